What follows belongs to an exercise in optimizing a design on an open flow for small area, a short achievable clock period and few clock cycles; a production flow would make more cautious choices.
RTL that was checked went through simulation tests only; none was proved equivalent to the original.
The runs stand in the order in which they began. Some may have run side by side, so a run need not build on the results above it, and the first need not be the original design.
Some runs may be left out. An edit can pass the tests and still lose a function that they never use.
For runs 2 and 3, only the layout was checked, not whether the RTL still works.
Power and IR drop assume default switching activity.

==> design/flow/config.mk <==
export PLATFORM = sky130hd
export DESIGN_NAME = kronos_top
export DESIGN_NICKNAME = kronos_top
export VERILOG_FILES = /design/flow/design.v
export SDC_FILE = /design/flow/constraint.sdc
export NUM_CORES = 4
export LEC_CHECK = 0
export CAP_MARGIN = 20
export CORE_MARGIN = 2
export CORE_UTILIZATION = 45
export PLACE_DENSITY = 0.6
export SLEW_MARGIN = 20
==> design/flow/constraint.sdc <==
create_clock -name core_clock -period 10.0 [get_ports {clk}]
set_input_delay 2.0000 -clock core_clock [delete_from_list [all_inputs] [get_ports {clk}]]
set_output_delay 2.0000 -clock core_clock [all_outputs]
set_load 0.01 [all_outputs]
==> design/flow/design.v <==
package kronos_types;
typedef logic [31:0] instr_t;
typedef struct packed {
    logic [31:0] pc;
    logic [31:0] ir;
} pipeIFID_t;
typedef struct packed {
    logic [31:0] pc;
    logic [31:0] ir;
    logic [31:0] op1;
    logic [31:0] op2;
    logic [31:0] addr;
    logic        basic;
    logic [3:0]  aluop;
    logic        regwr_alu;
    logic        jump;
    logic        branch;
    logic        load;
    logic        store;
    logic [3:0]  mask;
    logic        csr;
    logic        system;
    logic [1:0]  sysop;
    logic        illegal;
    logic        misaligned_jmp;
    logic        misaligned_ldst;
} pipeIDEX_t;
parameter logic [4:0] INSTR_LOAD  = 5'b00_000;
parameter logic [4:0] INSTR_STORE = 5'b01_000;
parameter logic [4:0] INSTR_BR    = 5'b11_000;
parameter logic [4:0] INSTR_JALR  = 5'b11_001;
parameter logic [4:0] INSTR_MISC  = 5'b00_011;
parameter logic [4:0] INSTR_JAL   = 5'b11_011;
parameter logic [4:0] INSTR_OPIMM = 5'b00_100;
parameter logic [4:0] INSTR_OP    = 5'b01_100;
parameter logic [4:0] INSTR_SYS   = 5'b11_100;
parameter logic [4:0] INSTR_AUIPC = 5'b00_101;
parameter logic [4:0] INSTR_LUI   = 5'b01_101;
parameter logic [3:0] ADD       = 4'b0000;
parameter logic [3:0] SUB       = 4'b1000;
parameter logic [3:0] SLT       = 4'b0010;
parameter logic [3:0] SLTU      = 4'b0011;
parameter logic [3:0] XOR       = 4'b0100;
parameter logic [3:0] OR        = 4'b0110;
parameter logic [3:0] AND       = 4'b0111;
parameter logic [3:0] SLL       = 4'b0001;
parameter logic [3:0] SRL       = 4'b0101;
parameter logic [3:0] SRA       = 4'b1101;
parameter logic [2:0] BEQ       = 3'b000;
parameter logic [2:0] BNE       = 3'b001;
parameter logic [2:0] BLT       = 3'b100;
parameter logic [2:0] BGE       = 3'b101;
parameter logic [2:0] BLTU      = 3'b110;
parameter logic [2:0] BGEU      = 3'b111;
parameter logic [1:0] EQ        = 2'b00;
parameter logic [1:0] LT        = 2'b01;
parameter logic [1:0] GT        = 2'b10;
parameter logic [1:0] BYTE      = 2'b00;
parameter logic [1:0] HALF      = 2'b01;
parameter logic [1:0] WORD      = 2'b10;
parameter logic [1:0] ECALL     = 2'b00;
parameter logic [1:0] EBREAK    = 2'b01;
parameter logic [1:0] MRET      = 2'b10;
parameter logic [1:0] WFI       = 2'b11;
parameter logic [31:0] ZERO   = 32'h0;
parameter logic [31:0] FOUR   = 32'h4;
parameter logic [3:0] SOFTWARE_INTERRUPT    = 4'd3;
parameter logic [3:0] TIMER_INTERRUPT       = 4'd7;
parameter logic [3:0] EXTERNAL_INTERRUPT    = 4'd11;
parameter logic [3:0] INSTR_ADDR_MISALIGNED = 4'd0;
parameter logic [3:0] ILLEGAL_INSTR         = 4'd2;
parameter logic [3:0] BREAKPOINT            = 4'd3;
parameter logic [3:0] LOAD_ADDR_MISALIGNED  = 4'd4;
parameter logic [3:0] STORE_ADDR_MISALIGNED = 4'd6;
parameter logic [3:0] ECALL_MACHINE         = 4'd11;
parameter logic [1:0]  CSR_RW       = 2'b01;
parameter logic [1:0]  CSR_RS       = 2'b10;
parameter logic [1:0]  CSR_RC       = 2'b11;
parameter logic [11:0] MSTATUS      = 12'h300;
parameter logic [11:0] MIE          = 12'h304;
parameter logic [11:0] MTVEC        = 12'h305;
parameter logic [11:0] MSCRATCH     = 12'h340;
parameter logic [11:0] MEPC         = 12'h341;
parameter logic [11:0] MCAUSE       = 12'h342;
parameter logic [11:0] MTVAL        = 12'h343;
parameter logic [11:0] MIP          = 12'h344;
parameter logic [11:0] MCYCLE       = 12'hB00;
parameter logic [11:0] MINSTRET     = 12'hB02;
parameter logic [11:0] MCYCLEH      = 12'hB80;
parameter logic [11:0] MINSTRETH    = 12'hB82;
parameter logic [1:0] PRIVILEGE_MACHINE = 2'b11;
parameter logic [1:0] DIRECT_MODE   = 2'b00;
endpackage
module kronos_counter64 #(
  parameter EN_COUNTERS = 1,
  parameter EN_COUNTERS64B = 1
)(
  input  logic        clk,
  input  logic        rstz,
  input  logic        incr,
  input  logic [31:0] load_data,
  input  logic        load_low,
  input  logic        load_high,
  output logic [63:0] count,
  output logic        count_vld
);
logic [31:0] count_low, count_high;
logic incr_high;
always_ff @(posedge clk) begin
  if (~rstz) begin
    count_low <= '0;
    count_high <= '0;
    incr_high <= 1'b0;
  end
  else begin
    incr_high <= 1'b0;
    if (load_low) count_low <= load_data;
    else if (load_high) count_high <= load_data;
    else begin
      if (incr) begin
        count_low <= count_low + 1'b1;
        incr_high <= count_low == '1;
      end
      if (incr_high) count_high <= count_high + 1'b1;
    end
  end
end
generate
  if (EN_COUNTERS) begin
    if (EN_COUNTERS64B) begin
      assign count = {count_high, count_low};
      assign count_vld = ~incr_high;
    end
    else begin
      assign count = {32'b0, count_low};
      assign count_vld = 1'b1;
    end
  end
  else begin
    assign count = '0;
    assign count_vld = 1'b1;
  end
endgenerate
endmodule
module kronos_alu
(
  input  logic [31:0] op1,
  input  logic [31:0] op2,
  input  logic [3:0]  aluop,
  output logic [31:0] result
);
function automatic logic [31:0] reverse_bits(input logic [31:0] value);
  logic [31:0] reversed_value;
  integer i;
  for (i = 0; i < 32; i = i + 1) begin
    reversed_value[i] = value[31 - i];
  end
  reverse_bits = reversed_value;
endfunction
logic cin, rev, uns;
logic [31:0] r_adder, r_and, r_or, r_xor, r_shift;
logic [31:0] adder_A, adder_B;
logic cout;
logic A_sign, B_sign, R_sign;
logic r_lt, r_ltu, r_comp;
logic [31:0] data;
logic [4:0] shamt;
logic shift_in;
logic [31:0] p0, p1, p2, p3, p4;
assign cin = aluop[3] || aluop[1];
assign rev = ~aluop[2];
assign uns = aluop[0];
always_comb begin
  adder_A = op1;
  adder_B = cin ? ~op2 : op2;
  /*verilator lint_off WIDTH*/
  {cout, r_adder} = {1'b0, adder_A} + {1'b0, adder_B} + cin;
  /*verilator lint_on WIDTH*/
end
always_comb begin
  r_and = op1 & op2;
  r_or  = op1 | op2;
  r_xor = op1 ^ op2;
end
always_comb begin
  A_sign = op1[31];
  B_sign = op2[31];
  R_sign = r_adder[31];
  case({A_sign, B_sign})
    2'b00: r_lt = R_sign;  
    2'b01: r_lt = 1'b0;    
    2'b10: r_lt = 1'b1;    
    2'b11: r_lt = R_sign;  
  endcase
  r_ltu = ~cout;
  r_comp = (uns) ? r_ltu : r_lt;
end
assign data = rev ? reverse_bits(op1) : op1;
assign shift_in = cin & op1[31];
assign shamt = op2[4:0];
assign p0 = shamt[0] ? {    shift_in  , data[31:1]} : data;
assign p1 = shamt[1] ? {{ 2{shift_in}}, p0[31:2]}   : p0;
assign p2 = shamt[2] ? {{ 4{shift_in}}, p1[31:4]}   : p1;
assign p3 = shamt[3] ? {{ 8{shift_in}}, p2[31:8]}   : p2;
assign p4 = shamt[4] ? {{16{shift_in}}, p3[31:16]}  : p3;
assign r_shift = rev ? reverse_bits(p4) : p4;
always_comb begin
  unique case(aluop)
    kronos_types::SLT,
    kronos_types::SLTU        : result = {31'b0, r_comp};
    kronos_types::XOR         : result = r_xor;
    kronos_types::OR          : result = r_or;
    kronos_types::AND         : result = r_and;
    kronos_types::SLL,
    kronos_types::SRL,
    kronos_types::SRA         : result = r_shift;
    default     : result = r_adder;  
  endcase
end
endmodule
module kronos_RF
(
  input  logic        clk,
  input  logic        rstz,
  input  logic [31:0] instr_data,
  input  logic        instr_vld,
  input  logic        fetch_rdy,
  output logic [31:0] immediate,
  output logic [31:0] regrd_rs1,
  output logic [31:0] regrd_rs2,
  output logic        regrd_rs1_en,
  output logic        regrd_rs2_en,
  input  logic [31:0] regwr_data,
  input  logic [4:0]  regwr_sel,
  input  logic        regwr_en
);
logic reg_vld, instr_rdy;
logic [4:0] reg_rs1, reg_rs2;
logic [31:0] IR;
logic [4:0] OP;
logic [4:0] rs1, rs2;
logic [2:0] funct3;
logic           ImmA;
logic [3:0]     ImmB;
logic [5:0]     ImmC;
logic           ImmD;
logic [7:0]     ImmE;
logic [11:0]    ImmF;
logic [31:0]    Imm;
logic sign;
logic format_I;
logic format_J;
logic format_S;
logic format_B;
logic format_U;
logic csr_regrd;
logic is_regrd_rs1_en;
logic is_regrd_rs2_en;
assign IR = instr_data;
assign OP = IR[6:2];
assign rs1 = IR[19:15];
assign rs2 = IR[24:20];
assign funct3 = IR[14:12];
assign sign = IR[31];
always_comb begin
  format_I = OP == kronos_types::INSTR_OPIMM || OP == kronos_types::INSTR_JALR || OP == kronos_types::INSTR_LOAD;
  format_J = OP == kronos_types::INSTR_JAL;
  format_S = OP == kronos_types::INSTR_STORE;
  format_B = OP == kronos_types::INSTR_BR;
  format_U = OP == kronos_types::INSTR_LUI || OP == kronos_types::INSTR_AUIPC;
  if (format_I) ImmA = IR[20];
  else if (format_S) ImmA = IR[7];
  else ImmA = 1'b0;  
  if (format_U) ImmB = 4'b0;
  else if (format_I || format_J) ImmB = IR[24:21];
  else ImmB = IR[11:8];  
  if (format_U) ImmC = 6'b0;
  else ImmC = IR[30:25];
  if (format_U) ImmD = 1'b0;
  else if (format_B) ImmD = IR[7];
  else if (format_J) ImmD = IR[20];
  else ImmD = sign;
  if (format_U || format_J) ImmE = IR[19:12];
  else ImmE = {8{sign}};
  if (format_U) ImmF = IR[31:20];
  else ImmF = {12{sign}};
end
assign Imm = {ImmF, ImmE, ImmD, ImmC, ImmB, ImmA};
assign csr_regrd = OP == kronos_types::INSTR_SYS && (funct3 == 3'b001
                                    || funct3 == 3'b010
                                    || funct3 == 3'b011);
assign is_regrd_rs1_en = OP == kronos_types::INSTR_OPIMM 
                || OP == kronos_types::INSTR_OP 
                || OP == kronos_types::INSTR_JALR 
                || OP == kronos_types::INSTR_BR
                || OP == kronos_types::INSTR_LOAD
                || OP == kronos_types::INSTR_STORE
                || csr_regrd;
assign is_regrd_rs2_en = OP == kronos_types::INSTR_OP 
                || OP == kronos_types::INSTR_BR
                || OP == kronos_types::INSTR_STORE;
logic [31:0] REG [32]  ;
always_ff @(posedge clk) begin
  if (~rstz) begin
    reg_vld <= 1'b0;
  end
  else begin
    if (instr_vld && instr_rdy) begin
      reg_vld <= 1'b1;
      immediate <= Imm;
      if (rs1 == 0) regrd_rs1 <= '0;
      else if (regwr_en && rs1 == regwr_sel) regrd_rs1 <= regwr_data;
      else regrd_rs1 <= REG[rs1];
      if (rs2 == 0) regrd_rs2 <= '0;
      else if (regwr_en && rs2 == regwr_sel) regrd_rs2 <= regwr_data;
      else regrd_rs2 <= REG[rs2];
      regrd_rs1_en <= is_regrd_rs1_en;
      regrd_rs2_en <= is_regrd_rs2_en;
      reg_rs1 <= rs1;
      reg_rs2 <= rs2;
    end
    else if (reg_vld && regwr_en) begin
      if (reg_rs1 == regwr_sel) regrd_rs1 <= regwr_data;
      if (reg_rs2 == regwr_sel) regrd_rs2 <= regwr_data;
    end
    else if (reg_vld && fetch_rdy) begin
      reg_vld <= 1'b0;
    end
  end
end
assign instr_rdy = ~reg_vld | fetch_rdy;
always_ff @(posedge clk) begin
  if (regwr_en) REG[regwr_sel] <= regwr_data;
end
logic _unused = &{1'b0
    , IR[1:0]
};
endmodule
module kronos_hcu 
(
  input  logic        clk,
  input  logic        rstz,
  input  logic        flush,
  input  logic [31:0] instr,
  input  logic        regrd_rs1_en,
  input  logic        regrd_rs2_en,
  input  logic        fetch_vld,
  input  logic        fetch_rdy,
  input  logic        decode_vld,
  input  logic        decode_rdy,
  input  logic [4:0]  regwr_sel,
  input  logic        regwr_en,
  input  logic        regwr_pending,
  output logic        stall
);
logic [4:0] OP;
logic [4:0] rs1, rs2, rd;
logic [2:0] funct3;
logic is_reg_write, csr_regwr;
logic rs1_hazard, rs2_hazard;
logic [4:0] rpend;
assign OP = instr[6:2];
assign rs1 = instr[19:15];
assign rs2 = instr[24:20];
assign rd  = instr[11: 7];
assign funct3 = instr[14:12];
assign is_reg_write = (rd != '0) &&  (OP == kronos_types::INSTR_LUI
                    || OP == kronos_types::INSTR_AUIPC
                    || OP == kronos_types::INSTR_JAL
                    || OP == kronos_types::INSTR_JALR
                    || OP == kronos_types::INSTR_OPIMM 
                    || OP == kronos_types::INSTR_OP
                    || OP == kronos_types::INSTR_LOAD
                    || csr_regwr);
assign csr_regwr = OP == kronos_types::INSTR_SYS && (funct3 == 3'b001
                    || funct3 == 3'b010
                    || funct3 == 3'b011
                    || funct3 == 3'b101
                    || funct3 == 3'b110
                    || funct3 == 3'b111);
assign rs1_hazard = regrd_rs1_en & regwr_pending & rpend == rs1;
assign rs2_hazard = regrd_rs2_en & regwr_pending & rpend == rs2;
assign stall = (rs1_hazard | rs2_hazard) & ~(regwr_en & ~(decode_vld && decode_rdy));
always_ff @(posedge clk) begin
    if(fetch_vld && fetch_rdy) begin
      rpend <= rd;
    end
end
logic _unused = &{1'b0
    , instr[1:0]
    , instr[31:25]
};
endmodule
module kronos_IF
#(
  parameter logic [31:0] BOOT_ADDR = 32'h0,
  parameter FAST_BRANCH = 0
)(
  input  logic        clk,
  input  logic        rstz,
  output logic [31:0] instr_addr,
  input  logic [31:0] instr_data,
  output logic        instr_req,
  input  logic        instr_ack,
  output kronos_types::pipeIFID_t   fetch,
  output logic [31:0] immediate,
  output logic [31:0] regrd_rs1,
  output logic [31:0] regrd_rs2,
  output logic        regrd_rs1_en,
  output logic        regrd_rs2_en,
  output logic        fetch_vld,
  input  logic        fetch_rdy,
  input logic [31:0]  branch_target,
  input logic         branch,
  input  logic [31:0] regwr_data,
  input  logic [4:0]  regwr_sel,
  input  logic        regwr_en
);
logic [31:0] pc, pc_last;
logic [31:0] skid_buffer;
logic pipe_rdy;
logic instr_vld;
logic [31:0] next_instr;
enum logic [1:0] {
  INIT,
  FETCH,
  MISS,
  STALL
} state, next_state;
always_ff @(posedge clk) begin
  if (~rstz) begin
    pc <= BOOT_ADDR;
    pc_last <= '0;
  end
  else if (branch) begin
    if (FAST_BRANCH) begin
      pc <= branch_target + 32'h4;
      pc_last <= branch_target;
    end
    else begin
      pc <= branch_target;
    end
  end
  else if (next_state == FETCH) begin
    pc <= pc + 32'h4;
    pc_last <= pc;
  end
end
always_ff @(posedge clk) begin
  if (~rstz) state <= INIT;
  else if (branch) state <= FAST_BRANCH ? FETCH : INIT;
  else state <= next_state;
end
always_comb begin
  next_state = state;
  /*verilator lint_off CASEINCOMPLETE*/
  unique case (state)
    INIT: next_state = FETCH;
    FETCH:
      if (instr_ack) begin
        if (pipe_rdy) next_state = FETCH;
        else next_state = STALL;
      end
      else next_state = MISS;
    MISS: if (instr_ack) begin
      if (pipe_rdy) next_state = FETCH;
      else next_state = STALL;
    end
    STALL: if (fetch_rdy) next_state = FETCH;
  endcase  
  /*verilator lint_on CASEINCOMPLETE*/
end
always_ff @(posedge clk) begin
  if (~rstz) begin
    fetch_vld <= '0;
  end
  else begin
    if (branch) begin
      fetch_vld <= 1'b0;
    end
    else if ((state == FETCH || state == MISS) && instr_ack) begin
      if (pipe_rdy) begin
        fetch.pc <= pc_last;
        fetch.ir <= instr_data;
        fetch_vld <= 1'b1;
      end
      else begin
        skid_buffer <= instr_data;
      end
    end
    else if (state == STALL && fetch_rdy) begin
      fetch.pc <= pc_last;
      fetch.ir <= skid_buffer;
      fetch_vld <= 1'b1;
    end
    else if (fetch_vld && fetch_rdy) begin
      fetch_vld <= 1'b0;
    end
  end
end
assign pipe_rdy = ~fetch_vld || fetch_rdy;
always_comb begin
  if (FAST_BRANCH & branch) instr_addr = branch_target;
  else instr_addr = ((state == FETCH || state == MISS) && ~instr_ack) ? pc_last : pc;
end
assign instr_req = 1'b1;
always_comb begin
  if ((state == FETCH || state == MISS) && instr_ack && pipe_rdy) begin
    instr_vld = 1'b1;
    next_instr = instr_data;
  end
  else if (state == STALL && fetch_rdy) begin
    instr_vld = 1'b1;
    next_instr = skid_buffer;
  end
  else begin
    instr_vld = 1'b0;
    next_instr = instr_data;
  end
end
kronos_RF u_rf (
  .clk         (clk         ),
  .rstz        (rstz        ),
  .instr_data  (next_instr  ),
  .instr_vld   (instr_vld   ),
  .fetch_rdy   (fetch_rdy   ),
  .immediate   (immediate   ),
  .regrd_rs1   (regrd_rs1   ),
  .regrd_rs2   (regrd_rs2   ),
  .regrd_rs1_en(regrd_rs1_en),
  .regrd_rs2_en(regrd_rs2_en),
  .regwr_data  (regwr_data  ),
  .regwr_sel   (regwr_sel   ),
  .regwr_en    (regwr_en    )
);
endmodule
module kronos_ID
#(
  parameter CATCH_ILLEGAL_INSTR = 1,
  parameter CATCH_MISALIGNED_JMP = 1,
  parameter CATCH_MISALIGNED_LDST = 1
)(
  input  logic        clk,
  input  logic        rstz,
  input  logic        flush,
  input  kronos_types::pipeIFID_t   fetch,
  input  logic [31:0] immediate,
  input  logic [31:0] regrd_rs1,
  input  logic [31:0] regrd_rs2,
  input  logic        regrd_rs1_en,
  input  logic        regrd_rs2_en,
  input  logic        fetch_vld,
  output logic        fetch_rdy,
  output kronos_types::pipeIDEX_t   decode,
  output logic        decode_vld,
  input  logic        decode_rdy,
  input  logic [31:0] regwr_data,
  input  logic [4:0]  regwr_sel,
  input  logic        regwr_en,
  input  logic        regwr_pending
);
logic [31:0] IR, PC;
logic [4:0] OP;
logic [6:0] opcode;
logic [4:0] rs1, rs2, rd;
logic [2:0] funct3;
logic [6:0] funct7;
logic [1:0] data_size;
logic [31:0] op1, op2;
logic [3:0] aluop;
logic regwr_alu;
logic branch;
logic csr;
logic [1:0] sysop;
logic is_fencei;
logic illegal;
logic instr_valid;
logic illegal_opcode;
logic [31:0] addr, base, offset;
logic misaligned_jmp;
logic misaligned_ldst;
logic [3:0] mask;
logic [1:0] byte_addr;
logic [3:0][7:0] sdata, store_data;
logic rs1_forward, rs2_forward;
logic [31:0] rs1_data, rs2_data;
logic stall;
assign IR = fetch.ir;
assign PC = fetch.pc;
assign opcode = IR[6:0];
assign OP = opcode[6:2];
assign rs1 = IR[19:15];
assign rs2 = IR[24:20];
assign rd  = IR[11: 7];
assign funct3 = IR[14:12];
assign funct7 = IR[31:25];
assign data_size = funct3[1:0];
assign illegal_opcode = opcode[1:0] != 2'b11;
assign regwr_alu = (rd != '0) && (OP == kronos_types::INSTR_LUI
                    || OP == kronos_types::INSTR_AUIPC
                    || OP == kronos_types::INSTR_JAL
                    || OP == kronos_types::INSTR_JALR
                    || OP == kronos_types::INSTR_OPIMM 
                    || OP == kronos_types::INSTR_OP);
assign rs1_forward = regwr_en & (regwr_sel == rs1);
assign rs2_forward = regwr_en & (regwr_sel == rs2);
assign rs1_data = rs1_forward ? regwr_data : regrd_rs1;
assign rs2_data = rs2_forward ? regwr_data : regrd_rs2;
always_comb begin
  instr_valid = 1'b0;
  is_fencei = 1'b0;
  sysop = 2'b0;
  csr = 1'b0;
  aluop = kronos_types::ADD;
  op1 = PC;
  op2 = kronos_types::FOUR;
  base = PC;
  offset = kronos_types::FOUR;
  byte_addr = addr[1:0];
  sdata = rs2_data;
  case(byte_addr)
    2'b00: store_data = sdata;
    2'b01: store_data = {sdata[2:0], sdata[3]};
    2'b10: store_data = {sdata[1:0], sdata[3:2]};
    2'b11: store_data = {sdata[0]  , sdata[3:1]};
  endcase
  if (OP == kronos_types::INSTR_STORE) begin
    if (data_size == kronos_types::BYTE) mask = 4'h1 << byte_addr;
    else if (data_size == kronos_types::HALF) mask = byte_addr[1] ? 4'hC : 4'h3;
    else mask = 4'hF;
  end
  else begin
    mask = 4'hF;
  end
  /*verilator lint_off CASEINCOMPLETE*/
  unique case(OP)
    kronos_types::INSTR_LUI: begin
      op1 = kronos_types::ZERO;
      op2 = immediate;
      instr_valid = 1'b1;
    end
    kronos_types::INSTR_AUIPC: begin
      op2 = immediate;
      instr_valid = 1'b1;
    end
    kronos_types::INSTR_JAL: begin
      op2 = kronos_types::FOUR;
      offset = immediate;
      instr_valid = 1'b1;
    end
    kronos_types::INSTR_JALR: begin
      op2 = kronos_types::FOUR;
      base = rs1_data;
      offset = immediate;
      instr_valid = funct3 == 3'b000;
    end
    kronos_types::INSTR_BR: begin
      offset = immediate;
      case(funct3)
        kronos_types::BEQ,
        kronos_types::BNE,
        kronos_types::BLT,
        kronos_types::BGE,
        kronos_types::BLTU,
        kronos_types::BGEU:
          instr_valid  = 1'b1;
      endcase  
    end
    kronos_types::INSTR_LOAD: begin
      base = rs1_data;
      offset = immediate;
      case(funct3)
        3'b000,  
        3'b001,  
        3'b010,  
        3'b100,  
        3'b101:  
          instr_valid = 1'b1;
      endcase  
    end
    kronos_types::INSTR_STORE: begin
      op2 = store_data;
      base = rs1_data;
      offset = immediate;
      case(funct3)
        3'b000,  
        3'b001,  
        3'b010:  
          instr_valid = 1'b1;
      endcase  
    end
    kronos_types::INSTR_OPIMM: begin
      if (funct3 == 3'b001 || funct3 == 3'b101) aluop = {funct7[5], funct3};
      else aluop = {1'b0, funct3};
      op1 = rs1_data;
      op2 = immediate;
      case(funct3)
        3'b000,  
        3'b010,  
        3'b011,  
        3'b100,  
        3'b110,  
        3'b111:  
          instr_valid = 1'b1;
        3'b001: begin  
          if (funct7 == 7'd0) instr_valid = 1'b1;
        end
        3'b101: begin  
          if (funct7 == 7'd0) instr_valid = 1'b1;
          else if (funct7 == 7'd32) instr_valid = 1'b1;
        end
      endcase  
    end
    kronos_types::INSTR_OP: begin
      aluop = {funct7[5], funct3};
      op1 = rs1_data;
      op2 = rs2_data;
      case(funct3)
        3'b000: begin  
          if (funct7 == 7'd0) instr_valid = 1'b1;
          else if (funct7 == 7'd32) instr_valid = 1'b1;
        end
        3'b001: begin  
          if (funct7 == 7'd0) instr_valid = 1'b1;
        end
        3'b010: begin  
          if (funct7 == 7'd0) instr_valid = 1'b1;
        end
        3'b011: begin  
          if (funct7 == 7'd0) instr_valid = 1'b1;
        end
        3'b100: begin  
          if (funct7 == 7'd0) instr_valid = 1'b1;
        end
        3'b101: begin  
          if (funct7 == 7'd0) instr_valid = 1'b1;
          else if (funct7 == 7'd32) instr_valid = 1'b1;
        end
        3'b110: begin  
          if (funct7 == 7'd0) instr_valid = 1'b1;
        end
        3'b111: begin  
          if (funct7 == 7'd0) instr_valid = 1'b1;
        end
      endcase  
    end
    kronos_types::INSTR_MISC: begin
      case(funct3)
        3'b000: begin  
          if (funct7[6:3] == '0 && rs1 == '0 && rd =='0) instr_valid = 1'b1;
        end
        3'b001: begin  
          if (IR[31:20] == 12'b0 && rs1 == '0 && rd =='0) begin
            is_fencei = 1'b1;
            instr_valid = 1'b1;
          end
        end
      endcase  
    end
    kronos_types::INSTR_SYS: begin
      unique case(funct3)
        3'b000: begin
          if (rs1 == '0 && rd =='0) begin
            if (IR[31:20] == 12'h000) begin  
              sysop = kronos_types::ECALL;
              instr_valid = 1'b1;
            end
            else if (IR[31:20] == 12'h001) begin  
              sysop = kronos_types::EBREAK;
              instr_valid = 1'b1;
            end
            else if (IR[31:20] == 12'h302) begin  
              sysop = kronos_types::MRET;
              instr_valid = 1'b1;
            end
            else if (IR[31:20] == 12'h105) begin  
              sysop = kronos_types::WFI;
              instr_valid = 1'b1;
            end
          end
        end
        3'b001,        
        3'b010,        
        3'b011: begin  
          op1 = rs1_data;
          csr = 1'b1;
          instr_valid = 1'b1;
        end
        3'b101,        
        3'b110,        
        3'b111: begin  
          csr = 1'b1;
          instr_valid = 1'b1;
        end
      endcase  
    end
    default: begin
    end
  endcase  
  /*verilator lint_on CASEINCOMPLETE*/
end
assign illegal = CATCH_ILLEGAL_INSTR ? (~instr_valid | illegal_opcode) : 1'b0;
kronos_agu #(
  .CATCH_MISALIGNED_JMP (CATCH_MISALIGNED_JMP),
  .CATCH_MISALIGNED_LDST(CATCH_MISALIGNED_LDST)
) u_agu (
  .instr          (IR             ),
  .base           (base           ),
  .offset         (offset         ),
  .addr           (addr           ),
  .misaligned_jmp (misaligned_jmp ),
  .misaligned_ldst(misaligned_ldst)
);
kronos_branch u_branch (
  .op    (funct3  ),
  .rs1   (rs1_data),
  .rs2   (rs2_data),
  .branch(branch  )
);
kronos_hcu u_hcu (
  .clk          (clk          ),
  .rstz         (rstz         ),
  .flush        (flush        ),
  .instr        (IR           ),
  .regrd_rs1_en (regrd_rs1_en ),
  .regrd_rs2_en (regrd_rs2_en ),
  .fetch_vld    (fetch_vld    ),
  .fetch_rdy    (fetch_rdy    ),
  .decode_vld   (decode_vld   ),
  .decode_rdy   (decode_rdy   ),
  .regwr_sel    (regwr_sel    ),
  .regwr_en     (regwr_en     ),
  .regwr_pending(regwr_pending),
  .stall        (stall        )
);
always_ff @(posedge clk) begin
  if (~rstz) begin
    decode_vld <= 1'b0;
  end
  else begin
    if (flush) begin
      decode_vld <= 1'b0;
    end
    else if(fetch_vld && fetch_rdy) begin
      decode_vld <= 1'b1;
      decode.pc <= PC;
      decode.ir <= IR;
      decode.basic <= OP == kronos_types::INSTR_LUI
                    || OP == kronos_types::INSTR_AUIPC
                    || OP == kronos_types::INSTR_OPIMM
                    || OP == kronos_types::INSTR_OP
                    || OP == kronos_types::INSTR_BR
                    || OP == kronos_types::INSTR_JAL
                    || OP == kronos_types::INSTR_JALR
                    || OP == kronos_types::INSTR_MISC;
      decode.aluop <= aluop;
      decode.regwr_alu <= regwr_alu;
      decode.op1 <= op1;
      decode.op2 <= op2;
      decode.addr <= addr;
      decode.jump <= OP == kronos_types::INSTR_JAL || OP == kronos_types::INSTR_JALR || is_fencei;
      decode.branch <= branch && OP == kronos_types::INSTR_BR;
      decode.load <= OP == kronos_types::INSTR_LOAD; 
      decode.store <= OP == kronos_types::INSTR_STORE;
      decode.mask  <= mask;
      decode.csr <= csr;
      decode.system <= OP == kronos_types::INSTR_SYS && ~csr;
      decode.sysop <= sysop;
      decode.illegal <= illegal;
      decode.misaligned_jmp <= misaligned_jmp;
      decode.misaligned_ldst <= misaligned_ldst;
    end
    else if (decode_vld && decode_rdy) begin
      decode_vld <= 1'b0;
    end
  end
end
assign fetch_rdy = (~decode_vld | decode_rdy) & ~stall;
endmodule
module kronos_csr
#(
  parameter logic [31:0]  BOOT_ADDR = 32'h0,
  parameter EN_COUNTERS = 1,
  parameter EN_COUNTERS64B = 1
)(
  input  logic        clk,
  input  logic        rstz,
  input  kronos_types::pipeIDEX_t   decode,
  input  logic        csr_vld,
  output logic        csr_rdy,
  output logic [31:0] csr_data,
  output logic        regwr_csr,
  input  logic        instret,
  input  logic        activate_trap,
  input  logic        return_trap,
  input  logic [31:0] trap_cause,
  input  logic [31:0] trap_value,
  output logic [31:0] trap_handle,
  output logic        trap_jump,
  input  logic        software_interrupt,
  input  logic        timer_interrupt,
  input  logic        external_interrupt,
  output logic        core_interrupt,
  output logic [3:0]  core_interrupt_cause
);
logic [2:0] funct3;
logic [11:0] addr;
logic [4:0] zimm, rd;
logic [31:0] wr_data;
logic [31:0] csr_rd_data, csr_wr_data;
logic csr_rd_vld, csr_wr_vld;
logic csr_rd_en, csr_wr_en;
struct packed {
  logic [1:0] mpp;
  logic mpie;
  logic mie;
} mstatus;
struct packed {
  logic meie;
  logic mtie;
  logic msie;
} mie;
struct packed {
  logic meip;
  logic mtip;
  logic msip;
} mip;
struct packed {
  logic [29:0] base;
  logic [1:0] mode;
} mtvec;
logic [31:0] mscratch, mepc, mcause, mtval;
logic mcycle_wrenl, mcycle_wrenh;
logic mcycle_rd_vld;
logic [63:0] mcycle;
logic minstret_wrenl, minstret_wrenh;
logic minstret_rd_vld;
logic [63:0] minstret;
enum logic [1:0] {
  IDLE,
  READ,
  WRITE
} state, next_state;
assign addr = decode.ir[31-:12];
assign funct3 = decode.ir[14:12];
assign rd = decode.ir[11:7];
assign zimm = decode.ir[19:15];
assign wr_data = funct3[2] ? {27'b0, zimm} : decode.op1;
assign csr_rdy = state == WRITE;
always_ff @(posedge clk) begin
  if (~rstz) state <= IDLE;
  else state <= next_state;
end
always_comb begin
  next_state = state;
  /*verilator lint_off CASEINCOMPLETE*/
  unique case (state)
    IDLE: if (csr_vld && decode.csr) next_state = READ;
    READ: if (csr_rd_vld) next_state = WRITE;
    WRITE: next_state = IDLE;
  endcase  
  /*verilator lint_on CASEINCOMPLETE*/
end
always_ff @(posedge clk) begin
  if (~rstz) begin
    csr_wr_vld <= 1'b0;
    regwr_csr <= 1'b0;
  end
  else if (state == IDLE && csr_vld && decode.csr) begin
    csr_wr_vld <= ~((funct3 == 3'b010 || funct3 == 3'b011) && zimm == '0);
    regwr_csr <= rd != '0;
  end
  else if (state == WRITE) begin
    regwr_csr <= 1'b0;
  end
end
assign csr_rd_vld = mcycle_rd_vld && minstret_rd_vld;
assign csr_rd_en = state == READ && csr_rd_vld;
assign csr_wr_en = state == WRITE && csr_wr_vld;
always_ff @(posedge clk) begin
  if (csr_rd_en) csr_data <= csr_rd_data;
end
always_ff @(posedge clk) begin
  if (~rstz) trap_jump <= 1'b0;
  else if (activate_trap) begin
    trap_jump <= 1'b1;
    trap_handle <= mtvec;  
  end
  else if (return_trap) begin
    trap_jump <= 1'b1;
    trap_handle <= mepc;
  end
  else trap_jump <= 1'b0;
end
always_comb begin
  csr_rd_data  = '0;
  /*verilator lint_off CASEINCOMPLETE*/
  case(addr)
    kronos_types::MSTATUS : begin
      csr_rd_data[3]    = mstatus.mie; 
      csr_rd_data[7]    = mstatus.mpie;
      csr_rd_data[12:11]= mstatus.mpp;
    end
    kronos_types::MIE : begin
      csr_rd_data[3]  = mie.msie; 
      csr_rd_data[7]  = mie.mtie;
      csr_rd_data[11] = mie.meie;
    end
    kronos_types::MTVEC     : csr_rd_data = mtvec;
    kronos_types::MSCRATCH  : csr_rd_data = mscratch;
    kronos_types::MEPC      : csr_rd_data = mepc;
    kronos_types::MCAUSE    : csr_rd_data = mcause;
    kronos_types::MTVAL     : csr_rd_data = mtval;
    kronos_types::MIP : begin
      csr_rd_data[3]  = mip.msip; 
      csr_rd_data[7]  = mip.mtip;
      csr_rd_data[11] = mip.meip;
    end
    kronos_types::MCYCLE    : csr_rd_data = mcycle[31:0];
    kronos_types::MINSTRET  : csr_rd_data = minstret[31:0];
    kronos_types::MCYCLEH   : csr_rd_data = mcycle[63:32];
    kronos_types::MINSTRETH : csr_rd_data = minstret[63:32];
  endcase  
  /*verilator lint_on CASEINCOMPLETE*/
end
always_comb begin
  case (funct3[1:0])
    kronos_types::CSR_RS: csr_wr_data = csr_data | wr_data;
    kronos_types::CSR_RC: csr_wr_data = csr_data & ~wr_data;
    default: csr_wr_data = wr_data;
  endcase
end
always_ff @(posedge clk) begin
  if (~rstz) begin
    mstatus.mie <= 1'b0;
    mstatus.mpie <= 1'b0;
    mstatus.mpp <= kronos_types::PRIVILEGE_MACHINE;  
    mip <= '0;
    mie <= '0;
    mtvec.base <= BOOT_ADDR[31:2];
    mtvec.mode <= kronos_types::DIRECT_MODE;  
  end
  else begin
    if (csr_wr_en) begin
      /*verilator lint_off CASEINCOMPLETE*/
      case (addr)
        kronos_types::MSTATUS: begin
          mstatus.mie <= csr_wr_data[3];
          mstatus.mpie <= csr_wr_data[7];
        end
        kronos_types::MIE: begin
          mie.msie <= csr_wr_data[3];
          mie.mtie <= csr_wr_data[7];
          mie.meie <= csr_wr_data[11];
        end
        kronos_types::MTVEC: begin
          mtvec.base <= csr_wr_data[31:2];
        end
        kronos_types::MSCRATCH: mscratch <= csr_wr_data;
        kronos_types::MEPC: mepc <= {csr_wr_data[31:2], 2'b00};
        kronos_types::MCAUSE: mcause <= csr_wr_data;
        kronos_types::MTVAL: mtval <= csr_wr_data;
      endcase  
      /*verilator lint_on CASEINCOMPLETE*/
    end
    else if (activate_trap) begin
      mstatus.mie <= 1'b0;
      mstatus.mpie <= mstatus.mie;
      mepc <= {decode.pc[31:2], 2'b00};
      mcause <= trap_cause;
      mtval <= trap_value;
    end
    else if (return_trap) begin
      mstatus.mie <= mstatus.mpie;
      mstatus.mpie <= 1'b1;
    end
    mip.msip <= software_interrupt & mstatus.mie & mie.msie;
    mip.mtip <= timer_interrupt    & mstatus.mie & mie.mtie;
    mip.meip <= external_interrupt & mstatus.mie & mie.meie;
  end
end
always_ff @(posedge clk) begin
  if (~rstz) begin
    core_interrupt <= 1'b0;
  end
  else begin
    core_interrupt <= |{mip};
    if (mip.meip)
      core_interrupt_cause <= kronos_types::EXTERNAL_INTERRUPT;
    else if (mip.msip) 
      core_interrupt_cause <= kronos_types::SOFTWARE_INTERRUPT;
    else if (mip.mtip) 
      core_interrupt_cause <= kronos_types::TIMER_INTERRUPT;
  end
end
assign mcycle_wrenl = csr_wr_en && addr == kronos_types::MCYCLE;
assign mcycle_wrenh = csr_wr_en && addr == kronos_types::MCYCLEH;
kronos_counter64 #(
  .EN_COUNTERS   (EN_COUNTERS),
  .EN_COUNTERS64B(EN_COUNTERS64B)
) u_hpmcounter0 (
  .clk      (clk          ),
  .rstz     (rstz         ),
  .incr     (1'b1         ),
  .load_data(csr_wr_data  ),
  .load_low (mcycle_wrenl ),
  .load_high(mcycle_wrenh ),
  .count    (mcycle       ),
  .count_vld(mcycle_rd_vld)
);
assign minstret_wrenl = csr_wr_en && addr == kronos_types::MINSTRET;
assign minstret_wrenh = csr_wr_en && addr == kronos_types::MINSTRETH;
kronos_counter64 #(
  .EN_COUNTERS   (EN_COUNTERS),
  .EN_COUNTERS64B(EN_COUNTERS64B)
) u_hpmcounter1 (
  .clk      (clk            ),
  .rstz     (rstz           ),
  .incr     (instret        ),
  .load_data(csr_wr_data    ),
  .load_low (minstret_wrenl ),
  .load_high(minstret_wrenh ),
  .count    (minstret       ),
  .count_vld(minstret_rd_vld)
);
logic _unused = &{1'b0
  , decode
};
endmodule
module kronos_lsu
(
  input  kronos_types::pipeIDEX_t   decode,
  input  logic        lsu_vld,
  output logic        lsu_rdy,
  output logic [31:0] load_data,
  output logic        regwr_lsu,
  output logic [31:0] data_addr,
  input  logic [31:0] data_rd_data,
  output logic [31:0] data_wr_data,
  output logic [3:0]  data_mask,
  output logic        data_wr_en,
  output logic        data_req,
  input  logic        data_ack
);
logic [4:0] rd;
logic [1:0] byte_addr;
logic [1:0] data_size;
logic load_uns;
logic [3:0][7:0] ldata;
logic [31:0] word_data, half_data, byte_data;
assign byte_addr = decode.addr[1:0];
assign data_size = decode.ir[13:12];
assign load_uns = decode.ir[14];
assign rd  = decode.ir[11:7];
assign data_addr = {decode.addr[31:2], 2'b0};
assign data_wr_data = decode.op2;
assign data_mask = decode.mask;
assign data_wr_en = lsu_vld && decode.store && ~data_ack;
assign data_req = lsu_vld && (decode.load | decode.store) && ~data_ack;
assign lsu_rdy = data_ack;
assign regwr_lsu = decode.load && rd != '0;
assign ldata = data_rd_data;
always_comb begin
  case(byte_addr)
    2'b00: word_data = ldata;
    2'b01: word_data = {ldata[0]  , ldata[3:1]};
    2'b10: word_data = {ldata[1:0], ldata[3:2]};
    2'b11: word_data = {ldata[2:0], ldata[3]};
  endcase
end
always_comb begin
  if (load_uns) byte_data = {24'b0, word_data[7:0]};
  else byte_data = {{24{word_data[7]}}, word_data[7:0]};
  if (load_uns) half_data = {16'b0, word_data[15:0]};
  else half_data = {{16{word_data[15]}}, word_data[15:0]};
end
always_comb begin
  if (data_size == kronos_types::BYTE) load_data = byte_data;
  else if (data_size == kronos_types::HALF) load_data = half_data;
  else load_data = word_data;
end
logic _unused = &{1'b0
  , decode
};
endmodule
module kronos_branch 
(
  input  logic [2:0]  op,
  input  logic [31:0] rs1,
  input  logic [31:0] rs2,
  output logic        branch
);
logic uns;
logic eq, lt;
assign uns = op[1];
assign eq = rs1 == rs2;
assign lt = uns ? (rs1 < rs2) : ($signed(rs1) < $signed(rs2));
always_comb begin
  unique case (op)
    kronos_types::BEQ: branch = eq;
    kronos_types::BNE: branch = ~eq;
    kronos_types::BGE,
    kronos_types::BGEU: branch = ~lt;
    default: branch = lt;  
  endcase  
end
endmodule
module kronos_agu
#(
  parameter CATCH_MISALIGNED_JMP = 1,
  parameter CATCH_MISALIGNED_LDST = 1
)(
  input  logic [31:0] instr,
  input  logic [31:0] base,
  input  logic [31:0] offset,
  output logic [31:0] addr,
  output logic        misaligned_jmp,
  output logic        misaligned_ldst
);
logic [4:0] OP;
logic [1:0] data_size;
logic align;
logic [31:0] addr_raw;
logic [1:0] byte_addr;
assign OP = instr[6:2];
assign data_size = instr[13:12];
assign align = OP == kronos_types::INSTR_JALR;
always_comb begin
  addr_raw = base + offset;
  addr[31:1] = addr_raw[31:1];
  addr[0] = ~align & addr_raw[0];
end
assign byte_addr = addr[1:0];
generate
  if (CATCH_MISALIGNED_JMP) begin
    assign misaligned_jmp = (OP == kronos_types::INSTR_JAL || OP == kronos_types::INSTR_JALR || OP == kronos_types::INSTR_BR)
                        && byte_addr != 2'b00;
  end
  else begin
    assign misaligned_jmp = 1'b0;
  end
endgenerate
generate
  if (CATCH_MISALIGNED_LDST) begin
    always_comb begin
      if (OP == kronos_types::INSTR_LOAD || OP == kronos_types::INSTR_STORE) begin
        if (data_size == kronos_types::WORD && byte_addr != 2'b00) misaligned_ldst = 1'b1;
        else if (data_size == kronos_types::HALF && byte_addr[0] != 1'b0) misaligned_ldst = 1'b1;
        else misaligned_ldst = 1'b0;
      end
      else misaligned_ldst = 1'b0;
    end
  end
  else begin
    assign misaligned_ldst = 1'b0;
  end
endgenerate
logic _unused = &{1'b0
  , instr[31:14]
  , instr[11:7]
  , instr[1:0]
};
endmodule
module kronos_EX
#(
  parameter logic [31:0]  BOOT_ADDR = 32'h0,
  parameter EN_COUNTERS = 1,
  parameter EN_COUNTERS64B = 1
)(
  input  logic        clk,
  input  logic        rstz,
  input  kronos_types::pipeIDEX_t   decode,
  input  logic        decode_vld,
  output logic        decode_rdy,
  output logic [31:0] regwr_data,
  output logic [4:0]  regwr_sel,
  output logic        regwr_en,
  output logic        regwr_pending,
  output logic [31:0] branch_target,
  output logic        branch,
  output logic [31:0] data_addr,
  input  logic [31:0] data_rd_data,
  output logic [31:0] data_wr_data,
  output logic [3:0]  data_mask,
  output logic        data_wr_en,
  output logic        data_req,
  input  logic        data_ack,
  input  logic        software_interrupt,
  input  logic        timer_interrupt,
  input  logic        external_interrupt
);
logic [31:0] result;
logic [4:0] rd;
logic instr_vld;
logic instr_jump;
logic basic_rdy;
logic lsu_vld, lsu_rdy;
logic [31:0] load_data;
logic regwr_lsu;
logic csr_vld,csr_rdy;
logic [31:0] csr_data;
logic regwr_csr;
logic instret;
logic core_interrupt;
logic [3:0] core_interrupt_cause;
logic exception;
logic activate_trap, return_trap;
logic [31:0] trap_cause, trap_handle, trap_value;
logic trap_jump;
logic regwr_pending_firstcycle, regwr_pending_later;
enum logic [2:0] {
  STEADY,
  LSU,
  CSR,
  TRAP,
  RETURN,
  WFINTR,
  JUMP
} state, next_state;
assign rd  = decode.ir[11:7];
always_ff @(posedge clk) begin
  if (~rstz) state <= STEADY;
  else state <= next_state;
end
always_comb begin
  next_state = state;
  /*verilator lint_off CASEINCOMPLETE*/
  unique case (state)
    STEADY: if (decode_vld) begin
      if (core_interrupt) next_state = TRAP;
      else if (exception) next_state = TRAP;
      else if (decode.system) begin
        unique case (decode.sysop)
          kronos_types::ECALL,
          kronos_types::EBREAK: next_state = TRAP;
          kronos_types::MRET  : next_state = RETURN;
          kronos_types::WFI   : next_state = WFINTR;
        endcase
      end
      else if (decode.load || decode.store) next_state = LSU;
      else if (decode.csr) next_state = CSR;
    end
    LSU: if (lsu_rdy) next_state = STEADY;
    CSR: if (csr_rdy) next_state = STEADY;
    WFINTR: if (core_interrupt) next_state = TRAP;
    TRAP: next_state = JUMP;
    RETURN: next_state = JUMP;
    JUMP: if (trap_jump) next_state = STEADY;
  endcase  
  /*verilator lint_on CASEINCOMPLETE*/
end
assign instr_vld = decode_vld && state == STEADY && ~exception && ~core_interrupt;
assign basic_rdy = instr_vld && decode.basic;
assign decode_rdy = |{basic_rdy, lsu_rdy, csr_rdy};
kronos_alu u_alu (
  .op1   (decode.op1  ),
  .op2   (decode.op2  ),
  .aluop (decode.aluop),
  .result(result      )
);
assign lsu_vld = instr_vld || state == LSU;
kronos_lsu u_lsu (
  .decode      (decode      ),
  .lsu_vld     (lsu_vld     ),
  .lsu_rdy     (lsu_rdy     ),
  .load_data   (load_data   ),
  .regwr_lsu   (regwr_lsu   ),
  .data_addr   (data_addr   ),
  .data_rd_data(data_rd_data),
  .data_wr_data(data_wr_data),
  .data_mask   (data_mask   ),
  .data_wr_en  (data_wr_en  ),
  .data_req    (data_req    ),
  .data_ack    (data_ack    )
);
assign regwr_pending_firstcycle = (decode_vld && decode_rdy) & (decode.regwr_alu | regwr_lsu | regwr_csr);
assign regwr_pending = regwr_pending_firstcycle | (~(decode_vld && decode_rdy) && regwr_pending_later);
always_ff @(posedge clk) begin
  if (~rstz) begin
    regwr_en <= 1'b0;
    regwr_pending_later <= 1'b0;
  end
  else begin
    regwr_sel <= rd;
    if (decode_vld && decode_rdy)
      regwr_pending_later <= (regwr_lsu && ~lsu_rdy) | (regwr_csr && ~csr_rdy);
    if (instr_vld && decode.regwr_alu) begin
      regwr_en <= 1'b1;
      regwr_data <= result;
    end
    else if (lsu_rdy && regwr_lsu) begin
      regwr_pending_later <= 1'b0;
      regwr_en <= 1'b1;
      regwr_data <= load_data;
    end
    else if (csr_rdy && regwr_csr) begin
      regwr_pending_later <= 1'b0;
      regwr_en <= 1'b1;
      regwr_data <= csr_data;
    end
    else begin
      regwr_en <= 1'b0;
    end
  end
end
assign branch_target = trap_jump ? trap_handle : decode.addr;
assign instr_jump =  decode.jump || decode.branch;
assign branch = (instr_vld && instr_jump) || trap_jump;
assign exception = decode.illegal || decode.misaligned_ldst || (instr_jump && decode.misaligned_jmp);
always_ff @(posedge clk) begin
  if (decode_vld && state == STEADY) begin
    if (core_interrupt) begin
      trap_cause <= {1'b1, 27'b0, core_interrupt_cause};
      trap_value <= '0;
    end
    else if (decode.illegal) begin
      trap_cause <= {28'b0, kronos_types::ILLEGAL_INSTR};
      trap_value <= decode.ir;
    end
    else if (decode.misaligned_jmp && instr_jump) begin
      trap_cause <= {28'b0, kronos_types::INSTR_ADDR_MISALIGNED};
      trap_value <= decode.addr;
    end
    else if (decode.misaligned_ldst && decode.load) begin
      trap_cause <= {28'b0, kronos_types::LOAD_ADDR_MISALIGNED};
      trap_value <= decode.addr;
    end
    else if (decode.misaligned_ldst && decode.store) begin
      trap_cause <= {28'b0, kronos_types::STORE_ADDR_MISALIGNED};
      trap_value <= decode.addr;
    end
    else if (decode.sysop == kronos_types::ECALL) begin
      trap_cause <= {28'b0, kronos_types::ECALL_MACHINE};
      trap_value <= '0;
    end
    else if (decode.sysop == kronos_types::EBREAK) begin
      trap_cause <= {28'b0, kronos_types::BREAKPOINT};
      trap_value <= decode.pc;
    end
  end
  else if (state == WFINTR) begin
    if (core_interrupt) begin
      trap_cause <= {1'b1, 27'b0, core_interrupt_cause};
      trap_value <= '0;
    end
  end
end
assign csr_vld = instr_vld || state == CSR;
kronos_csr #(
  .BOOT_ADDR     (BOOT_ADDR     ),
  .EN_COUNTERS   (EN_COUNTERS   ),
  .EN_COUNTERS64B(EN_COUNTERS64B)
) u_csr (
  .clk                 (clk                 ),
  .rstz                (rstz                ),
  .decode              (decode              ),
  .csr_vld             (csr_vld             ),
  .csr_rdy             (csr_rdy             ),
  .csr_data            (csr_data            ),
  .regwr_csr           (regwr_csr           ),
  .instret             (instret             ),
  .activate_trap       (activate_trap       ),
  .return_trap         (return_trap         ),
  .trap_cause          (trap_cause          ),
  .trap_value          (trap_value          ),
  .trap_handle         (trap_handle         ),
  .trap_jump           (trap_jump           ),
  .software_interrupt  (software_interrupt  ),
  .timer_interrupt     (timer_interrupt     ),
  .external_interrupt  (external_interrupt  ),
  .core_interrupt      (core_interrupt      ),
  .core_interrupt_cause(core_interrupt_cause)
);
assign activate_trap = state == TRAP;
assign return_trap = state == RETURN;
always_ff @(posedge clk) begin
  if (~rstz) instret <= 1'b0;
  else instret <= (decode_vld && decode_rdy)
              || (decode.system && trap_jump);
end
endmodule
module kronos_core 
#(
  parameter logic [31:0]  BOOT_ADDR = 32'h0,
  parameter FAST_BRANCH = 1,
  parameter EN_COUNTERS = 1,
  parameter EN_COUNTERS64B = 1,
  parameter CATCH_ILLEGAL_INSTR = 1,
  parameter CATCH_MISALIGNED_JMP = 1,
  parameter CATCH_MISALIGNED_LDST = 1
)(
  input  logic        clk,
  input  logic        rstz,
  output logic [31:0] instr_addr,
  input  logic [31:0] instr_data,
  output logic        instr_req,
  input  logic        instr_ack,
  output logic [31:0] data_addr,
  input  logic [31:0] data_rd_data,
  output logic [31:0] data_wr_data,
  output logic [3:0]  data_mask,
  output logic        data_wr_en,
  output logic        data_req,
  input  logic        data_ack,
  input  logic        software_interrupt,
  input  logic        timer_interrupt,
  input  logic        external_interrupt
);
logic [31:0] immediate;
logic [31:0] regrd_rs1;
logic [31:0] regrd_rs2;
logic regrd_rs1_en;
logic regrd_rs2_en;
logic [31:0] branch_target;
logic branch;
logic [31:0] regwr_data;
logic [4:0] regwr_sel;
logic regwr_en;
logic flush;
kronos_types::pipeIFID_t fetch;
kronos_types::pipeIDEX_t decode;
logic fetch_vld, fetch_rdy;
logic decode_vld, decode_rdy;
logic regwr_pending;
kronos_IF #(
  .BOOT_ADDR(BOOT_ADDR),
  .FAST_BRANCH(FAST_BRANCH)
) u_if (
  .clk          (clk          ),
  .rstz         (rstz         ),
  .instr_addr   (instr_addr   ),
  .instr_data   (instr_data   ),
  .instr_req    (instr_req    ),
  .instr_ack    (instr_ack    ),
  .fetch        (fetch        ),
  .immediate    (immediate    ),
  .regrd_rs1    (regrd_rs1    ),
  .regrd_rs2    (regrd_rs2    ),
  .regrd_rs1_en (regrd_rs1_en ),
  .regrd_rs2_en (regrd_rs2_en ),
  .fetch_vld    (fetch_vld    ),
  .fetch_rdy    (fetch_rdy    ),
  .branch_target(branch_target),
  .branch       (branch       ),
  .regwr_data   (regwr_data   ),
  .regwr_sel    (regwr_sel    ),
  .regwr_en     (regwr_en     )
);
kronos_ID #(
  .CATCH_ILLEGAL_INSTR(CATCH_ILLEGAL_INSTR),
  .CATCH_MISALIGNED_JMP(CATCH_MISALIGNED_JMP),
  .CATCH_MISALIGNED_LDST(CATCH_MISALIGNED_LDST)
) u_id (
  .clk           (clk          ),
  .rstz          (rstz         ),
  .flush         (flush        ),
  .fetch         (fetch        ),
  .immediate     (immediate    ),
  .regrd_rs1     (regrd_rs1    ),
  .regrd_rs2     (regrd_rs2    ),
  .regrd_rs1_en  (regrd_rs1_en ),
  .regrd_rs2_en  (regrd_rs2_en ),
  .fetch_vld     (fetch_vld    ),
  .fetch_rdy     (fetch_rdy    ),
  .decode        (decode       ),
  .decode_vld    (decode_vld   ),
  .decode_rdy    (decode_rdy   ),
  .regwr_data    (regwr_data   ),
  .regwr_sel     (regwr_sel    ),
  .regwr_en      (regwr_en     ),
  .regwr_pending (regwr_pending)
);
kronos_EX #(
  .BOOT_ADDR     (BOOT_ADDR),
  .EN_COUNTERS   (EN_COUNTERS),
  .EN_COUNTERS64B(EN_COUNTERS64B)
) u_ex (
  .clk               (clk               ),
  .rstz              (rstz              ),
  .decode            (decode            ),
  .decode_vld        (decode_vld        ),
  .decode_rdy        (decode_rdy        ),
  .regwr_data        (regwr_data        ),
  .regwr_sel         (regwr_sel         ),
  .regwr_en          (regwr_en          ),
  .regwr_pending     (regwr_pending     ),
  .branch_target     (branch_target     ),
  .branch            (branch            ),
  .data_addr         (data_addr         ),
  .data_rd_data      (data_rd_data      ),
  .data_wr_data      (data_wr_data      ),
  .data_mask         (data_mask         ),
  .data_wr_en        (data_wr_en        ),
  .data_req          (data_req          ),
  .data_ack          (data_ack          ),
  .software_interrupt(software_interrupt),
  .timer_interrupt   (timer_interrupt   ),
  .external_interrupt(external_interrupt)
);
assign flush = branch;
endmodule
module kronos_top (
  input  logic        clk,
  input  logic        rstz,
  output logic [31:0] instr_addr,
  input  logic [31:0] instr_data,
  output logic        instr_req,
  input  logic        instr_ack,
  output logic [31:0] data_addr,
  input  logic [31:0] data_rd_data,
  output logic [31:0] data_wr_data,
  output logic [3:0]  data_mask,
  output logic        data_wr_en,
  output logic        data_req,
  input  logic        data_ack
);
kronos_core #(
  .BOOT_ADDR            (32'h0),
  .FAST_BRANCH          (1),
  .EN_COUNTERS          (1),
  .EN_COUNTERS64B       (1),
  .CATCH_ILLEGAL_INSTR  (1),
  .CATCH_MISALIGNED_JMP (1),
  .CATCH_MISALIGNED_LDST(1)
) u_core (
  .clk               (clk         ),
  .rstz              (rstz        ),
  .instr_addr        (instr_addr  ),
  .instr_data        (instr_data  ),
  .instr_req         (instr_req   ),
  .instr_ack         (instr_ack   ),
  .data_addr         (data_addr   ),
  .data_rd_data      (data_rd_data),
  .data_wr_data      (data_wr_data),
  .data_mask         (data_mask   ),
  .data_wr_en        (data_wr_en  ),
  .data_req          (data_req    ),
  .data_ack          (data_ack    ),
  .software_interrupt(1'b0        ),
  .timer_interrupt   (1'b0        ),
  .external_interrupt(1'b0        )
);
endmodule
==> design/flow/run.sh <==
#!/bin/bash
# synth_recipe.tcl (not shown) runs the flow's synth.tcl, then flattens the netlist and writes it again
# the make line also repeats each setting of config.mk as NAME=value (left out here)
make -C /OpenROAD-flow-scripts/flow DESIGN_CONFIG=/design/flow/config.mk WORK_HOME=/design/flow/orfs CLKGATE_MAP_FILE= SYNTH_SCRIPT=/design/flow/synth_recipe.tcl finish
==> results.yml, run 1 <==
status:
  status: "no timing/DRC/antenna violations"
pwr:
  irDropWorstVdd_uv: 181
  switching_share_pct: 26.8
  p_per_area_mw_per_mm2: 170
  p_seq_share_pct: 47.7
  finalPower_w: 0.0193
  pwr-share-comb_pct: 12.6
  power_leakage_nw: 38.2
  power_switching_w: 0.00519
  internal-power_w: 0.0142
  clkPwrFrac_pct: 39.7
floorplanning:
  die_y_um: 480
  num_rows: 174
  core_mm2: 0.225
  die_w_um: 480
  start_util_pct: 45.3
  dieArea_mm2: 0.230
  ioPinCount: 171
synth:
  synth_top_family_by_area: "compound AO/OA/AOI/OAI gates"
  synth_top_area_share_pct: 49.3
  syn_inst: 8613
  yosys_warnings: 11
  synth-seq-cells: 1920
  synth_mux_area_share_pct: 12.3
  synth_top_cells_by_area: "edfxtp_1 49%, mux4_2 6.8%, dfxtp_1 4.8%, mux2i_1 3.6%, a211oi_1 3.1%"
  synth-xor-area-share_pct: 1.53
  yosys.area_share.simple_pct: 10.8
  synth_ff_type: "edfxtp_1"
  ys_async_sr_fraction_pct: 0
  syn-cell-area_mm2: 0.102
  synth_cell_types: 101
  avgSynthCellArea_um2: 11.8
  yosysSeqAreaShare_pct: 54.1
  synth_area_leader_cell: "edfxtp_1"
  synthAdderAreaFrac_pct: 2.15
  synth-compound-area-share_pct: 15.1
  synth_edf_count: 1675
placed_design:
  dp_hpwl_um: 251000
  routabilityCongestion: 0.993
  port_buffers: 167
cts:
  root_buffer: "clkbuf_16"
  post_cts_buffers: 0
  cts_tree: "yes"
  ctsResizeCount: 0
  htree_levels: 4
  clk_path_buf_depth: 3
  insertion_delay_ns: 0.91
  cts_buffers: 201
  clock-sinks: 1920
  clkTransAtPathRegs_ns: 0.06
  cts_hold_buf: 0
sta:
  skew_ns: 0.0825
  slew_headroom_pct: 7.98
  finalCriticalPeriod_ns: 6.95
  worst_pin_slew_ns: 1.34
  finalHoldViolCount: 0
  fmax_mhz: 144
  finalMaxSlewViolations: 0
  post-route-period-util_pct: 69.5
  setup_tns_ns: 0
  grt_setup_unrepaired: "no"
  finalSetupViolations: 0
layout:
  layout.nets: 8748
  mostFrequentLayoutCells: "1,675 x edfxtp_1, 791 x nand2_1, 545 x nor2_1"
  final_common_cell: "edfxtp_1"
  num-fill-cells: 19500
  multiInputGateArea_mm2: 0.0435
  drive_gt1_share_pct: 13.5
  ff_latch_area_mm2: 0.0552
  syn2layout_area_growth_pct: 11.4
critical_path:
  cp.required_ns: 8.00
  critPathCaptureType: "output pin"
  reg2reg_depth: 17
  worstPathMaxFanout: 28
  critPathBufInv: 2
  worst_path_largest_cell_delay_ns: 0.72
  startpoint_type: "input port"
  worst_path_max_delay_cell: "nand2b_2"
  path_depth: 7
  cpLargestDelayFamily: "buffers and inverters"
  path_class: "input port to output pin"
  cp_data_arrival_time_ns: 4.95
  crit_path_cell_trace: "clkdlybuf4s50_1 -> nand2b_2 -> nand2_1 -> a21oi_1 -> a21oi_1 -> o21ai_0 -> clkdlybuf4s50_1"
detailed_routing:
  drc: 0
  antenna_left: 0
  routedWlPerCell_um: 33.4
  routed_wirelength_um: 390000
  via_per_inst: 6.73
  drt_iter0_drc: 11700
  num_vias: 78600
  firstDrtPassIters: 9
global_route:
  grt_util_all_layers_pct: 32.9
  antenna_found_initial: 23
  use_met2_pct: 51.7
  grt_max_degree: 161
  grt_overflow: 0
  met1_usage_pct: 41.1
  top_usage_layer: "met2"
  grt_pass1_vias: 74300
  grt_pass1_wl_um: 545000
  grtUsageMet3_pct: 7.06
hold_path:
  min_path_type: "flip-flop to flip-flop"
  min_path_cells: 0
run:
  maxCapViolCount: 0
[area by class of cell]
type                            instances  share of cell area [%]
Clock inverter                        117                    1.22
Sequential cell                      1920                    48.6
Tap cell                             2992                    3.30
Timing Repair Buffer                  392                    3.18
Multi-Input combinational cell       5790                    38.3
Clock buffer                          260                    4.71
Inverter                              201                   0.691
Antenna cell                            8                  0.0176
[registers in the layout (all words and copies together) (netlist names), 32 cells and up]
name / cells
u_core.u_if.pc_last: 32
u_core.u_ex.u_csr.mcause: 32
u_core.u_ex.u_csr.u_hpmcounter1.count_high: 32
u_core.u_if.pc: 32
u_core.u_ex.trap_value: 32
u_core.u_if.u_rf.regrd_rs1: 32
u_core.u_if.fetch: 64
u_core.u_ex.u_csr.u_hpmcounter0.count_high: 32
u_core.u_ex.u_csr.mscratch: 32
u_core.u_if.u_rf.immediate: 32
u_core.u_ex.u_csr.u_hpmcounter0.count_low: 32
u_core.u_if.u_rf.REG: 1024
u_core.u_ex.u_csr.csr_data: 32
u_core.u_id.decode: 181
u_core.u_if.skid_buffer: 32
u_core.u_if.u_rf.regrd_rs2: 32
u_core.u_ex.u_csr.u_hpmcounter1.count_low: 32
u_core.u_ex.regwr_data: 32
u_core.u_ex.u_csr.mtval: 32
[final timing paths]
path	start	endpoint	slack (ns)
setup reg to reg	u_core.u_ex.regwr_sel[4]$_DFFE_PP_	u_core.u_id.decode[52]$_DFFE_PP_	3.71
hold / removal	u_core.u_if.fetch[27]$_DFFE_PP_	u_core.u_id.decode[144]$_DFFE_PP_	0.44
hold reg to reg	u_core.u_if.fetch[27]$_DFFE_PP_	u_core.u_id.decode[144]$_DFFE_PP_	0.44
setup / recovery	instr_ack	instr_addr[4]	3.05
[cells in the mapped netlist, types with 53 or more instances]
| cell type | instances |
|---|---|
| a221oi_1 | 55 |
| xnor2_1 | 119 |
| xor2_1 | 59 |
| nor2_1 | 597 |
| buf_2 | 122 |
| nand3_1 | 113 |
| and3_1 | 58 |
| a22oi_1 | 187 |
| nor2b_1 | 163 |
| a21oi_1 | 438 |
| mux2_2 | 167 |
| o21ai_0 | 376 |
| buf_4 | 84 |
| mux4_2 | 306 |
| dfxtp_1 | 245 |
| nand2_1 | 802 |
| a311oi_1 | 79 |
| nand4_1 | 102 |
| nor3_1 | 129 |
| o211ai_1 | 96 |
| edfxtp_1 | 1675 |
| a22o_1 | 59 |
| clkbuf_1 | 445 |
| a211oi_1 | 416 |
| inv_1 | 190 |
| a31oi_1 | 53 |
| o32ai_1 | 69 |
| a21o_1 | 116 |
| and2_1 | 211 |
| o31ai_1 | 71 |
| mux2i_1 | 365 |
| ha_1 | 172 |
[worst register-to-register path: cells and delay by family (launching register included)]
family,cells,cell delay [ns]
and+or+nand+nor,7,1.51
adders and majority gates,1,0.42
buffers and inverters,1,0.51
DFF,1,0.91
xor gates and xnor gates,1,0.21
AOI/OAI and AO/OA,6,1.52
muxes,1,0.94
[power by group through the flow]
stage | registers (W) | logic, W | clock network [W]
floorplan | 0.00926 | 0.00148 | 0
global placement | 0.00939 | 0.00231 | 0
detailed placement | 0.00939 | 0.00234 | 0
CTS | 0.00922 | 0.00235 | 0.00773
global route | 0.00923 | 0.00257 | 0.00807
finish | 0.00923 | 0.00243 | 0.00769
[through the flow]
step                      std cells  hold slack [ns]  setup slack (ns)  util (%)  area (µm²)
after CTS                     11700            0.456              3.16      50.3      113000
final                         11700            0.444              3.05      50.5      114000
after detailed placement      11300            0.435              2.63      47.4      107000
after global placement        11300            0.433              2.72      47.3      107000
after floorplan                8614            0.417              2.30         -      102000
after global routing          11700            0.463              3.04      50.4      114000
[layer usage]
| layer | part of all wire (%) | vias up |
|---|---|---|
| met2 | 46 | 5116 |
| met5 | 0.023 | - |
| li1 | - | 33000 |
| met4 | 7.6 | 14 |
| met1 | 36 | 39300 |
| met3 | 10 | 1128 |
[cells by family (layout without fill, tap and decap cells)]
logic type,Yosys count,count (layout)
xor+xnor,178,178
simple gates,2341,2341
compound gates,2249,2249
other cells,2,11
buf+inv,904,970
mux,845,845
flops,1920,1920
fa+ha+maj,174,174
Testbench counts, summed over its fixed seeds: cycles 119,675.
==> run 2: changes to the inputs <==
==> design/flow/design.v (replaced) <==
package kronos_types;
typedef logic [31:0] instr_t;
typedef struct packed {
    logic [31:0] pc;
    logic [31:0] ir;
} pipeIFID_t;
typedef struct packed {
    logic [31:0] pc;
    logic [31:0] ir;
    logic [31:0] op1;
    logic [31:0] op2;
    logic [31:0] addr;
    logic        basic;
    logic [3:0]  aluop;
    logic        regwr_alu;
    logic        jump;
    logic        branch;
    logic        load;
    logic        store;
    logic [3:0]  mask;
    logic        csr;
    logic        system;
    logic [1:0]  sysop;
    logic        illegal;
    logic        misaligned_jmp;
    logic        misaligned_ldst;
} pipeIDEX_t;
parameter logic [4:0] INSTR_LOAD  = 5'b00_000;
parameter logic [4:0] INSTR_STORE = 5'b01_000;
parameter logic [4:0] INSTR_BR    = 5'b11_000;
parameter logic [4:0] INSTR_JALR  = 5'b11_001;
parameter logic [4:0] INSTR_MISC  = 5'b00_011;
parameter logic [4:0] INSTR_JAL   = 5'b11_011;
parameter logic [4:0] INSTR_OPIMM = 5'b00_100;
parameter logic [4:0] INSTR_OP    = 5'b01_100;
parameter logic [4:0] INSTR_SYS   = 5'b11_100;
parameter logic [4:0] INSTR_AUIPC = 5'b00_101;
parameter logic [4:0] INSTR_LUI   = 5'b01_101;
parameter logic [3:0] ADD       = 4'b0000;
parameter logic [3:0] SUB       = 4'b1000;
parameter logic [3:0] SLT       = 4'b0010;
parameter logic [3:0] SLTU      = 4'b0011;
parameter logic [3:0] XOR       = 4'b0100;
parameter logic [3:0] OR        = 4'b0110;
parameter logic [3:0] AND       = 4'b0111;
parameter logic [3:0] SLL       = 4'b0001;
parameter logic [3:0] SRL       = 4'b0101;
parameter logic [3:0] SRA       = 4'b1101;
parameter logic [2:0] BEQ       = 3'b000;
parameter logic [2:0] BNE       = 3'b001;
parameter logic [2:0] BLT       = 3'b100;
parameter logic [2:0] BGE       = 3'b101;
parameter logic [2:0] BLTU      = 3'b110;
parameter logic [2:0] BGEU      = 3'b111;
parameter logic [1:0] EQ        = 2'b00;
parameter logic [1:0] LT        = 2'b01;
parameter logic [1:0] GT        = 2'b10;
parameter logic [1:0] BYTE      = 2'b00;
parameter logic [1:0] HALF      = 2'b01;
parameter logic [1:0] WORD      = 2'b10;
parameter logic [1:0] ECALL     = 2'b00;
parameter logic [1:0] EBREAK    = 2'b01;
parameter logic [1:0] MRET      = 2'b10;
parameter logic [1:0] WFI       = 2'b11;
parameter logic [31:0] ZERO   = 32'h0;
parameter logic [31:0] FOUR   = 32'h4;
parameter logic [3:0] SOFTWARE_INTERRUPT    = 4'd3;
parameter logic [3:0] TIMER_INTERRUPT       = 4'd7;
parameter logic [3:0] EXTERNAL_INTERRUPT    = 4'd11;
parameter logic [3:0] INSTR_ADDR_MISALIGNED = 4'd0;
parameter logic [3:0] ILLEGAL_INSTR         = 4'd2;
parameter logic [3:0] BREAKPOINT            = 4'd3;
parameter logic [3:0] LOAD_ADDR_MISALIGNED  = 4'd4;
parameter logic [3:0] STORE_ADDR_MISALIGNED = 4'd6;
parameter logic [3:0] ECALL_MACHINE         = 4'd11;
parameter logic [1:0]  CSR_RW       = 2'b01;
parameter logic [1:0]  CSR_RS       = 2'b10;
parameter logic [1:0]  CSR_RC       = 2'b11;
parameter logic [11:0] MSTATUS      = 12'h300;
parameter logic [11:0] MIE          = 12'h304;
parameter logic [11:0] MTVEC        = 12'h305;
parameter logic [11:0] MSCRATCH     = 12'h340;
parameter logic [11:0] MEPC         = 12'h341;
parameter logic [11:0] MCAUSE       = 12'h342;
parameter logic [11:0] MTVAL        = 12'h343;
parameter logic [11:0] MIP          = 12'h344;
parameter logic [11:0] MCYCLE       = 12'hB00;
parameter logic [11:0] MINSTRET     = 12'hB02;
parameter logic [11:0] MCYCLEH      = 12'hB80;
parameter logic [11:0] MINSTRETH    = 12'hB82;
parameter logic [1:0] PRIVILEGE_MACHINE = 2'b11;
parameter logic [1:0] DIRECT_MODE   = 2'b00;
endpackage
module kronos_top (
  input  logic        clk,
  input  logic        rstz,
  output logic [31:0] instr_addr,
  input  logic [31:0] instr_data,
  output logic        instr_req,
  input  logic        instr_ack,
  output logic [31:0] data_addr,
  input  logic [31:0] data_rd_data,
  output logic [31:0] data_wr_data,
  output logic [3:0]  data_mask,
  output logic        data_wr_en,
  output logic        data_req,
  input  logic        data_ack
);
logic [31:2] f_addr;      
logic [31:2] d_pc;        
logic [31:2] d_pc4;       
logic        d_valid;     
logic        f_same;      
logic        e_valid;
logic [31:2] e_pc;
logic [31:0] e_a, e_b, e_c;
logic [4:0]  e_rd;
logic        e_rdw;            
logic [2:0]  e_f3;
logic        e_sub, e_shl, e_sra;
logic [2:0]  e_rsel;           
logic        e_jal, e_jalr, e_br, e_load, e_store, e_csr, e_csr_we;
logic        e_fencei, e_ecall, e_ebreak, e_mret, e_wfi, e_illegal, e_syscnt;
logic        e_misjmp;         
logic        m_valid;
logic [31:2] m_addr;
logic [31:0] m_wdata;
logic [3:0]  m_mask;
logic        m_we;
logic        m_rdw;            
logic [4:0]  m_rd;
logic [1:0]  m_ba;
logic [2:0]  m_f3;
logic        lb_valid;
logic [4:0]  lb_rd;
logic [31:0] lb_data;
logic [31:1][31:0] rf;
logic        mst_mie, mst_mpie;
logic        mie_msie, mie_mtie, mie_meie;
logic [31:2] mtvec;
logic [31:0] mscratch, mcause, mtval;
logic [31:2] mepc;
logic [63:0] mcycle, minstret;
logic [32:0] sum;
logic [31:0] alu_res, shin, shr, shout;
logic        lt, ltu, eq, br_taken;
assign sum = {1'b0, e_a} + {1'b0, (e_sub ? ~e_b : e_b)} + {32'b0, e_sub};
assign ltu = ~sum[32];
assign lt  = (e_a[31] ^ e_b[31]) ? e_a[31] : sum[31];
assign eq  = e_a == e_b;
always_comb begin
  for (int i = 0; i < 32; i++) shin[i] = e_shl ? e_a[31-i] : e_a[i];
end
assign shr = 32'($signed({e_sra & e_a[31], shin}) >>> e_b[4:0]);
always_comb begin
  for (int i = 0; i < 32; i++) shout[i] = e_shl ? shr[31-i] : shr[i];
end
always_comb begin
  case (e_rsel)
    3'b000: alu_res = sum[31:0];
    3'b001: alu_res = shout;
    3'b010: alu_res = {31'b0, lt};
    3'b011: alu_res = {31'b0, ltu};
    3'b100: alu_res = e_a ^ e_b;
    3'b101: alu_res = shout;
    3'b110: alu_res = e_a | e_b;
    default: alu_res = e_a & e_b;
  endcase
end
always_comb begin
  case (e_f3)
    3'b000:  br_taken = eq;
    3'b001:  br_taken = ~eq;
    3'b100:  br_taken = lt;
    3'b101:  br_taken = ~lt;
    3'b110:  br_taken = ltu;
    default: br_taken = ~ltu;
  endcase
end
logic jump_taken, mis_jmp, mis_ldst, trap, mret_go, redirect, e_done, e_free;
logic retire, m_free, m_take;
logic [31:0] trap_cause, trap_value;
logic [31:2] target;
assign jump_taken = e_jal | e_jalr | (e_br & br_taken);
assign mis_jmp  = jump_taken & (e_jalr ? sum[1] : e_misjmp);
assign mis_ldst = (e_load | e_store) &
                  ((e_f3[1:0] == 2'b10 && sum[1:0] != 2'b00) || (e_f3[1:0] == 2'b01 && sum[0]));
assign trap     = e_valid & (e_illegal | mis_jmp | mis_ldst | e_ecall | e_ebreak);
assign mret_go  = e_valid & e_mret;
always_comb begin
  if (e_illegal) begin
    trap_cause = 32'd2;
    trap_value = e_c;
  end
  else if (mis_jmp) begin
    trap_cause = 32'd0;
    trap_value = e_jalr ? {sum[31:1], 1'b0} : e_c;
  end
  else if (mis_ldst) begin
    trap_cause = e_load ? 32'd4 : 32'd6;
    trap_value = sum[31:0];
  end
  else if (e_ecall) begin
    trap_cause = 32'd11;
    trap_value = 32'd0;
  end
  else begin
    trap_cause = 32'd3;
    trap_value = {e_pc, 2'b00};
  end
end
logic e_wb_en;
assign m_free = ~m_valid | data_ack;
always_comb begin
  if (!e_valid)                    e_done = 1'b0;
  else if (trap)                   e_done = 1'b1;
  else if (e_store)                e_done = m_free;
  else if (e_load)                 e_done = m_free;
  else if (e_wfi)                  e_done = 1'b0;
  else                             e_done = 1'b1;
end
assign e_free = ~e_valid | e_done;
assign m_take = e_valid & (e_load | e_store) & ~trap & e_done;
assign redirect = trap | mret_go | (e_valid & (e_fencei | jump_taken));
always_comb begin
  if (trap)         target = mtvec;
  else if (e_mret)  target = mepc;
  else if (e_jalr)  target = sum[31:2];
  else              target = e_c[31:2];
end
assign retire = e_valid & (trap ? e_syscnt : e_done);
logic [31:0] st_data;
logic [3:0]  st_mask;
logic [1:0]  ba;
assign ba = sum[1:0];
always_comb begin
  case (ba)
    2'b00: st_data = e_c;
    2'b01: st_data = {e_c[23:0], e_c[31:24]};
    2'b10: st_data = {e_c[15:0], e_c[31:16]};
    default: st_data = {e_c[7:0], e_c[31:8]};
  endcase
  if (e_f3[1:0] == 2'b00)      st_mask = 4'b0001 << ba;
  else if (e_f3[1:0] == 2'b01) st_mask = ba[1] ? 4'b1100 : 4'b0011;
  else                         st_mask = 4'b1111;
end
always_ff @(posedge clk) begin
  if (m_take) m_rdw <= e_load & e_rdw;
  else if (e_wb_en && e_rd == m_rd) m_rdw <= 1'b0;
end
always_ff @(posedge clk) begin
  if (~rstz) m_valid <= 1'b0;
  else if (m_take) m_valid <= 1'b1;
  else if (data_ack) m_valid <= 1'b0;
end
always_ff @(posedge clk) begin
  if (m_free) begin
    m_addr  <= sum[31:2];
    m_wdata <= st_data;
    m_mask  <= st_mask;
    m_we    <= e_store;
    m_rd    <= e_rd;
    m_ba    <= ba;
    m_f3    <= e_f3;
  end
end
assign data_req     = m_valid;
assign data_addr    = {m_addr, 2'b00};
assign data_wr_en   = m_we;
assign data_wr_data = m_wdata;
assign data_mask    = m_mask;
logic [31:0] ld_word, ld_data;
logic        ld_wr;       
always_comb begin
  case (m_ba)
    2'b00: ld_word = data_rd_data;
    2'b01: ld_word = {data_rd_data[7:0], data_rd_data[31:8]};
    2'b10: ld_word = {data_rd_data[15:0], data_rd_data[31:16]};
    default: ld_word = {data_rd_data[23:0], data_rd_data[31:24]};
  endcase
  if (m_f3[1:0] == 2'b00)      ld_data = {{24{~m_f3[2] & ld_word[7]}}, ld_word[7:0]};
  else if (m_f3[1:0] == 2'b01) ld_data = {{16{~m_f3[2] & ld_word[15]}}, ld_word[15:0]};
  else                         ld_data = ld_word;
end
assign ld_wr = m_valid & m_rdw & data_ack;
logic [11:0] csr_addr;
logic [31:0] csr_rdata, csr_wdata;
logic        csr_wen;
assign csr_addr = e_b[11:0];
always_comb begin
  csr_rdata = 32'b0;
  case (csr_addr)
    12'h300: begin csr_rdata[3] = mst_mie; csr_rdata[7] = mst_mpie; csr_rdata[12:11] = 2'b11; end
    12'h304: begin csr_rdata[3] = mie_msie; csr_rdata[7] = mie_mtie; csr_rdata[11] = mie_meie; end
    12'h305: csr_rdata = {mtvec, 2'b00};
    12'h340: csr_rdata = mscratch;
    12'h341: csr_rdata = {mepc, 2'b00};
    12'h342: csr_rdata = mcause;
    12'h343: csr_rdata = mtval;
    12'hB00: csr_rdata = mcycle[31:0];
    12'hB02: csr_rdata = minstret[31:0];
    12'hB80: csr_rdata = mcycle[63:32];
    12'hB82: csr_rdata = minstret[63:32];
    default: csr_rdata = 32'b0;
  endcase
end
always_comb begin
  case (e_f3[1:0])
    2'b10:   csr_wdata = csr_rdata | e_a;
    2'b11:   csr_wdata = csr_rdata & ~e_a;
    default: csr_wdata = e_a;
  endcase
end
assign csr_wen = e_valid & e_csr & e_csr_we;
logic [31:0] e_wb_data;
assign e_wb_en = e_valid & e_rdw & ~e_load & ~trap;
always_comb begin
  if (e_csr)       e_wb_data = csr_rdata;
  else if (e_jalr) e_wb_data = e_c;
  else             e_wb_data = alu_res;
end
logic        rf_we;
logic [4:0]  rf_wa;
logic [31:0] rf_wd;
always_comb begin
  if (e_wb_en) begin
    rf_we = 1'b1; rf_wa = e_rd; rf_wd = e_wb_data;
  end
  else if (ld_wr) begin
    rf_we = 1'b1; rf_wa = m_rd; rf_wd = ld_data;
  end
  else begin
    rf_we = lb_valid; rf_wa = lb_rd; rf_wd = lb_data;
  end
end
always_ff @(posedge clk) begin
  for (int i = 1; i < 32; i++)
    if (rf_we && rf_wa == 5'(i)) rf[i] <= rf_wd;
end
always_ff @(posedge clk) begin
  if (~rstz) lb_valid <= 1'b0;
  else if (ld_wr && e_wb_en) lb_valid <= e_rd != m_rd;
  else if (e_wb_en) lb_valid <= lb_valid & (e_rd != lb_rd);
  else lb_valid <= 1'b0;
end
always_ff @(posedge clk) begin
  if (ld_wr) begin
    lb_rd <= m_rd;
    lb_data <= ld_data;
  end
end
logic [31:0] ir;
logic [4:0]  OP, rs1, rs2, rd;
logic [2:0]  f3;
logic [6:0]  f7;
assign ir  = instr_data;
assign OP  = ir[6:2];
assign rs1 = ir[19:15];
assign rs2 = ir[24:20];
assign rd  = ir[11:7];
assign f3  = ir[14:12];
assign f7  = ir[31:25];
logic is_lui, is_auipc, is_jal, is_jalr, is_br, is_load, is_store, is_opimm, is_op, is_misc, is_sys;
assign is_lui   = OP == 5'b01101;
assign is_auipc = OP == 5'b00101;
assign is_jal   = OP == 5'b11011;
assign is_jalr  = OP == 5'b11001;
assign is_br    = OP == 5'b11000;
assign is_load  = OP == 5'b00000;
assign is_store = OP == 5'b01000;
assign is_opimm = OP == 5'b00100;
assign is_op    = OP == 5'b01100;
assign is_misc  = OP == 5'b00011;
assign is_sys   = OP == 5'b11100;
logic sys0, d_ecall, d_ebreak, d_mret, d_wfi, d_fence, d_fencei, d_csr;
assign sys0     = is_sys && f3 == 3'b000 && rs1 == 5'd0 && rd == 5'd0;
assign d_ecall  = sys0 && ir[31:20] == 12'h000;
assign d_ebreak = sys0 && ir[31:20] == 12'h001;
assign d_mret   = sys0 && ir[31:20] == 12'h302;
assign d_wfi    = sys0 && ir[31:20] == 12'h105;
assign d_csr    = is_sys && f3[1:0] != 2'b00;
assign d_fence  = is_misc && f3 == 3'b000 && ir[31:28] == 4'd0 && rs1 == 5'd0 && rd == 5'd0;
assign d_fencei = is_misc && f3 == 3'b001 && ir[31:20] == 12'd0 && rs1 == 5'd0 && rd == 5'd0;
logic valid, d_illegal;
always_comb begin
  valid = 1'b0;
  if (is_lui || is_auipc || is_jal) valid = 1'b1;
  if (is_jalr)  valid = f3 == 3'b000;
  if (is_br)    valid = f3[2:1] != 2'b01;
  if (is_load)  valid = f3 == 3'b000 || f3 == 3'b001 || f3 == 3'b010 || f3 == 3'b100 || f3 == 3'b101;
  if (is_store) valid = f3 == 3'b000 || f3 == 3'b001 || f3 == 3'b010;
  if (is_opimm) valid = (f3 == 3'b001) ? (f7 == 7'd0) :
                        (f3 == 3'b101) ? (f7 == 7'd0 || f7 == 7'd32) : 1'b1;
  if (is_op)    valid = f7 == 7'd0 || (f7 == 7'd32 && (f3 == 3'b000 || f3 == 3'b101));
  if (is_misc)  valid = d_fence | d_fencei;
  if (is_sys)   valid = d_csr | d_ecall | d_ebreak | d_mret | d_wfi;
end
assign d_illegal = ~valid | (ir[1:0] != 2'b11);
logic [31:0] imm_i, imm_s, imm_b, imm_u, imm_j;
assign imm_i = {{20{ir[31]}}, ir[31:20]};
assign imm_s = {{20{ir[31]}}, ir[31:25], ir[11:7]};
assign imm_b = {{19{ir[31]}}, ir[31], ir[7], ir[30:25], ir[11:8], 1'b0};
assign imm_u = {ir[31:12], 12'b0};
assign imm_j = {{11{ir[31]}}, ir[31], ir[19:12], ir[20], ir[30:21], 1'b0};
logic [31:0] pc_imm;
assign pc_imm = {d_pc, 2'b00} + (is_jal ? imm_j : imm_b);
logic [31:0][31:0] rfa;
logic [31:0] rv1, rv2, rs1_old, rs2_old;
assign rfa = {rf, 32'b0};
always_comb begin
  if (ld_wr && m_rd == rs1)         rs1_old = ld_data;
  else if (lb_valid && lb_rd == rs1) rs1_old = lb_data;
  else                              rs1_old = rfa[rs1];
  if (ld_wr && m_rd == rs2)         rs2_old = ld_data;
  else if (lb_valid && lb_rd == rs2) rs2_old = lb_data;
  else                              rs2_old = rfa[rs2];
end
assign rv1 = (e_wb_en && e_rd == rs1) ? e_wb_data : rs1_old;
assign rv2 = (e_wb_en && e_rd == rs2) ? e_wb_data : rs2_old;
logic uses_rs1, uses_rs2, hazard;
assign uses_rs1 = is_op | is_opimm | is_jalr | is_br | is_load | is_store | (is_sys & ~f3[2]);
assign uses_rs2 = is_op | is_br | is_store;
assign hazard = (e_valid & e_load & e_rdw &
                  ((uses_rs1 & e_rd == rs1) | (uses_rs2 & e_rd == rs2))) |
                (m_valid & m_rdw & ~data_ack &
                  ((uses_rs1 & m_rd == rs1) | (uses_rs2 & m_rd == rs2)));
logic [31:0] d_a, d_b, d_c;
always_comb begin
  if (is_lui)                    d_a = 32'b0;
  else if (is_auipc || is_jal)   d_a = {d_pc, 2'b00};
  else if (is_sys && f3[2])      d_a = {27'b0, rs1};
  else                           d_a = rv1;
  if (is_op || is_br)            d_b = rv2;
  else if (is_store)             d_b = imm_s;
  else if (is_lui || is_auipc)   d_b = imm_u;
  else if (is_jal)               d_b = 32'd4;
  else if (is_sys)               d_b = {20'b0, ir[31:20]};
  else                           d_b = imm_i;
  if (d_illegal)                 d_c = ir;
  else if (is_store)             d_c = rv2;
  else if (is_br || is_jal)      d_c = pc_imm;
  else                           d_c = {d_pc4, 2'b00};
end
logic d_ok, adv, busy_next;
logic [31:2] need_pc, need_pc4;
logic        nd_valid, nf_same;
assign instr_req  = 1'b1;
assign instr_addr = {f_addr, 2'b00};
assign d_ok = d_valid & instr_ack;
assign adv  = d_ok & e_free & ~redirect & ~hazard;
assign busy_next = adv & (is_load | is_store) & m_take;
always_comb begin
  if (redirect) begin
    need_pc  = target;
    need_pc4 = target + 30'd1;
  end
  else if (adv) begin
    need_pc  = d_pc4;
    need_pc4 = d_pc4 + 30'd1;
  end
  else begin
    need_pc  = d_pc;
    need_pc4 = d_pc4;
  end
  nd_valid = ~redirect & (adv ? ~f_same : f_same);
  nf_same = ~nd_valid | busy_next;
end
always_ff @(posedge clk) begin
  if (~rstz) begin
    d_pc    <= 30'b0;
    d_pc4   <= 30'b1;
    d_valid <= 1'b0;
    f_same  <= 1'b1;
    f_addr  <= 30'b0;
  end
  else begin
    d_pc    <= need_pc;
    d_pc4   <= need_pc4;
    d_valid <= nd_valid;
    f_same  <= nf_same;
    f_addr  <= nf_same ? need_pc : need_pc4;
  end
end
always_ff @(posedge clk) begin
  if (~rstz) e_valid <= 1'b0;
  else if (adv) e_valid <= 1'b1;
  else if (e_done) e_valid <= 1'b0;
end
logic e_en;
assign e_en = ~e_valid | ~(e_wfi | ((e_load | e_store) & ~m_free));
always_ff @(posedge clk) begin
  if (e_en) begin
    e_pc  <= d_pc;
    e_a   <= d_a;
    e_b   <= d_b;
    e_c   <= d_c;
    e_rd  <= rd;
    e_f3  <= f3;
    e_illegal <= d_illegal;
    e_rdw <= ~d_illegal && rd != 5'd0 &&
             (is_lui || is_auipc || is_jal || is_jalr || is_opimm || is_op || is_load || d_csr);
    e_sub <= (is_op & f7[5] & (f3 == 3'b000)) | ((is_op | is_opimm) & (f3[2:1] == 2'b01)) | is_br;
    e_shl <= (is_op | is_opimm) & (f3 == 3'b001);
    e_sra <= (is_op | is_opimm) & f7[5];
    e_rsel <= (is_op | is_opimm) ? f3 : 3'b000;
    e_jal    <= ~d_illegal & is_jal;
    e_jalr   <= ~d_illegal & is_jalr;
    e_br     <= ~d_illegal & is_br;
    e_load   <= ~d_illegal & is_load;
    e_store  <= ~d_illegal & is_store;
    e_csr    <= ~d_illegal & d_csr;
    e_csr_we <= ~(~f3[2] && f3[1] && rs1 == 5'd0);
    e_fencei <= ~d_illegal & d_fencei;
    e_ecall  <= ~d_illegal & d_ecall;
    e_ebreak <= ~d_illegal & d_ebreak;
    e_mret   <= ~d_illegal & d_mret;
    e_wfi    <= ~d_illegal & d_wfi;
    e_syscnt <= is_sys & (f3[1:0] == 2'b00);
    e_misjmp <= is_jal ? ir[21] : ir[8];
  end
end
logic wr_mcycle_l, wr_mcycle_h, wr_minstret_l, wr_minstret_h;
assign wr_mcycle_l   = csr_wen && csr_addr == 12'hB00;
assign wr_mcycle_h   = csr_wen && csr_addr == 12'hB80;
assign wr_minstret_l = csr_wen && csr_addr == 12'hB02;
assign wr_minstret_h = csr_wen && csr_addr == 12'hB82;
logic [63:0] minstret_base, minstret_inc;
always_comb begin
  minstret_base = minstret;
  if (wr_minstret_l) minstret_base[31:0] = csr_wdata;
  if (wr_minstret_h) minstret_base[63:32] = csr_wdata;
end
assign minstret_inc = minstret_base + 64'd1;
always_ff @(posedge clk) begin
  if (~rstz) begin
    mst_mie <= 1'b0;
    mst_mpie <= 1'b0;
    mie_msie <= 1'b0;
    mie_mtie <= 1'b0;
    mie_meie <= 1'b0;
    mtvec <= 30'b0;
    mcycle <= 64'b0;
    minstret <= 64'b0;
  end
  else begin
    if (wr_mcycle_l)      mcycle[31:0] <= csr_wdata;
    else if (wr_mcycle_h) mcycle[63:32] <= csr_wdata;
    else                  mcycle <= mcycle + 64'd1;
    minstret <= retire ? minstret_inc : minstret_base;
    if (csr_wen && csr_addr == 12'h300) begin
      mst_mie <= csr_wdata[3];
      mst_mpie <= csr_wdata[7];
    end
    else if (trap) begin
      mst_mie <= 1'b0;
      mst_mpie <= mst_mie;
    end
    else if (mret_go) begin
      mst_mie <= mst_mpie;
      mst_mpie <= 1'b1;
    end
    if (csr_wen && csr_addr == 12'h304) begin
      mie_msie <= csr_wdata[3];
      mie_mtie <= csr_wdata[7];
      mie_meie <= csr_wdata[11];
    end
    if (csr_wen && csr_addr == 12'h305) mtvec <= csr_wdata[31:2];
  end
end
always_ff @(posedge clk) begin
  if (csr_wen && csr_addr == 12'h340) mscratch <= csr_wdata;
  if (csr_wen && csr_addr == 12'h341) mepc <= csr_wdata[31:2];
  else if (trap) mepc <= e_pc;
  if (csr_wen && csr_addr == 12'h342) mcause <= csr_wdata;
  else if (trap) mcause <= trap_cause;
  if (csr_wen && csr_addr == 12'h343) mtval <= csr_wdata;
  else if (trap) mtval <= trap_value;
end
endmodule
--- a/design/flow/config.mk
+++ b/design/flow/config.mk
@@ -6,7 +6,9 @@
 export NUM_CORES = 4
 export LEC_CHECK = 0
+export ABC_CLOCK_PERIOD_IN_PS = 4500
 export CAP_MARGIN = 20
 export CORE_MARGIN = 2
 export CORE_UTILIZATION = 45
 export PLACE_DENSITY = 0.6
+export SETUP_SLACK_MARGIN = 5
 export SLEW_MARGIN = 20
==> results.yml, run 2 <==
critical_path:
  reg2reg_depth: 20
  worstPathMaxFanout: 11
  cp.required_ns: 10.56
  cp_data_arrival_time_ns: 5.92
  critPathCaptureType: "flip-flop"
  path_class: "flip-flop to flip-flop"
  ff2ff_setup_slack_ns: 4.64
  startpoint_type: "flip-flop"
global_route:
  grt_pass1_wl_um: 607000
  grt_pass1_vias: 73900
  grt_max_degree: 100
  grt_overflow: 0
  grt_util_all_layers_pct: 41.3
  antenna_found_initial: 18
detailed_routing:
  routedWlPerCell_um: 41.5
  firstDrtPassIters: 8
  num_vias: 81000
  antenna_left: 0
  drt_iter0_drc: 13200
  routed_wirelength_um: 473000
  via_per_inst: 7.10
  drc: 0
synth:
  ys_async_sr_fraction_pct: 0
  synth_edf_count: 1352
  syn-cell-area_mm2: 0.0937
  synth_ff_type: "edfxtp_1"
  synth_top_area_share_pct: 43.3
  syn_inst: 7875
  avgSynthCellArea_um2: 11.9
  synth_cell_types: 102
  post-synth-top-count-cell: "edfxtp_1"
  synth-seq-cells: 1647
  yosys_warnings: 1
  synth_top_cells_by_area: "edfxtp_1 43%, mux4_2 14%, dfxtp_1 6.3%, mux2i_1 4.1%, nand2_1 2.9%"
  yosys-top-cells-count: "1,352 x edfxtp_1, 718 x nand2_1, 597 x mux4_2"
  synth_area_leader_cell: "edfxtp_1"
  yosysSeqAreaShare_pct: 49.6
layout:
  drive_gt1_share_pct: 28.5
  mostFrequentLayoutCells: "1,352 x edfxtp_1, 672 x nand2_1, 597 x mux4_2"
  multiInputGateArea_mm2: 0.0485
  ff_latch_area_mm2: 0.0465
  final_common_cell: "edfxtp_1"
  num-fill-cells: 16500
  largest_reg_flops: 992
  top_regs: "rf (992), mcycle (64), minstret (64)"
  syn2layout_area_growth_pct: 26.3
  layout.nets: 8655
  max_flop_register: "rf"
sta:
  finalSetupViolations: 0
  finalHoldViolCount: 0
  slew_headroom_pct: 18.9
  grt_setup_unrepaired: "yes"
  fmax_mhz: 186
  worst_pin_slew_ns: 1.22
  finalCriticalPeriod_ns: 5.36
  post-route-period-util_pct: 53.6
  setup_tns_ns: 0
  skew_ns: 0.0907
  finalMaxSlewViolations: 0
cts:
  cts_hold_buf: 0
  cts_tree: "yes"
  root_buffer: "clkbuf_16"
  clk_path_buf_depth: 3
  htree_levels: 4
  cts_buffers: 183
  clkTransAtPathRegs_ns: 0.06
  insertion_delay_ns: 0.90
  clock-sinks: 1647
run:
  maxCapViolCount: 0
placed_design:
  routabilityCongestion: 1.08
  port_buffers: 165
  dp_hpwl_um: 291000
hold_path:
  min_path_cells: 2
  min_path_type: "flip-flop to flip-flop"
pwr:
  irDropWorstVdd_uv: 202
  finalPower_w: 0.0190
  p_per_area_mw_per_mm2: 160
  power_leakage_nw: 42.9
floorplanning:
  num_rows: 167
  die_y_um: 460
  start_util_pct: 45.3
  dieArea_mm2: 0.212
  core_mm2: 0.207
  die_w_um: 460
  ioPinCount: 171
status:
  status: "no timing/DRC/antenna violations"
## run 2: worst paths after layout
path	start	to
max reg2reg	e_a[27]$_SDFFCE_PP0P_	rf[188]$_DFFE_PP_
max	e_a[27]$_SDFFCE_PP0P_	rf[188]$_DFFE_PP_
min	lb_data[17]$_DFF_P_	lb_data[17]$_DFF_P_
min reg2reg	lb_data[17]$_DFF_P_	lb_data[17]$_DFF_P_
## run 2: timing repair
item	CTS	global route
pin swaps	138	160
resized for setup	693	455
cloned	74	87
endpoints found under the setup margin	2371	2310
buffers inserted	254	148
## run 2: layout make-up
cell class                 count  share of cell area, %
clock buffer                 224                   4.06
tap                         2788                   2.95
timing repair buffer         978                   11.0
inverter                     170                  0.572
multi-input combinational   5475                   41.0
antenna                       18                 0.0381
sequential                  1647                   39.3
clock inverter               109                   1.10
## run 2: worst max-delay path, stage by stage (launching register included)
cell	delay [ns]
edfxtp_1	0.33
buf_4	0.24
inv_1	0.14
ha_1	0.38
nor4_4	0.36
nand4_1	0.17
or4_4	0.55
o21ai_2	0.18
or2_4	0.18
o21ai_1	0.14
a41o_4	0.29
or3_4	0.40
buf_12	0.15
and3_4	0.19
or3_4	0.39
o31ai_4	0.07
buf_6	0.16
nand2_8	0.08
nor2_4	0.20
buf_8	0.22
buf_12	0.21
## run 2: cell families (layout without fill, tap and decap cells)
group	after synthesis	count (layout)	share of synthesized area, %
AND/OR/NAND/NOR	2097	2101	10.4
AO/OA/AOI/OAI	1880	1909	12.9
flip-flops	1647	1647	49.6
multiplexers	1111	1111	20.0
buffers and inverters	789	1481	3.30
XOR/XNOR	217	217	2.03
adder cells (fa/ha/maj)	132	132	1.78
other	2	23	0.00801
## run 2: report_power, final
part / internal [W] / switching, W
clock: 0.00396 / 0.00306
sequential: 0.00756 / 0.000225
combinational: 0.00149 / 0.00267
## run 2: per-layer routing
| layer | wire [µm] | vias to the layer above | GRT usage [%] |
|---|---|---|---|
| li1 | - | 32000 | - |
| met1 | 156000 | 40400 | 50.5 |
| met2 | 204000 | 6681 | 61.7 |
| met3 | 56700 | 1931 | 10.9 |
| met4 | 56100 | 8 | 33.2 |
| met5 | 50 | - | 0.0689 |
## run 2: per-stage QoR
| step | hold slack, ns | utilization [%] | instances | area [µm²] | worst slack, ns |
|---|---|---|---|---|---|
| finish | 0.493 | 57.2 | 11400 | 118000 | 4.64 |
| global route | 0.535 | 57.1 | 11400 | 118000 | 4.59 |
| CTS | 0.483 | 54.5 | 11200 | 113000 | 4.72 |
| detailed placement | 0.472 | 48.2 | 10500 | 99700 | 2.63 |
| global placement | 0.462 | 48.1 | 10500 | 99700 | 2.76 |
| floorplan | 0.424 | - | 7878 | 94800 | 4.07 |
==> run 3: changes to the inputs <==
--- a/design/flow/design.v
+++ b/design/flow/design.v
@@ -111,5 +111,11 @@
 logic [31:2] d_pc4;       
 logic        d_valid;     
+logic [31:2] d_nxt;       
+logic        d_pt;        
 logic        f_same;      
+logic        d_fresh;     
+logic [7:0]      bt_v;
+logic [7:0][2:0] bt_tag;
+logic [7:0][7:0] bt_tgt;
 logic        e_valid;
 logic [31:2] e_pc;
@@ -123,4 +129,6 @@
 logic        e_fencei, e_ecall, e_ebreak, e_mret, e_wfi, e_illegal, e_syscnt;
 logic        e_misjmp;         
+logic        e_pt;             
+logic        e_st2, e_tq;      
 logic        m_valid;
 logic [31:2] m_addr;
@@ -182,6 +190,8 @@
 logic [31:0] trap_cause, trap_value;
 logic [31:2] target;
+logic brwait;
+assign brwait   = e_valid & e_br & e_misjmp & ~e_st2;
 assign jump_taken = e_jal | e_jalr | (e_br & br_taken);
-assign mis_jmp  = jump_taken & (e_jalr ? sum[1] : e_misjmp);
+assign mis_jmp  = (e_jal & e_misjmp) | (e_jalr & sum[1]) | (e_br & e_misjmp & e_st2 & e_tq);
 assign mis_ldst = (e_load | e_store) &
                   ((e_f3[1:0] == 2'b10 && sum[1:0] != 2'b00) || (e_f3[1:0] == 2'b01 && sum[0]));
@@ -217,15 +227,35 @@
   else if (e_store)                e_done = m_free;
   else if (e_load)                 e_done = m_free;
-  else if (e_wfi)                  e_done = 1'b0;
+  else if (e_wfi | brwait)         e_done = 1'b0;
   else                             e_done = 1'b1;
 end
 assign e_free = ~e_valid | e_done;
 assign m_take = e_valid & (e_load | e_store) & ~trap & e_done;
-assign redirect = trap | mret_go | (e_valid & (e_fencei | jump_taken));
-always_comb begin
-  if (trap)         target = mtvec;
-  else if (e_mret)  target = mepc;
-  else if (e_jalr)  target = sum[31:2];
-  else              target = e_c[31:2];
+logic ctl_taken, tgt_ok;
+logic [31:2] e_pc1;
+assign ctl_taken = e_jal | (e_br & ~e_misjmp & br_taken);
+assign tgt_ok    = e_c[31:2] == d_pc;
+assign e_pc1     = e_pc + 30'd1;
+assign redirect = trap | mret_go |
+                  (e_valid & ~brwait & (e_fencei | e_jalr | (e_pt ? ~(ctl_taken & tgt_ok) : ctl_taken)));
+always_comb begin
+  if (trap)                        target = mtvec;
+  else if (e_mret)                 target = mepc;
+  else if (e_jalr)                 target = sum[31:2];
+  else if (ctl_taken | e_fencei)   target = e_c[31:2];
+  else                             target = e_pc1;
+end
+logic [2:0] e_idx;
+assign e_idx = e_pc[4:2];
+always_ff @(posedge clk) begin
+  if (~rstz) bt_v <= 8'b0;
+  else if (e_valid & ~trap & ctl_taken) bt_v[e_idx] <= 1'b1;
+  else if (e_valid & e_pt) bt_v[e_idx] <= 1'b0;
+end
+always_ff @(posedge clk) begin
+  if (e_valid & ctl_taken) begin
+    bt_tag[e_idx] <= e_pc[7:5];
+    bt_tgt[e_idx] <= e_c[9:2];
+  end
 end
 assign retire = e_valid & (trap ? e_syscnt : e_done);
@@ -299,7 +329,7 @@
     12'h343: csr_rdata = mtval;
     12'hB00: csr_rdata = mcycle[31:0];
-    12'hB02: csr_rdata = minstret[31:0];
+    12'hB02: csr_rdata = minstret_now[31:0];
     12'hB80: csr_rdata = mcycle[63:32];
-    12'hB82: csr_rdata = minstret[63:32];
+    12'hB82: csr_rdata = minstret_now[63:32];
     default: csr_rdata = 32'b0;
   endcase
@@ -314,5 +344,5 @@
 assign csr_wen = e_valid & e_csr & e_csr_we;
 logic [31:0] e_wb_data;
-assign e_wb_en = e_valid & e_rdw & ~e_load & ~trap;
+assign e_wb_en = e_valid & e_rdw & ~e_load & ~(e_jalr & sum[1]);
 always_comb begin
   if (e_csr)       e_wb_data = csr_rdata;
@@ -443,6 +473,7 @@
 end
 logic d_ok, adv, busy_next;
-logic [31:2] need_pc, need_pc4;
-logic        nd_valid, nf_same;
+logic [31:2] need_pc, need_pc4, need_nxt, dn4;
+logic        need_pt, nd_valid, nf_same, bt_hit;
+logic [2:0]  bt_i;
 assign instr_req  = 1'b1;
 assign instr_addr = {f_addr, 2'b00};
@@ -450,16 +481,27 @@
 assign adv  = d_ok & e_free & ~redirect & ~hazard;
 assign busy_next = adv & (is_load | is_store) & m_take;
+logic [31:2] nk;
+assign nk     = d_fresh ? d_pc : d_nxt;
+assign bt_i   = nk[4:2];
+assign bt_hit = bt_v[bt_i] && bt_tag[bt_i] == nk[7:5];
+assign dn4    = nk + 30'd1;
 always_comb begin
   if (redirect) begin
     need_pc  = target;
-    need_pc4 = target + 30'd1;
+    need_pc4 = d_pc4;
+    need_nxt = d_nxt;
+    need_pt  = 1'b0;
   end
-  else if (adv) begin
-    need_pc  = d_pc4;
-    need_pc4 = d_pc4 + 30'd1;
+  else if (adv | d_fresh) begin
+    need_pc  = nk;
+    need_pc4 = dn4;
+    need_nxt = bt_hit ? {nk[31:10], bt_tgt[bt_i]} : dn4;
+    need_pt  = bt_hit;
   end
   else begin
     need_pc  = d_pc;
     need_pc4 = d_pc4;
+    need_nxt = d_nxt;
+    need_pt  = d_pt;
   end
   nd_valid = ~redirect & (adv ? ~f_same : f_same);
@@ -470,4 +512,7 @@
     d_pc    <= 30'b0;
     d_pc4   <= 30'b1;
+    d_nxt   <= 30'b1;
+    d_pt    <= 1'b0;
+    d_fresh <= 1'b0;
     d_valid <= 1'b0;
     f_same  <= 1'b1;
@@ -477,7 +522,10 @@
     d_pc    <= need_pc;
     d_pc4   <= need_pc4;
+    d_nxt   <= need_nxt;
+    d_pt    <= need_pt;
+    d_fresh <= redirect;
     d_valid <= nd_valid;
     f_same  <= nf_same;
-    f_addr  <= nf_same ? need_pc : need_pc4;
+    f_addr  <= nf_same ? need_pc : need_nxt;
   end
 end
@@ -488,5 +536,13 @@
 end
 logic e_en;
-assign e_en = ~e_valid | ~(e_wfi | ((e_load | e_store) & ~m_free));
+assign e_en = ~e_valid | ~(e_wfi | brwait | ((e_load | e_store) & ~m_free));
+always_ff @(posedge clk) begin
+  if (~rstz) e_st2 <= 1'b0;
+  else if (brwait) e_st2 <= 1'b1;
+  else if (e_en) e_st2 <= 1'b0;
+end
+always_ff @(posedge clk) begin
+  if (brwait) e_tq <= br_taken;
+end
 always_ff @(posedge clk) begin
   if (e_en) begin
@@ -498,5 +554,5 @@
     e_f3  <= f3;
     e_illegal <= d_illegal;
-    e_rdw <= ~d_illegal && rd != 5'd0 &&
+    e_rdw <= ~d_illegal && rd != 5'd0 && ~(is_jal && ir[21]) &&
              (is_lui || is_auipc || is_jal || is_jalr || is_opimm || is_op || is_load || d_csr);
     e_sub <= (is_op & f7[5] & (f3 == 3'b000)) | ((is_op | is_opimm) & (f3[2:1] == 2'b01)) | is_br;
@@ -518,4 +574,5 @@
     e_syscnt <= is_sys & (f3[1:0] == 2'b00);
     e_misjmp <= is_jal ? ir[21] : ir[8];
+    e_pt     <= d_pt;
   end
 end
@@ -525,11 +582,12 @@
 assign wr_minstret_l = csr_wen && csr_addr == 12'hB02;
 assign wr_minstret_h = csr_wen && csr_addr == 12'hB82;
-logic [63:0] minstret_base, minstret_inc;
-always_comb begin
-  minstret_base = minstret;
-  if (wr_minstret_l) minstret_base[31:0] = csr_wdata;
-  if (wr_minstret_h) minstret_base[63:32] = csr_wdata;
+logic        retire_q;
+logic [63:0] minstret_now, minstret_wr;
+assign minstret_now = retire_q ? minstret + 64'd1 : minstret;
+always_comb begin
+  minstret_wr = minstret_now;
+  if (wr_minstret_l) minstret_wr[31:0] = csr_wdata;
+  if (wr_minstret_h) minstret_wr[63:32] = csr_wdata;
 end
-assign minstret_inc = minstret_base + 64'd1;
 always_ff @(posedge clk) begin
   if (~rstz) begin
@@ -542,4 +600,5 @@
     mcycle <= 64'b0;
     minstret <= 64'b0;
+    retire_q <= 1'b0;
   end
   else begin
@@ -547,5 +606,6 @@
     else if (wr_mcycle_h) mcycle[63:32] <= csr_wdata;
     else                  mcycle <= mcycle + 64'd1;
-    minstret <= retire ? minstret_inc : minstret_base;
+    minstret <= (wr_minstret_l | wr_minstret_h) ? minstret_wr : minstret_now;
+    retire_q <= retire;
     if (csr_wen && csr_addr == 12'h300) begin
       mst_mie <= csr_wdata[3];
==> results.yml, run 3 <==
pwr:
  clkPwrFrac_pct: 39.4
  irDropWorstVdd_uv: 176
  internal-power_w: 0.0135
  power_leakage_nw: 41.5
  power_switching_w: 0.00572
  p_per_area_mw_per_mm2: 168
  switching_share_pct: 29.7
  pwr-share-comb_pct: 17.7
  p_seq_share_pct: 42.9
sta:
  grt_setup_unrepaired: "yes"
  worst_pin_slew_ns: 1.27
  fmax_mhz: 194
  whs_ns: 0.447
  setup_tns_ns: 0
  skew_ns: 0.0703
  finalMaxSlewViolations: 0
  post-route-period-util_pct: 51.5
  finalCriticalPeriod_ns: 5.15
  finalHoldViolCount: 0
  finalSetupViolations: 0
  slew_headroom_pct: 15.5
cts:
  cts_tree: "yes"
  htree_levels: 4
  clkTransAtPathRegs_ns: 0.07
  clk_path_buf_depth: 3
  cts_buffers: 193
  clock-sinks: 1779
  root_buffer: "clkbuf_16"
  insertion_delay_ns: 0.90
synth:
  post-synth-top-count-cell: "edfxtp_1"
  yosys-top-cells-count: "1,442 x edfxtp_1, 848 x nand2_1, 598 x mux4_2"
  syn-cell-area_mm2: 0.0992
  yosysSeqAreaShare_pct: 50.4
  synth_top_cells_by_area: "edfxtp_1 44%, mux4_2 14%, dfxtp_1 6.8%, nand2_1 3.2%, mux2i_1 3.2%"
  ys_async_sr_fraction_pct: 0
  syn_inst: 8313
  synth-seq-cells: 1779
  synth_ff_type: "edfxtp_1"
  avgSynthCellArea_um2: 11.9
  yosys_warnings: 1
  synth_cell_types: 108
  synth_top_area_share_pct: 43.6
  synth_edf_count: 1442
  synth_area_leader_cell: "edfxtp_1"
layout:
  drive_gt1_share_pct: 21.5
  mostFrequentLayoutCells: "1,442 x edfxtp_1, 833 x nand2_1, 598 x mux4_2"
  largest_reg_flops: 992
  instances_no_fill: 11600
  finalInstanceArea_mm2: 0.115
  final_common_cell: "edfxtp_1"
  layout.nets: 8702
  finish.utilization_pct: 52.2
  syn2layout_area_growth_pct: 15.6
  max_flop_register: "rf"
  num-fill-cells: 18800
critical_path:
  cp_data_arrival_time_ns: 5.80
  startpoint_type: "flip-flop"
  crit_path_cell_trace: "buf_8 -> mux2_2 -> fa_2 -> a211oi_2 -> o21ai_2 -> o21ai_2 -> a21o_1 -> buf_4 -> xor2_1 -> o211ai_1 -> nand3_1 -> o211ai_1 -> nand2_1 -> o21ai_0 -> buf_4 -> a221o_1"
  cpLargestDelayFamily: "compound AO/OA/AOI/OAI gates"
  worst_path_largest_cell_delay_ns: 0.87
  path_class: "flip-flop to flip-flop"
  crit_start: "e_sub$_DFFE_PP_"
  worstPathMaxFanout: 26
  critPathBufInv: 3
  cp.required_ns: 10.65
  r2r_start: "e_sub$_DFFE_PP_"
  worst_path_max_delay_cell: "xor2_1"
  critPathCaptureType: "flip-flop"
placed_design:
  dpl-instance-area_mm2: 0.105
  routabilityCongestion: 1.08
  placedCellCount: 11000
  port_buffers: 165
  dp_hpwl_um: 308000
status:
  status: "no timing/DRC/antenna violations"
detailed_routing:
  drt_iter0_drc: 12600
  firstDrtPassIters: 9
  via_per_inst: 6.97
  routed_wirelength_um: 452000
  drc: 0
  routedWlPerCell_um: 39.0
  antenna_left: 0
  num_vias: 80600
floorplanning:
  die_w_um: 474
  die_y_um: 474
  start_util_pct: 45.2
  ioPinCount: 171
  core_mm2: 0.220
  dieArea_mm2: 0.224
  num_rows: 172
global_route:
  grt_util_all_layers_pct: 39.4
  grt_pass1_wl_um: 616000
  grt_max_degree: 82
  antenna_found_initial: 38
  grt_pass1_vias: 75900
  grt_overflow: 0
run:
  maxCapViolCount: 0
hold_path:
  hp-start: "d_pt$_SDFFE_PP0N_"
  min_path_type: "flip-flop to flip-flop"
[run 3: cell count changes in the layout (fill, tap and decap cells not counted), moves of 52 or more]
| cell | before | now |
|---|---|---|
| edfxtp_1 | 1352 | 1442 |
| nand2_1 | 672 | 833 |
| o21ai_0 | 355 | 458 |
| clkbuf_16 | 250 | 196 |
| buf_6 | 109 | 35 |
| buf_12 | 154 | 20 |
| xnor2_1 | 99 | 151 |
| mux2i_1 | 362 | 306 |
| buf_16 | 68 | 8 |
[run 3: power groups by stage]
stage          Sequential [W]  Combinational (W)  Clock [W]
6_report              0.00825            0.00341    0.00759
5_1_grt               0.00825            0.00344    0.00790
4_1_cts               0.00825            0.00316    0.00762
3_5_place_dp          0.00842            0.00304          0
3_3_place_gp          0.00842            0.00304          0
2_1_floorplan         0.00837            0.00153          0
[run 3: repair_timing]
| item | in CTS | in global routing |
|---|---|---|
| gates resized for setup | 196 | 145 |
| setup buffers | 60 | 45 |
| hold buffers | 0 | 0 |
| endpoints found under the hold margin | 0 | 0 |
| pin swaps | 27 | 26 |
| endpoints found under the setup margin | 1819 | 1155 |
| cloned | 8 | 4 |
[run 3: final cells by class]
cell class,count,area (µm²),share of cell area (%)
Antenna cell,34,85.1,0.0742
Clock buffer,239,5160,4.50
Clock inverter,122,1520,1.33
Inverter,181,741,0.646
Multi-Input combinational cell,5735,47900,41.8
Sequential cell,1779,50000,43.7
Tap cell,2871,3590,3.13
Timing Repair Buffer,605,5630,4.91
Timing Repair inverter,1,5.00,0.00437
[run 3: cells by family after synthesis]
kind of cell / share of synthesized area [%]
AND/OR/NAND/NOR: 10.1
AO/OA/AOI/OAI: 13.5
flip-flops: 50.4
multiplexers: 18.3
buffers and inverters: 3.17
XOR/XNOR: 2.74
adder cells (fa/ha/maj): 1.76
other: 0.00757
[run 3: through the flow]
stage / total power (W) / setup WS (ns)
floorplan: 0.00990 / 2.87
global placement: 0.0115 / 2.80
detailed placement: 0.0115 / 2.81
CTS: 0.0190 / 4.84
global route: 0.0196 / 4.93
finish: 0.0192 / 4.85
[run 3: layer usage]
layer  wire [µm]  part of all wire, %  GRT usage, %  vias up
li1            -                    -             -    32800
met1      159000                   35          48.5    40500
met2      202000                   45          60.3     5820
met5          44               0.0097             0        -
met3       47400                   11          8.71     1524
met4       43400                  9.6          30.7        6
[run 3: path summary, 6_finish.rpt]
check | end | slack (ns) | depth (start not counted)
worst min-delay path | e_pt$_DFFE_PP_ | 0.45 | 0
worst max register to register | e_b[16]$_DFFE_PP_ | 4.85 | 16
worst min register to register | e_pt$_DFFE_PP_ | 0.45 | 0
worst max-delay path | e_b[16]$_DFFE_PP_ | 4.85 | 16

==> what the ideal ports hide <==
The results above use ideal ports. As a check the final layouts listed here were re-extracted and re-timed, cells and wires unchanged. Step 1 (the two cells are an assumption about what drives the block):
set clk [get_ports {clk}]
set_driving_cell -lib_cell sky130_fd_sc_hd__clkbuf_16 $clk
set_driving_cell -lib_cell sky130_fd_sc_hd__buf_2 [delete_from_list [all_inputs] $clk]
Step 2, shift: input delay + t, output delay - t, t = (earliest + latest rising clock arrival at the registers) / 2. This alone moves slack from input paths to output paths. Slacks: no drivers / after step 1 / after step 2; pairs: no drivers / after step 1.
run	shift t [ns]	setup slack, ns	worst slew at a driven data input, ns
run 1	0.957	3.054 / 3.032 / 2.347	0.22
run 2	0.943	4.636 / 4.636 / 3.928	0.09
run 3	0.960	4.847 / 4.847 / 4.124	0.16
After both steps every run listed still meets setup and hold. For run 3, which loses most, drivers alone change the setup slack by 0.000 ns; drivers and shift together by -0.723 ns.
